Source: an optimization exercise on an open RTL-to-GDS flow (aim: small area). Production flows keep margins and buffers that such runs may drop. Function was checked by simulation only, so behaviour that the tests miss may differ from the original. Order is by start time. A run may have started before the one above it ended, and the first run may already hold edits. Some runs may be left out. An edit can pass the tests and still lose a function that they never use. The clock cells of runs 5 to 8 come from the design's own scripts or RTL, not from TritonCTS. No driver is modelled on the clock port, so clock power and skew are understated where the tree is cut down; a real chip needs a root buffer or a tree. Power figures rest on the tool's default switching activity, not on a simulated workload.

`flow/design.v`:
```
`timescale 1ns/1ps
module uart_rx #
(
    parameter BAUD_RATE = 9600,
    parameter CLOCK_FREQ = 50000000    
)
(
    input wire clk,
    input wire data_in,      
    input wire rst,
    output reg rx_ready,
    output reg busy,
    output reg frame_error,      
    output reg [7:0] rx
);
localparam CLKS_PER_BIT = CLOCK_FREQ / BAUD_RATE;
reg [31:0] bit_count;
reg [2:0] bit_index;
reg [2:0] state;
reg [7:0] rx_shift;      
wire baud_tick = (bit_count == CLKS_PER_BIT-1);
wire sample_tick = (bit_count == (CLKS_PER_BIT-1)/2);
localparam IDLE  = 3'b00;
localparam START = 3'b01;
localparam DATA  = 3'b10;
localparam STOP  = 3'b11;
always @(posedge clk) begin
    if (rst) begin
        state <= IDLE;
        bit_count <= 0;
        bit_index <= 0;
        rx_ready <= 0;
        rx_shift <= 0;
        frame_error <= 0;
        rx <= 0;
        busy <= 0;
    end else begin
        rx_ready <= 0;
        frame_error <= 0;
        case (state) 
            IDLE: begin
                bit_index <= 3'b0;
                bit_count <= 32'b0;
                busy <= 0;
                if (data_in == 1'b0) begin
                    state <= START; 
                    busy <= 1;
                end
            end
            START: begin
                if (sample_tick) begin
                    if (data_in == 1'b1) 
                        state <= IDLE;   
                    else
                        bit_count <= bit_count + 1;
                end else if (baud_tick) begin
                    state <= DATA;
                    bit_count <= 0;
                end else
                    bit_count <= bit_count + 1;
            end
            DATA: begin
                if (sample_tick)
                    rx_shift[bit_index] <= data_in;
                if (baud_tick) begin
                    if (bit_index == 3'b111)
                        state <= STOP;
                    else
                        bit_index <= bit_index + 1;
                    bit_count <= 0;
                end else
                    bit_count <= bit_count + 1;
            end
            STOP: begin
                if (sample_tick) begin
                    if (data_in == 1'b1) begin
                        rx <= rx_shift;     
                        rx_ready <= 1'b1;
                        frame_error <= 1'b0;
                    end else
                        frame_error <= 1'b1;
                end 
                if (baud_tick) begin
                    state <= IDLE;
                    bit_count <= 0;
                    busy <= 0;
                end else
                    bit_count <= bit_count + 1;
            end
            default: state <= IDLE;
        endcase
    end
end
endmodule
`timescale 1ns/1ps
module uart_tx # 
(
    parameter BAUD_RATE = 9600,
    parameter CLOCK_FREQ = 50000000    
)
(
    input wire clk,              
    input wire rst,
    input wire start,            
    input wire [7:0] data_in,    
    output reg busy,             
    output reg tx                
);
localparam CLKS_PER_BIT = CLOCK_FREQ / BAUD_RATE;
reg [2:0] state;         
reg [7:0] data_reg;
reg [31:0] bit_count;
reg [2:0] bit_index;
wire baud_tick = (bit_count == CLKS_PER_BIT-1);
localparam IDLE  = 3'b00;
localparam START = 3'b01;
localparam DATA  = 3'b10;
localparam STOP  = 3'b11;
always @(posedge clk) begin
    if (rst) begin
        bit_count <= 32'b0;      
        state <= IDLE;
        busy <= 1'b0;
        tx <= 1'b1;              
        bit_index <= 3'b0;
        data_reg <= 0;
    end else begin
        case (state)
            IDLE: begin
                tx <= 1'b1;            
                busy <= 1'b0;           
                bit_index <= 3'b0;
                bit_count <= 32'b0;      
                if (start) begin
                    data_reg <= data_in;
                    state <= START;
                    busy <= 1'b1;
                end
            end
            START: begin
                tx <= 1'b0;
                if (baud_tick) begin
                    state <= DATA;
                    bit_count <= 0;
                end else
                    bit_count <= bit_count + 1;
            end
            DATA: begin
                tx <= data_reg[bit_index];
                if (baud_tick) begin
                    if (bit_index == 3'b111) begin
                        state <= STOP;
                     end else
                        bit_index <= bit_index + 1;
                    bit_count <= 0;
                end else
                    bit_count <= bit_count + 1;
            end
            STOP: begin
                tx <= 1'b1;
                if (baud_tick) begin
                    state <= IDLE;       
                    busy <= 1'b0;
                    bit_count <= 0;
                end else
                    bit_count <= bit_count + 1;
            end
            default: state <= IDLE;
        endcase
    end
end
endmodule
`timescale 1ns/1ps
module uart #
(
    parameter BAUD_RATE = 9600,
    parameter CLOCK_FREQ = 50000000    
)
(
    input wire clk,
    input wire rst,
    input wire start,    
    input wire [7:0] tx_data_in,    
    input wire rx_data_in,  
    output wire busy_tx, 
    output wire busy_rx,
    output wire rx_ready,
    output wire frame_error,
    output wire tx_data_out, 
    output wire [7:0] rx_data_out
);
uart_rx #(
    .BAUD_RATE (BAUD_RATE),
    .CLOCK_FREQ (CLOCK_FREQ)
) receiver (
    .clk         (clk),
    .rst         (rst),
    .data_in     (rx_data_in),
    .rx          (rx_data_out),
    .frame_error (frame_error),
    .rx_ready    (rx_ready),
    .busy        (busy_rx)
);
uart_tx #( 
    .BAUD_RATE (BAUD_RATE), 
    .CLOCK_FREQ (CLOCK_FREQ)
) transmitter (
    .clk     (clk),
    .rst     (rst),
    .start   (start),
    .data_in (tx_data_in),
    .busy    (busy_tx),
    .tx      (tx_data_out)
);
endmodule
```
`flow/run.sh`:
```
#!/bin/bash
# synth_recipe.tcl (not shown) runs the flow's synth.tcl, then flattens the netlist and writes it again
# the make line also repeats each setting of config.mk as NAME=value (left out here)
make -C /OpenROAD-flow-scripts/flow DESIGN_CONFIG=/design/flow/config.mk WORK_HOME=/design/flow/orfs CLKGATE_MAP_FILE= SYNTH_SCRIPT=/design/flow/synth_recipe.tcl finish
```
`flow/config.mk`:
```
export PLATFORM = sky130hd
export DESIGN_NAME = uart
export DESIGN_NICKNAME = uart
export VERILOG_FILES = /design/flow/design.v
export SDC_FILE = /design/flow/constraint.sdc
export NUM_CORES = 4
export LEC_CHECK = 0
export CAP_MARGIN = 20
export CORE_MARGIN = 2
export CORE_UTILIZATION = 40
export SLEW_MARGIN = 20
```
`flow/constraint.sdc`:
```
create_clock -name core_clock -period 20.0 [get_ports {clk}]
set_input_delay 4.0000 -clock core_clock [delete_from_list [all_inputs] [get_ports {clk}]]
set_output_delay 4.0000 -clock core_clock [all_outputs]
set_load 0.01 [all_outputs]
```
==> reports/results.txt, run 1 <==
Total GRT Usage = 0.176
Filler Cell Count = 1257
Library cells used by synthesis = 55
Largest net degree at the start of global routing = 39
CP max stage cell = clkdlybuf4s50_1
Starting DRT DRC Count = 359
Die area = 14000 µm²
Power share of the sequential group = 0.452
Total clock sinks = 103
Crit-path max cell delay = 0.71 ns
Peak supply drop = 0.0410 mV
Die height = 118 µm
Initial antenna violation count = 0
Syn_nets = 654
Top cell type's share of synthesized area = 0.394
Row count = 41
WL per Instance = 14.5 µm
Cell taking the most area after synthesis = dfxtp_1
Routability cong. = 0.826
Critical path fanouts, max = 11
Post-layout net count = 665
Layout Area Growth over Synthesis = 13.0%
Vias/cell = 5.69
Largest registers = receiver.bit_count (32), transmitter.bit_count (32)
Root Driver = clkbuf_16
Final core utilization = 0.466
Clock slew at reported path FFs = 0.07 ns
Sw Pwr = 143 µW
Multi-input logic area = 3000 µm²
FF-to-FF setup slack = 17.36 ns
Drt pass-1 iters = 5
Skew final = 0.00743 ns
Status = no timing/DRC/antenna violations
Die Wd = 118 µm
Logic pwr share = 0.189
Critical path arrival = 6.21 ns
Layout cells sized above 1 = 0.0575
ANT nets after route = 0
N_diodes = 0
Max-slew violation count = 0
IO Count = 25
Mapped cell area = 5230 µm²
Top cells by count, synth = dfxtp_1, nand2_1, nor2_1, a21oi_1, nand3_1
Worst Setup End Kind = flop
Register bit total from synthesis = 103
Cts hold-fix bufs = 0
Max-cap violation count = 0
Clock Power Share = 0.359
Final Setup Violations = 0
Slew @ Worst Pin = 0.901 ns
Worst-Skew Late Latency = 0.34 ns
Mean area per synthesized cell = 8.34 µm²
Cell-internal power = 349 µW
CTS tree = done
CP required = 20.22 ns
H-tree Lvls = 3
Post-CTS resize count = 0
Post-layout min period = 5.99 ns
Post-synth EDFFs = 0
Via count = 4635
Setup crit start kind = primary input
Endpoints failing hold = 0
Drt total wl = 11.8 mm
Post-CTS Setup Bufs = 0
Vias in the first global route = 4464
Crit-path cells = clkdlybuf4s50_1 > nand2_1 > or4_4 > nor4_4 > mux2i_1 > nor2_1
Cells after DPL = 799
Clock Path Buffers = 2
GR Overflow Total = 0
Core Area = 12700 µm²
DRC = 0
Hold Crit Class = reg -> reg
Final Total Pwr = 492 µW
Leakage power = 0.00199 µW
Num CTS Buffers = 9
Sequential fraction of the synthesis area = 0.394
Switching Fraction = 0.290
Starting Density = 0.413
RSZ-0062 raised after global routing = no
Global-route wire length before repair = 20.7 mm
Synth top area cells = dfxtp_1, nand2_1, xor2_1
FFs w/ async S/R, synth = 0
Fin crit share = 0.299
WS Path Type = in -> reg
Pwr dens = 83.2 nW/µm²
Worst rel slew slack = 0.395
Synth Instances = 627
Number of port buffers = 24
Most frequent cell after synthesis = dfxtp_1
Register area = 2060 µm²
Synth warn = 2
HPWL Detailed = 8.22 mm
Fin cells = 815
Post-route setup TNS = 0 ns
Dominant register cell in the synthesized netlist = dfxtp_1
Fmax = 167 MHz
-- per-layer routing --
layer  vias to the layer above  part of all wire  wire, µm  global-route usage
met3                        15             0.032       375              0.0352
li1                       2330                 -         -                   -
met2                        74              0.47      5590               0.292
met1                      2216              0.48      5670               0.230
met5                         -                 0         0                   0
met4                         0             0.014       162              0.0550
-- worst max-delay path, delay by kind of cell --
kind	cells	cell delay [ns]
buffers and inverters	1	0.71
multiplexers	1	0.28
AND/OR/NAND/NOR	4	1.21
-- placed cells by master, fill, tap and decap left out, drive strengths merged, types with 16 or more instances in the layout --
cell,instances
nor4,16
nand3,38
nor2,62
nand2,67
o21ai,20
xor2,27
nand4,32
nor3,17
a21oi,44
clkdlybuf4s50,24
dfxtp,103
-- power groups by stage --
stage / Clock (µW) / Sequential, µW / Combinational [µW]
global placement: 0 / 226 / 90.8
finish: 177 / 222 / 92.9
detailed placement: 0 / 227 / 92.4
floorplan: 0 / 225 / 68.0
CTS: 182 / 222 / 93.0
global route: 191 / 224 / 104
-- kinds of logic (layout without fill, tap and decap cells) --
logic type / after synthesis / in the layout / share of synthesized area
AO/OA/AOI/OAI: 114 / 114 / 0.135
XOR/XNOR: 31 / 31 / 0.0519
adder cells (fa/ha/maj): 15 / 15 / 0.0359
buffers and inverters: 44 / 60 / 0.0330
flip-flops: 103 / 103 / 0.394
multiplexers: 20 / 20 / 0.0440
AND/OR/NAND/NOR: 300 / 300 / 0.306
-- path summary, 6_finish.rpt --
kind                                          endpoint                            startpoint  depth (start not counted)
hold reg to reg   transmitter.data_reg[5]$_SDFFE_PP0P_  transmitter.data_reg[5]$_SDFFE_PP0P_                          2
setup reg to reg    receiver.bit_index[1]$_SDFFE_PP0P_   receiver.bit_count[23]$_SDFFE_PP0P_                          5
setup / recovery           receiver.rx[5]$_SDFFE_PP0P_                            rx_data_in                          6
hold / removal    transmitter.data_reg[5]$_SDFFE_PP0P_  transmitter.data_reg[5]$_SDFFE_PP0P_                          2
-- per-stage QoR --
step | cell area (µm²) | setup slack (ns) | hold WS (ns)
final | 5910 | 14.01 | 0.456
after global placement | 5610 | 13.78 | 0.441
after detailed placement | 5610 | 13.70 | 0.449
after global routing | 5910 | 13.96 | 0.482
after floorplan | 5230 | 14.57 | 0.433
after CTS | 5910 | 14.04 | 0.458
-- layout make-up --
cell class	instances	share of cell area
Inverter	15	0.00953
Clock inverter	5	0.00974
Timing Repair Buffer	29	0.0470
Multi-Input combinational cell	480	0.507
Sequential cell	103	0.349
Tap cell	172	0.0364
Clock buffer	11	0.0411
==> inputs of run 2 (changes only) <==
==> flow/design.v (replaced) <==
`timescale 1ns/1ps
module uart_rx
(
    input wire clk,
    input wire data_in,
    input wire rst,
    output reg rx_ready,
    output wire busy,
    output reg frame_error,
    output reg [7:0] rx
);
reg [11:0] lfsr;
reg [4:0] phase;
reg [7:0] rx_shift;
wire idle = (phase[4:1] == 4'd1);
wire half_end = (lfsr & 12'hEFD) == 12'h2F1;
wire [11:0] lfsr_next = {lfsr[10:0], ~(lfsr[11] ^ lfsr[0])};
assign busy = (phase != 5'd2);
always @(posedge clk) begin
    if (idle || half_end)
        lfsr <= 12'd0;
    else
        lfsr <= lfsr_next;
    if (!idle && half_end && phase[4] && !phase[0])
        rx_shift <= {data_in, rx_shift[7:1]};
    if (rst) begin
        phase <= 5'd2;
        rx_ready <= 1'b0;
        frame_error <= 1'b0;
        rx <= 8'd0;
    end else begin
        rx_ready <= 1'b0;
        frame_error <= 1'b0;
        if (idle) begin
            phase <= data_in ? 5'd2 : 5'd14;
        end else if (half_end) begin
            if (phase == 5'd14 && data_in)
                phase <= 5'd3;
            else
                phase <= phase + 5'd1;
            if (phase == 5'd0) begin
                if (data_in) begin
                    rx <= rx_shift;
                    rx_ready <= 1'b1;
                end else
                    frame_error <= 1'b1;
            end
        end
    end
end
endmodule
`timescale 1ns/1ps
module uart_tx
(
    input wire clk,
    input wire rst,
    input wire start,
    input wire [7:0] data_in,
    output wire busy,
    output reg tx
);
reg [12:0] lfsr;
reg [3:0] state;
reg [7:0] data_reg;
wire idle = (state == 4'd1);
wire bit_end = (lfsr & 13'h17DB) == 13'h00CB;
wire [12:0] lfsr_next = {lfsr[11:0], ~(lfsr[12] ^ lfsr[9])};
assign busy = !idle;
always @(posedge clk) begin
    if (idle || bit_end)
        lfsr <= 13'd0;
    else
        lfsr <= lfsr_next;
    if (idle)
        data_reg <= data_in;
    if (rst) begin
        state <= 4'd1;
        tx <= 1'b1;
    end else begin
        if (idle) begin
            tx <= 1'b1;
            if (start)
                state <= 4'd7;
        end else begin
            if (state == 4'd7)
                tx <= 1'b0;
            else if (state[3])
                tx <= data_reg[state[2:0]];
            else
                tx <= 1'b1;
            if (bit_end)
                state <= state + 4'd1;
        end
    end
end
endmodule
`timescale 1ns/1ps
module uart #
(
    parameter BAUD_RATE = 9600,
    parameter CLOCK_FREQ = 50000000
)
(
    input wire clk,
    input wire rst,
    input wire start,
    input wire [7:0] tx_data_in,
    input wire rx_data_in,
    output wire busy_tx,
    output wire busy_rx,
    output wire rx_ready,
    output wire frame_error,
    output wire tx_data_out,
    output wire [7:0] rx_data_out
);
uart_rx receiver (
    .clk         (clk),
    .rst         (rst),
    .data_in     (rx_data_in),
    .rx          (rx_data_out),
    .frame_error (frame_error),
    .rx_ready    (rx_ready),
    .busy        (busy_rx)
);
uart_tx transmitter (
    .clk     (clk),
    .rst     (rst),
    .start   (start),
    .data_in (tx_data_in),
    .busy    (busy_tx),
    .tx      (tx_data_out)
);
endmodule
==> reports/results.txt, run 2 <==
WS Path Type = reg -> out
Number of port buffers = 24
Pre-CTS setup slack = 14.26 ns
Top cell type's share of synthesized area = 0.398
Sequential fraction of the synthesis area = 0.611
Flip-flop count of the largest register after layout = 13
Library cells used by synthesis = 42
Post-layout min period = 6.08 ns
Max-slew violation count = 0
Mean area per synthesized cell = 11.4 µm²
Crit-path cells = ha_1 > or3b_2 > clkdlybuf4s50_1
Commonest non-fill, non-tap cell in the layout = dfxtp_1
Final Setup Violations = 0
Starting Density = 0.413
Clock Path Buffers = 2
GR Overflow Total = 0
Die Wd = 79.2 µm
Worst Setup End Kind = output port
Post-CTS resize count = 0
Drt total wl = 3.94 mm
Total GRT Usage = 0.139
RSZ-0062 raised after global routing = no
Endpoints failing hold = 0
Routability cong. = 0.808
Synth Instances = 198
Synth top area cells = dfxtp_1, edfxtp_1, and2_1
Total clock sinks = 61
Most frequent cells in the layout = dfxtp_1, clkdlybuf4s50_1, and2_1, edfxtp_1
Pwr dens = 96.0 nW/µm²
Critical path arrival = 2.08 ns
Setup crit start kind = flop
Worst-Skew Late Latency = 0.33 ns
Fin crit share = 0.304
FFs w/ async S/R, synth = 0
Biggest register = transmitter.lfsr
Fmax = 165 MHz
Largest registers = transmitter.lfsr (13), receiver.lfsr (12)
Post-route setup TNS = 0 ns
Clock slew at reported path FFs = 0.06 ns
Starting DRT DRC Count = 98
Register bit total from synthesis = 61
CTS tree = done
Max-cap violation count = 0
Dominant register cell in the synthesized netlist = dfxtp_1
CP max stage cell = or3b_2
Vias in the first global route = 1428
Initial antenna violation count = 0
Final setup margin = 13.92 ns
N_diodes = 0
Global-route wire length before repair = 6.60 mm
Layout Area Growth over Synthesis = 20.9%
Most frequent cell after synthesis = dfxtp_1
WL per Instance = 13.1 µm
Layout cells sized above 1 = 0.0913
Num CTS Buffers = 9
IO Count = 25
Critical path fanouts, max = 7
Post-layout net count = 242
ANT nets after route = 0
Filler Cell Count = 515
Vias/cell = 4.98
Largest net degree at the start of global routing = 22
Drt pass-1 iters = 6
Syn_nets = 215
Skew final = 0.00793 ns
Top cells by count, synth = dfxtp_1, and2_1, edfxtp_1, a21oi_1, o21ai_0
Slew @ Worst Pin = 0.780 ns
H-tree Lvls = 3
DRC = 0
Crit-path max cell delay = 0.53 ns
Cell taking the most area after synthesis = dfxtp_1
Die height = 79.2 µm
Cts hold-fix bufs = 0
Via count = 1505
Root Driver = clkbuf_8
Status = no timing/DRC/antenna violations
Hold Crit Class = reg -> reg
Core Area = 5470 µm²
HPWL Detailed = 2.61 mm
Die area = 6270 µm²
Synth warn = 2
Worst rel slew slack = 0.478
Post-CTS Setup Bufs = 0
Peak supply drop = 0.0421 mV
CP required = 16.00 ns
Leakage power = 0.000978 µW
Post-synth EDFFs = 16
Mapped cell area = 2260 µm²
Row count = 27
Register area = 1380 µm²
Multi-input logic area = 821 µm²
## run 2: area by class of cell
cell class | instances | share of cell area
Sequential cell | 61 | 0.505
Multi-Input combinational cell | 123 | 0.300
Timing Repair Buffer | 26 | 0.0934
Clock buffer | 14 | 0.0595
Tap cell | 72 | 0.0330
Inverter | 4 | 0.00549
Clock inverter | 2 | 0.00320
## run 2: power breakdown
| group | internal, µW | total (µW) | switching, µW |
|---|---|---|---|
| combinational | 13.3 | 27.5 | 14.2 |
| sequential | 136 | 141 | 4.77 |
| clock | 51.3 | 94.0 | 42.7 |
| total | 201 | 262 | 61.7 |
## run 2: path summary, 6_finish.rpt
path                                     startpoint                           endpoint  slack (ns)  cells after the start
setup / recovery  transmitter.state[0]$_SDFFE_PP1P_                            busy_tx       13.92                      3
hold / removal      transmitter.lfsr[11]$_SDFF_PP0_    transmitter.lfsr[12]$_SDFF_PP0_        0.42                      1
setup reg to reg  transmitter.state[0]$_SDFFE_PP1P_  transmitter.state[1]$_SDFFE_PP0P_       17.84                      5
hold reg to reg     transmitter.lfsr[11]$_SDFF_PP0_    transmitter.lfsr[12]$_SDFF_PP0_        0.42                      1
## run 2: critical path: cells and delay by family (launching register included)
kind / cells / cell delay [ns]
and+or+nand+nor: 1 / 0.53
buffers and inverters: 1 / 0.51
DFF: 1 / 0.50
adders and majority gates: 1 / 0.21
## run 2: cells by family (layout without fill, tap and decap cells)
family                   count (synthesis)  after routing  synth area share
AND/OR/NAND/NOR                         76             76             0.204
flip-flops                              61             61             0.611
AO/OA/AOI/OAI                           37             37            0.0974
buffers and inverters                   14             46            0.0288
adder cells (fa/ha/maj)                  5              5            0.0277
XOR/XNOR                                 3              3            0.0116
multiplexers                             2              2            0.0199
## run 2: stage by stage
step                 util  hold WS [ns]  total power (µW)  instance area [µm²]  cells
floorplan               -         0.406               161                 2260    198
global placement    0.468         0.407               171                 2560    286
detailed placement  0.468         0.412               171                 2560    286
CTS                 0.500         0.427               266                 2730    302
global route        0.500         0.442               275                 2730    302
finish              0.500         0.424               262                 2730    302
## run 2: per-layer routing
layer / track usage / share of wire / vias up / wire, µm
met5: 0 / 0 / - / 0
met4: 0.0879 / 0.013 / 0 / 53
met3: 0.0443 / 0.041 / 4 / 161
met2: 0.203 / 0.45 / 30 / 1780
met1: 0.178 / 0.49 / 701 / 1950
li1: - / - / 770 / -
==> inputs of run 3 (changes only) <==
==> flow/design.v (replaced) <==
`timescale 1ns/1ps
module uart_rx
(
    input wire clk,
    input wire data_in,
    input wire rst,
    output reg rx_ready,
    output wire busy,
    output reg frame_error,
    output reg [7:0] rx
);
reg [11:0] lfsr_q;      
localparam [11:0] POL = 12'hAAA;
wire [11:0] lfsr = lfsr_q ^ POL;
reg [3:0] bitno;
reg half;
reg [7:0] rx_shift;
wire idle = !bitno[3] && !bitno[2] && bitno[0];
wire in_start = !bitno[3] && bitno[2];
wire in_stop = !bitno[3] && !bitno[2] && !bitno[0];
wire half_end = (lfsr & 12'hEFD) == 12'h2F1;
wire [11:0] lfsr_next = {lfsr[10:0], ~(lfsr[11] ^ lfsr[0])};
wire mid = half_end && !half;                
wire stop_sample = mid && in_stop;
wire rx_load = stop_sample && data_in;
assign busy = !(idle && !half);
always @(posedge clk) begin
    if (idle || half_end)
        lfsr_q <= POL;
    else
        lfsr_q <= lfsr_next ^ POL;
    if (mid && bitno[3])
        rx_shift <= {data_in, rx_shift[7:1]};
    if (rx_load || rst)
        rx <= rx_shift & {8{~rst}};
    rx_ready <= !rst && rx_load;
    frame_error <= !rst && stop_sample && !data_in;
    half <= !rst && !idle && (half ^ half_end);
    if (rst)
        bitno <= 4'd1;
    else if (idle)
        bitno <= data_in ? 4'd1 : 4'd7;
    else if (half_end && half)
        bitno <= bitno + 4'd1;
    else if (mid && in_start && data_in)
        bitno <= 4'd1;                       
end
endmodule
`timescale 1ns/1ps
module uart_tx
(
    input wire clk,
    input wire rst,
    input wire start,
    input wire [7:0] data_in,
    output wire busy,
    output reg tx
);
reg [12:0] lfsr_q;      
localparam [12:0] POL = 13'h0AAA;
wire [12:0] lfsr = lfsr_q ^ POL;
reg [9:0] frame;
wire idle = (frame == 10'd0);
wire bit_end = (lfsr & 13'h17DB) == 13'h00CB;
wire [12:0] lfsr_next = {lfsr[11:0], ~(lfsr[12] ^ lfsr[9])};
assign busy = !idle;
always @(posedge clk) begin
    if (idle || bit_end)
        lfsr_q <= POL;
    else
        lfsr_q <= lfsr_next ^ POL;
    tx <= rst || idle || frame[0];
    if (rst)
        frame <= 10'd0;
    else if (idle) begin
        if (start)
            frame <= {1'b1, data_in, 1'b0};
    end else if (bit_end)
        frame <= {1'b0, frame[9:1]};
end
endmodule
`timescale 1ns/1ps
module uart #
(
    parameter BAUD_RATE = 9600,
    parameter CLOCK_FREQ = 50000000
)
(
    input wire clk,
    input wire rst,
    input wire start,
    input wire [7:0] tx_data_in,
    input wire rx_data_in,
    output wire busy_tx,
    output wire busy_rx,
    output wire rx_ready,
    output wire frame_error,
    output wire tx_data_out,
    output wire [7:0] rx_data_out
);
uart_rx receiver (
    .clk         (clk),
    .rst         (rst),
    .data_in     (rx_data_in),
    .rx          (rx_data_out),
    .frame_error (frame_error),
    .rx_ready    (rx_ready),
    .busy        (busy_rx)
);
uart_tx transmitter (
    .clk     (clk),
    .rst     (rst),
    .start   (start),
    .data_in (tx_data_in),
    .busy    (busy_tx),
    .tx      (tx_data_out)
);
endmodule
==> flow/flow/run.sh (new file) <==
#!/bin/bash
# Own layout flow: the standard ORFS flow (standard.sh) with three changes
# that only affect area:
#  - synthesis: the standard flow's script, but ABC maps for area instead of speed
#  - port buffers: sky130_fd_sc_hd__buf_1 on every input and output
#  - clock tree: clkbuf_4 buffers, no dummy loads
# Every tool's output goes to the ORFS logs under orfs/logs/, make's to flow.log.
set -euo pipefail
here=$(cd "$(dirname "${BASH_SOURCE[0]}")" && pwd)
work=$(pwd)
{
  echo "set my_abc_script $here/abc_area.script"
  cat "$here/abc_override.tcl"
  cat "$work/synth_recipe.tcl"
} > "$work/own_synth.tcl"
cts="-sink_clustering_enable -repair_clock_nets -sink_clustering_size 20 -sink_clustering_max_diameter 200 -buf_list sky130_fd_sc_hd__clkbuf_4 -dont_use_dummy_load"
bash "$work/standard.sh" \
  SYNTH_SCRIPT="$work/own_synth.tcl" \
  BUFFER_PORTS_ARGS="-buffer_cell sky130_fd_sc_hd__buf_1" \
  CTS_ARGS="$cts" \
  finish > "$work/flow.log" 2>&1
==> flow/flow/abc_area.script (new file) <==
strash
&get -n
&dch -f
&nf -a -R 1000
&put
topo
dnsize
==> flow/flow/abc_override.tcl (new file) <==
# Map with an area-oriented ABC script instead of ORFS's speed script
# (which buffers and upsizes for timing the 20 ns clock never needs).
proc abc {args} {
  global my_abc_script
  set i [lsearch -exact $args -script]
  if {$i >= 0} { set args [lreplace $args $i [expr {$i + 1}] -script $my_abc_script] }
  set j [lsearch -exact $args -D]
  if {$j >= 0} { set args [lreplace $args $j [expr {$j + 1}]] }
  yosys abc {*}$args
}
==> flow/standard.sh (new file) <==
#!/bin/bash
# synth_recipe.tcl (not shown) runs the flow's synth.tcl, then flattens the netlist and writes it again
# the make line also repeats each setting of config.mk as NAME=value (left out here)
make -C /OpenROAD-flow-scripts/flow DESIGN_CONFIG=/design/flow/config.mk WORK_HOME=/design/flow/orfs CLKGATE_MAP_FILE= SYNTH_SCRIPT=/design/flow/synth_recipe.tcl "${@:-finish}"
removed: flow/run.sh
==> reports/results.txt, run 3 <==
Clock slew at reported path FFs = 0.09 ns
Peak supply drop = 0.0390 mV
Main combinational cell family by area after synthesis = simple AND/OR/NAND/NOR gates
Pre-CTS setup slack = 14.60 ns
Die area = 5500 µm²
Final Setup Violations = 0
Multi-input logic area = 617 µm²
Root Driver = clkbuf_4
Top cells by count, synth = dfxtp_1, nor2_1, nand2_1, edfxtp_1
Syn_nets = 190
Slew @ Worst Pin = 0.597 ns
Clock Path Buffers = 2
Cell-internal power = 185 µW
Drt total wl = 3.07 mm
Vias/cell = 4.73
Depth of the most critical reg-to-reg path = 8
Largest net degree at the start of global routing = 28
Layout Area Growth over Synthesis = 13.0%
FFs w/ async S/R, synth = 0
Routability cong. = 0.737
Post-layout net count = 227
Initial antenna violation count = 0
Critical Path Start = transmitter.frame[9]$_SDFFE_PP0P_
Simple-gate portion of the synthesized area = 0.199
Hold WS = 0.370 ns
ANT nets after route = 0
Post-route setup TNS = 0 ns
Setup crit start kind = flop
Commonest non-fill, non-tap cell in the layout = dfxtp_1
HPWL Detailed = 2.10 mm
Most frequent cell after synthesis = dfxtp_1
DRC = 0
Fmax = 171 MHz
WP buf/inv = 2
Final setup margin = 14.16 ns
Skew final = 0.0215 ns
Sequential fraction of the synthesis area = 0.681
Top cell type's share of synthesized area = 0.437
Endpoints failing hold = 0
Hold Crit Class = reg -> reg
Global-route wire length before repair = 5.20 mm
Post-CTS resize count = 0
Number of cells on the critical path = 4
Max-cap violation count = 0
Critical path arrival = 1.84 ns
Worst rel slew slack = 0.598
Register area = 1340 µm²
Flip-flop count of the largest register after layout = 13
Hold Path Stages = 1
Mean area per synthesized cell = 11.3 µm²
Status = no timing/DRC/antenna violations
Cell taking the most area after synthesis = dfxtp_1
CP max stage cell = and3_1
CP required = 16.00 ns
Starting DRT DRC Count = 76
Dominant register cell in the synthesized netlist = dfxtp_1
WL per Instance = 11.1 µm
Worst-Skew Late Latency = 0.38 ns
Filler Cell Count = 442
Core Area = 4720 µm²
Post-layout min period = 5.84 ns
Synth warn = 2
Vias in the first global route = 1218
Synth Area in Adders = 0.0191
Post-synth EDFFs = 16
N_diodes = 0
Total GRT Usage = 0.131
Sw Pwr = 80.5 µW
Layout cells sized above 1 = 0.0524
Largest registers = transmitter.lfsr_q (13), receiver.lfsr_q (12), transmitter.frame (10)
Logic pwr share = 0.227
Cts hold-fix bufs = 0
Starting Density = 0.417
Hold Startpoint = transmitter.lfsr_q[0]$_SDFF_PP0_
H-tree Lvls = 3
Worst Setup End Kind = output port
Crit-path max cell delay = 0.42 ns
Number of port buffers = 24
Clock Power Share = 0.205
Synth Instances = 175
Library cells used by synthesis = 24
Power share of the sequential group = 0.568
Switching Fraction = 0.304
Max-slew violation count = 0
Worst reg2reg path startpoint = transmitter.frame[9]$_SDFFE_PP0P_
Pwr dens = 119 nW/µm²
Biggest register = transmitter.lfsr_q
CTS tree = done
Die Wd = 74.2 µm
Leakage power = 0.000782 µW
Crit-path cells = nor4_1 > and3_1 > clkinv_1 > buf_1
Num CTS Buffers = 9
Via count = 1310
WS Path Type = reg -> out
RSZ-0062 raised after global routing = no
Post-synthesis mux area share = 0.0102
Post-CTS Setup Bufs = 0
Die height = 74.2 µm
Top delay family on crit path = simple AND/OR/NAND/NOR gates
IO Count = 25
Register bit total from synthesis = 59
Drt pass-1 iters = 4
Post-synthesis xor/xnor area fraction = 0.0178
Critical path fanouts, max = 11
Post-synthesis compound-gate area fraction = 0.0667
Fin crit share = 0.292
Mapped cell area = 1970 µm²
Synth top area cells = dfxtp_1, edfxtp_1, nor2_1
Most frequent cells in the layout = dfxtp_1, nor2_1, buf_1, nand2_1, edfxtp_1
Row count = 25
Total clock sinks = 59
GR Overflow Total = 0
==> run 3: cell count changes in the layout (fill, tap and decap cells not counted), sizes merged, moves of 4 or more <==
| cell | delta |
|---|---|
| buf | +24 |
| and2 | -17 |
| nor2 | +23 |
| nand2 | +18 |
| inv | -4 |
| o21ai | -11 |
| clkdlybuf4s50 | -24 |
| or4 | -4 |
| a211oi | +8 |
| nand3 | -6 |
| clkbuf | -5 |
| nor3 | -6 |
==> run 3: power by group through the flow <==
stage | clock network [µW] | logic [µW] | registers [µW]
after floorplan | 0 | 44.1 | 152
after global placement | 0 | 58.8 | 153
after detailed placement | 0 | 58.8 | 153
after CTS | 57.3 | 59.1 | 151
after global routing | 62.5 | 69.1 | 153
final | 54.2 | 60.3 | 151
==> run 3: worst paths after layout <==
check                                            to  slack [ns]
hold reg to reg    transmitter.lfsr_q[1]$_SDFF_PP1_        0.37
setup reg to reg  transmitter.frame[1]$_SDFFE_PP0P_       17.29
hold / removal     transmitter.lfsr_q[1]$_SDFF_PP1_        0.37
setup / recovery                            busy_tx       14.16
==> run 3: through the flow <==
step	instance area, µm²	utilization	cells	total power [µW]
2_1_floorplan	1970	-	175	196
3_3_place_gp	2150	0.455	267	212
3_5_place_dp	2150	0.455	267	212
4_1_cts	2220	0.470	276	267
5_1_grt	2230	0.471	277	284
6_report	2230	0.471	277	265
==> run 3: layout make-up <==
type | count | share of cell area
sequential | 59 | 0.603
multi-input combinational | 113 | 0.277
timing repair buffer | 26 | 0.0472
tap | 67 | 0.0377
clock buffer | 9 | 0.0304
inverter | 3 | 0.00506
==> run 3: routing by layer <==
layer  up-vias  part of all wire  GRT usage
met5         -                 0          0
met4         0             0.029      0.103
met3         9             0.047     0.0501
li1        679                 -          -
met2        26              0.43      0.188
met1       596              0.49      0.158
==> run 3: cell families after synthesis <==
logic type	Yosys count
AND/OR/NAND/NOR	83
flip-flops	59
AO/OA/AOI/OAI	21
XOR/XNOR	4
buffers and inverters	3
adder cells (fa/ha/maj)	3
multiplexers	2
==> inputs of run 4 (changes only) <==
--- a/flow/design.v
+++ b/flow/design.v
@@ -5,7 +5,7 @@
     input wire data_in,
     input wire rst,
-    output reg rx_ready,
+    output wire rx_ready,
     output wire busy,
-    output reg frame_error,
+    output wire frame_error,
     output reg [7:0] rx
 );
@@ -15,5 +15,6 @@
 reg [3:0] bitno;
 reg half;
-reg [7:0] rx_shift;
+reg [7:0] rx_shift_n;    
+reg stop_pulse;          
 wire idle = !bitno[3] && !bitno[2] && bitno[0];
 wire in_start = !bitno[3] && bitno[2];
@@ -24,4 +25,6 @@
 wire stop_sample = mid && in_stop;
 wire rx_load = stop_sample && data_in;
+assign rx_ready = stop_pulse && !rx_shift_n[7];
+assign frame_error = stop_pulse && rx_shift_n[7];
 assign busy = !(idle && !half);
 always @(posedge clk) begin
@@ -30,10 +33,9 @@
     else
         lfsr_q <= lfsr_next ^ POL;
-    if (mid && bitno[3])
-        rx_shift <= {data_in, rx_shift[7:1]};
+    if (mid && (bitno[3] || in_stop))
+        rx_shift_n <= {~data_in, rx_shift_n[7:1]};
     if (rx_load || rst)
-        rx <= rx_shift & {8{~rst}};
-    rx_ready <= !rst && rx_load;
-    frame_error <= !rst && stop_sample && !data_in;
+        rx <= ~rx_shift_n & {8{~rst}};
+    stop_pulse <= !rst && stop_sample;
     half <= !rst && !idle && (half ^ half_end);
     if (rst)
==> reports/results.txt, run 4 <==
Simple-gate portion of the synthesized area = 0.190
Fin cells = 262
Crit-path max cell delay = 0.42 ns
Post-layout net count = 225
Sequential fraction of the synthesis area = 0.683
Hold Path Stages = 1
Endpoints failing hold = 0
Cell taking the most area after synthesis = dfxtp_1
Drt total wl = 2.99 mm
Most frequent cell after synthesis = dfxtp_1
Drt pass-1 iters = 4
ANT nets after route = 0
Die height = 73.6 µm
WL per Instance = 11.4 µm
Starting DRT DRC Count = 55
Mean area per synthesized cell = 11.1 µm²
Core Area = 4690 µm²
Skew final = 0.0225 ns
Worst-Skew Late Latency = 0.39 ns
Status = no timing/DRC/antenna violations
Synth Area in Adders = 0.0194
Critical path fanouts, max = 11
Worst reg2reg path startpoint = transmitter.frame[9]$_SDFFE_PP0P_
Filler Cell Count = 446
H-tree Lvls = 3
Hold Startpoint = receiver.lfsr_q[8]$_SDFF_PP0_
Vias/cell = 4.93
Top cells by count, synth = dfxtp_1, nor2_1, nand2_1, edfxtp_1, a21oi_1
HPWL Detailed = 2.08 mm
Cts hold-fix bufs = 0
Post-CTS Setup Bufs = 0
FF-to-FF setup slack = 17.19 ns
Routability cong. = 0.723
N_diodes = 0
Critical Path Start = transmitter.frame[9]$_SDFFE_PP0P_
RSZ-0062 raised after global routing = no
Post-CTS resize count = 0
Worst Setup End Kind = output port
Post-synthesis compound-gate area fraction = 0.0718
Crit-path cells = nor4_1 > and3_1 > clkinv_1 > buf_1
Total GRT Usage = 0.135
Hold WS = 0.364 ns
Setup crit start kind = flop
Slew @ Worst Pin = 0.976 ns
Layout Area Growth over Synthesis = 11.7%
Worst rel slew slack = 0.347
Clock Path Buffers = 2
Register bit total from synthesis = 58
Syn_nets = 190
Final Setup Violations = 0
Cells after DPL = 253
Most frequent cells in the layout = dfxtp_1, nor2_1, buf_1, nand2_1, edfxtp_1
Flip-flop count of the largest register after layout = 13
Depth of the most critical reg-to-reg path = 7
Synth Instances = 175
Top cell type's share of synthesized area = 0.434
FFs w/ async S/R, synth = 0
Global-route wire length before repair = 5.22 mm
Post-route setup TNS = 0 ns
Fmax = 172 MHz
Synth top area cells = dfxtp_1, edfxtp_1, nor2_1
Post-layout min period = 5.83 ns
CP max stage cell = and3_1
Post-synth EDFFs = 16
Vias in the first global route = 1200
Die area = 5410 µm²
Num CTS Buffers = 9
Total clock sinks = 58
Largest registers = transmitter.lfsr_q (13), receiver.lfsr_q (12), transmitter.frame (10)
Mapped cell area = 1940 µm²
Via count = 1292
Initial antenna violation count = 0
Peak supply drop = 0.0436 mV
Library cells used by synthesis = 26
CTS tree = done
Max-cap violation count = 0
Hold Crit Class = reg -> reg
Dominant register cell in the synthesized netlist = dfxtp_1
Root Driver = clkbuf_4
Starting Density = 0.413
Leakage power = 0.000773 µW
Biggest register = transmitter.lfsr_q
Main combinational cell family by area after synthesis = simple AND/OR/NAND/NOR gates
Register area = 1320 µm²
Die Wd = 73.6 µm
Post-synthesis xor/xnor area fraction = 0.0181
Number of port buffers = 24
Row count = 25
Critical path arrival = 1.83 ns
Pwr dens = 121 nW/µm²
Clock slew at reported path FFs = 0.08 ns
Largest net degree at the start of global routing = 27
CP required = 16.00 ns
Fin crit share = 0.291
Commonest non-fill, non-tap cell in the layout = dfxtp_1
Synth warn = 2
GR Overflow Total = 0
Layout cells sized above 1 = 0.0481
WS Path Type = reg -> out
Post-synthesis mux area share = 0.0103
Max-slew violation count = 0
Multi-input logic area = 599 µm²
IO Count = 25
DRC = 0
run 4: worst paths after layout:
| path | to |
|---|---|
| max reg2reg | transmitter.frame[0]$_SDFFE_PP0P_ |
| min | receiver.lfsr_q[9]$_SDFF_PP1_ |
| min reg2reg | receiver.lfsr_q[9]$_SDFF_PP1_ |
| max | busy_tx |
run 4: worst max-delay path, delay by kind of cell (launching register included):
kind	cells	cell delay, ns
and+or+nand+nor	2	0.70
buffers and inverters	2	0.41
DFF	1	0.33
run 4: cell families after synthesis:
group,Yosys count
muxes,2
buffers and inverters,4
adders and majority gates,3
xor gates and xnor gates,4
and+or+nand+nor,82
DFF,58
AOI/OAI and AO/OA,22
run 4: metrics by stage:
stage / total power (µW) / setup WS, ns / instance area, µm² / util
finish: 261 / 14.17 / 2160 / 0.461
floorplan: 194 / 14.91 / 1940 / -
detailed placement: 210 / 14.38 / 2090 / 0.446
global placement: 210 / 14.39 / 2090 / 0.446
global route: 282 / 13.93 / 2160 / 0.461
CTS: 266 / 14.13 / 2160 / 0.461
run 4: power breakdown:
part           total, µW  leakage [µW]  internal (µW)  switching (µW)
Clock               54.4     0.0000414           20.8            33.5
Sequential           149      0.000496            139            9.60
Combinational       58.2      0.000236           21.3            36.9
Total                261      0.000773            181            80.0
run 4: area by class of cell:
class                   instances  area share
inverters                       4     0.00694
multi-input cells             113       0.277
well taps                      54      0.0313
clock buffers                   9      0.0313
repair buffers                 24      0.0422
flip-flops and latches         58       0.611
run 4: routing by layer:
metal  up-vias  GRT usage  part of all wire
li1        681          -                 -
met5         -          0                 0
met1       578      0.159              0.49
met3         7     0.0796             0.059
met4         0     0.0788             0.023
met2        26      0.189              0.43
==> inputs of run 5 (changes only) <==
==> flow/flow/run.sh (replaced) <==
#!/bin/bash
# Own layout flow: the standard ORFS flow (standard.sh) with changes that
# only affect area:
#  - synthesis: the standard flow's script, but ABC maps for area instead of speed
#    (abc_override.tcl, abc_area.script); the flip-flops are mapped before
#    ABC runs, so they are the standard synthesis's
#  - port buffers: sky130_fd_sc_hd__buf_1 on every input and output
#  - clock tree: a flat tree of 4 buffers (clock_tree.tcl, run after CTS)
# Every tool's output goes to its ORFS log under orfs/logs/, make's to flow.log.
set -euo pipefail
here=$(cd "$(dirname "${BASH_SOURCE[0]}")" && pwd)
work=$(pwd)
{
  echo "set my_abc_script $here/abc_area.script"
  cat "$here/abc_override.tcl"
  cat "$work/synth_recipe.tcl"
} > "$work/own_synth.tcl"
bash "$work/standard.sh" \
  SYNTH_SCRIPT="$work/own_synth.tcl" \
  BUFFER_PORTS_ARGS="-buffer_cell sky130_fd_sc_hd__buf_1" \
  CTS_ARGS="-sink_clustering_enable -repair_clock_nets -buf_list sky130_fd_sc_hd__clkbuf_4 -dont_use_dummy_load" \
  POST_CTS_TCL="$here/clock_tree.tcl" \
  finish > "$work/flow.log" 2>&1
==> flow/flow/clock_tree.tcl (new file) <==
# POST_CTS hook: replace the clock tree that CTS built (a root buffer and 8
# leaf buffers) by a flat one: the clock port drives 4 buffers directly (the
# limit for the clock port), each feeding an equal share of the flip-flops,
# grouped by k-means on their placement.  All flip-flops sit one buffer from
# the clock port, so the tree adds no deliberate skew.
set ct_n    4
set ct_cell sky130_fd_sc_hd__buf_6

set block [ord::get_db_block]
set clk [$block findNet clk]

# flip-flop clock pins, wherever they hang in the current tree
set sinks {}
foreach inst [$block getInsts] {
  set it [$inst findITerm CLK]
  if {$it != "NULL" && [$it getNet] != "NULL"} { lappend sinks $it }
}
# remove every buffer and net of the current tree
set ::ct_old_insts {}
set ::ct_old_nets {}
proc walk {net} {
  global ct_old_insts ct_old_nets
  foreach it [$net getITerms] {
    if {[$it isInputSignal] && [[$it getInst] findITerm CLK] == "NULL"} {
      set inst [$it getInst]
      set m [[$inst getMaster] getName]
      if {[string match *clkbuf* $m] || [string match *clkinv* $m] || [string match *buf* $m]} {
        lappend ct_old_insts $inst
        foreach ot [$inst getITerms] {
          if {[$ot isOutputSignal] && [$ot getNet] != "NULL"} {
            lappend ct_old_nets [$ot getNet]
            walk [$ot getNet]
          }
        }
      }
    }
  }
}
walk $clk
foreach it $sinks { $it disconnect }
foreach inst $::ct_old_insts { odb::dbInst_destroy $inst }
foreach net $::ct_old_nets { if {[llength [$net getITerms]] == 0} { odb::dbNet_destroy $net } }
puts "clock_tree: [llength $sinks] sinks, removed [llength $::ct_old_insts] buffers"

# k-means on sink locations
set pts {}
foreach it $sinks {
  set b [[$it getInst] getBBox]
  lappend pts [list [expr {([$b xMin] + [$b xMax]) / 2.0}] [expr {([$b yMin] + [$b yMax]) / 2.0}]]
}
set pts_sorted [lsort -real -index 0 $pts]
set cents {}
for {set k 0} {$k < $ct_n} {incr k} {
  lappend cents [lindex $pts_sorted [expr {int(($k + 0.5) * [llength $pts] / $ct_n)}]]
}
for {set iter 0} {$iter < 50} {incr iter} {
  set assign {}
  foreach p $pts {
    set best 0; set bd 1e30
    for {set k 0} {$k < $ct_n} {incr k} {
      set c [lindex $cents $k]
      set d [expr {abs([lindex $p 0] - [lindex $c 0]) + abs([lindex $p 1] - [lindex $c 1])}]
      if {$d < $bd} { set bd $d; set best $k }
    }
    lappend assign $best
  }
  set new {}
  for {set k 0} {$k < $ct_n} {incr k} {
    set sx 0; set sy 0; set n 0
    foreach p $pts a $assign { if {$a == $k} { set sx [expr {$sx + [lindex $p 0]}]; set sy [expr {$sy + [lindex $p 1]}]; incr n } }
    if {$n > 0} { lappend new [list [expr {$sx / $n}] [expr {$sy / $n}]] } else { lappend new [lindex $cents $k] }
  }
  set cents $new
}
# balance: at most ceil(n/k) flip-flops per buffer, nearest centre first
set cap [expr {([llength $pts] + $ct_n - 1) / $ct_n}]
set order {}
set i 0
foreach p $pts {
  set ds {}
  foreach c $cents { lappend ds [expr {abs([lindex $p 0] - [lindex $c 0]) + abs([lindex $p 1] - [lindex $c 1])}] }
  set s [lsort -real $ds]
  lappend order [list $i [expr {[lindex $s 1] - [lindex $s 0]}] $ds]
  incr i
}
set load {}
for {set k 0} {$k < $ct_n} {incr k} { lappend load 0 }
set assign [lrepeat [llength $pts] 0]
foreach o [lsort -real -decreasing -index 1 $order] {
  set ds [lindex $o 2]
  set best -1; set bd 1e30
  for {set k 0} {$k < $ct_n} {incr k} {
    if {[lindex $load $k] < $cap && [lindex $ds $k] < $bd} { set bd [lindex $ds $k]; set best $k }
  }
  lset assign [lindex $o 0] $best
  lset load $best [expr {[lindex $load $best] + 1}]
}
for {set k 0} {$k < $ct_n} {incr k} {
  set sx 0; set sy 0; set n 0
  foreach p $pts a $assign { if {$a == $k} { set sx [expr {$sx + [lindex $p 0]}]; set sy [expr {$sy + [lindex $p 1]}]; incr n } }
  if {$n > 0} { lset cents $k [list [expr {$sx / $n}] [expr {$sy / $n}]] }
}
set master [[ord::get_db] findMaster $ct_cell]
for {set k 0} {$k < $ct_n} {incr k} {
  set inst [odb::dbInst_create $block $master clkbuf_flat_$k]
  set net [odb::dbNet_create $block clknet_flat_$k]
  $net setSigType CLOCK
  [$inst findITerm A] connect $clk
  [$inst findITerm X] connect $net
  set n 0
  foreach it $sinks a $assign { if {$a == $k} { $it connect $net; incr n } }
  set c [lindex $cents $k]
  $inst setLocation [expr {int([lindex $c 0])}] [expr {int([lindex $c 1])}]
  $inst setPlacementStatus PLACED
  puts "clock_tree: buffer $k drives $n flip-flops"
}
detailed_placement
estimate_parasitics -placement
report_clock_skew
==> reports/results.txt, run 5 <==
Synth warn = 2
Global-route wire length before repair = 5.07 mm
Max-slew violation count = 0
Vias/cell = 4.97
N_diodes = 0
Syn_nets = 190
Layout Area Growth over Synthesis = 10.5%
Fin crit share = 0.279
Hold Crit Class = reg -> reg
Mapped cell area = 1940 µm²
Filler Cell Count = 445
Post-route setup TNS = 0 ns
Cells after DPL = 253
Library cells used by synthesis = 26
Register bit total from synthesis = 58
Max-cap violation count = 0
Routability cong. = 0.723
Crit-path max cell delay = 0.42 ns
WS Path Type = reg -> out
Hold Startpoint = transmitter.lfsr_q[2]$_SDFF_PP0_
Synth Instances = 175
Die height = 73.6 µm
Setup crit start kind = flop
Crit-path cells = nor4_1 > and3_1 > clkinv_1 > buf_1
Endpoints failing hold = 0
Skew final = 0.00982 ns
Commonest non-fill, non-tap cell in the layout = dfxtp_1
Sequential fraction of the synthesis area = 0.683
Mean area per synthesized cell = 11.1 µm²
Depth of the most critical reg-to-reg path = 7
Final Setup Violations = 0
Total GRT Usage = 0.124
Dominant register cell in the synthesized netlist = dfxtp_1
Worst reg2reg path startpoint = transmitter.frame[9]$_SDFFE_PP0P_
Peak supply drop = 0.0450 mV
Critical path arrival = 1.57 ns
Worst-Skew Late Latency = 0.13 ns
Starting Density = 0.413
Leakage power = 0.000756 µW
DRC = 0
Largest net degree at the start of global routing = 27
Post-synth EDFFs = 16
Die Wd = 73.6 µm
WL per Instance = 11.3 µm
Die area = 5410 µm²
Via count = 1277
Number of port buffers = 24
Row count = 25
Core Area = 4690 µm²
Post-layout min period = 5.57 ns
Initial antenna violation count = 0
Pwr dens = 117 nW/µm²
Starting DRT DRC Count = 56
CP max stage cell = and3_1
Critical Path Start = transmitter.frame[9]$_SDFFE_PP0P_
GR Overflow Total = 0
Biggest register = transmitter.lfsr_q
Worst Setup End Kind = output port
Worst rel slew slack = 0.333
HPWL Detailed = 2.08 mm
Vias in the first global route = 1164
Most frequent cell after synthesis = dfxtp_1
Post-layout net count = 220
Fin cells = 257
RSZ-0062 raised after global routing = no
FF-to-FF setup slack = 17.17 ns
Layout cells sized above 1 = 0.0246
Worst Setup EP = busy_tx
Status = no timing/DRC/antenna violations
Cell taking the most area after synthesis = dfxtp_1
FF-to-FF End = transmitter.frame[0]$_SDFFE_PP0P_
Total clock sinks = 58
FFs w/ async S/R, synth = 0
Top cells by count, synth = dfxtp_1, nor2_1, nand2_1, edfxtp_1, a21oi_1
Slew @ Worst Pin = 0.997 ns
Drt pass-1 iters = 4
Largest registers = transmitter.lfsr_q (13), receiver.lfsr_q (12), transmitter.frame (10)
Critical path fanouts, max = 11
Top cell type's share of synthesized area = 0.434
CP required = 16.00 ns
Fmax = 180 MHz
IO Count = 25
Clock slew at reported path FFs = 0.09 ns
Flip-flop count of the largest register after layout = 13
Synth top area cells = dfxtp_1, edfxtp_1, nor2_1
Most frequent cells in the layout = dfxtp_1, nor2_1, buf_1, nand2_1, edfxtp_1
ANT nets after route = 0
Drt total wl = 2.90 mm
[run 5: changes by cell type in the layout (fill, tap and decap cells not counted)]
cell	change
buf_6	+4
clkbuf_4	-9
[run 5: worst min path at each step]
stage                                                  end  slack (ns)  cells past startpoint
after floorplan              receiver.lfsr_q[9]$_SDFF_PP1_        0.34                      1
after global placement       receiver.lfsr_q[9]$_SDFF_PP1_        0.35                      1
after detailed placement  transmitter.lfsr_q[3]$_SDFF_PP1_        0.35                      1
after global routing      transmitter.lfsr_q[3]$_SDFF_PP1_        0.38                      1
final                     transmitter.lfsr_q[3]$_SDFF_PP1_        0.37                      1
[run 5: per-stage QoR]
stage	cell area (µm²)	hold WS [ns]	power (µW)	setup WS, ns	utilization
after global placement	2090	0.347	210	14.39	0.446
after global routing	2140	0.380	268	14.23	0.456
after floorplan	1940	0.343	194	14.91	-
after detailed placement	2090	0.354	210	14.38	0.446
final	2140	0.372	250	14.43	0.456
[run 5: kinds of logic after synthesis]
logic type | share of synthesized area
and+or+nand+nor | 0.190
DFF | 0.683
AOI/OAI and AO/OA | 0.0718
xor gates and xnor gates | 0.0181
buffers and inverters | 0.00775
adders and majority gates | 0.0194
muxes | 0.0103
[run 5: worst max-delay path: cells and delay by family (launching register included)]
kind                   cells  cell delay (ns)
buffers and inverters      2             0.41
and+or+nand+nor            2             0.70
DFF                        1             0.34
[run 5: layer usage]
layer  GRT usage  wire length (µm)  vias to the layer above
met5           0                 0                        -
li1            -                 -                      666
met2       0.191              1270                       27
met3      0.0343               129                        6
met1       0.158              1430                      578
met4      0.0667                68                        0
[run 5: power breakdown]
| group | total, µW | internal, µW | switching [µW] |
|---|---|---|---|
| sequential | 149 | 139 | 9.46 |
| clock | 42.7 | 16.0 | 26.6 |
| combinational | 58.5 | 21.3 | 37.1 |
| total | 250 | 176 | 73.2 |
[run 5: layout make-up]
class	count	area, µm²	share of cell area
repair buffers	24	91.3	0.0427
multi-input cells	113	599	0.280
inverters	4	15.0	0.00702
flip-flops and latches	58	1320	0.618
plain buffers	4	45.0	0.0211
well taps	54	67.6	0.0316
==> inputs of run 6 (changes only) <==
--- a/flow/design.v
+++ b/flow/design.v
@@ -10,21 +10,20 @@
     output reg [7:0] rx
 );
+localparam IDLE = 2'd0, START = 2'd1, DATA = 2'd2, STOP = 2'd3;
 reg [11:0] lfsr_q;      
 localparam [11:0] POL = 12'hAAA;
 wire [11:0] lfsr = lfsr_q ^ POL;
-reg [3:0] bitno;
+reg [1:0] state;
 reg half;
-reg [7:0] rx_shift_n;    
+reg [8:0] shreg;
 reg stop_pulse;          
-wire idle = !bitno[3] && !bitno[2] && bitno[0];
-wire in_start = !bitno[3] && bitno[2];
-wire in_stop = !bitno[3] && !bitno[2] && !bitno[0];
+wire idle = (state == IDLE);
 wire half_end = (lfsr & 12'hEFD) == 12'h2F1;
 wire [11:0] lfsr_next = {lfsr[10:0], ~(lfsr[11] ^ lfsr[0])};
 wire mid = half_end && !half;                
-wire stop_sample = mid && in_stop;
-wire rx_load = stop_sample && data_in;
-assign rx_ready = stop_pulse && !rx_shift_n[7];
-assign frame_error = stop_pulse && rx_shift_n[7];
+wire bit_end = half_end && half;
+wire stop_sample = mid && state == STOP;
+assign rx_ready = stop_pulse && shreg[8];
+assign frame_error = stop_pulse && !shreg[8];
 assign busy = !(idle && !half);
 always @(posedge clk) begin
@@ -33,18 +32,22 @@
     else
         lfsr_q <= lfsr_next ^ POL;
-    if (mid && (bitno[3] || in_stop))
-        rx_shift_n <= {~data_in, rx_shift_n[7:1]};
-    if (rx_load || rst)
-        rx <= ~rx_shift_n & {8{~rst}};
+    if (idle)
+        shreg <= 9'h100;
+    else if (mid && state[1])
+        shreg <= {data_in, shreg[8:1]};
+    if (rst)
+        rx <= 8'd0;
+    else if (stop_sample && data_in)
+        rx <= shreg[8:1];
     stop_pulse <= !rst && stop_sample;
     half <= !rst && !idle && (half ^ half_end);
     if (rst)
-        bitno <= 4'd1;
+        state <= IDLE;
     else if (idle)
-        bitno <= data_in ? 4'd1 : 4'd7;
-    else if (half_end && half)
-        bitno <= bitno + 4'd1;
-    else if (mid && in_start && data_in)
-        bitno <= 4'd1;                       
+        state <= data_in ? IDLE : START;
+    else if (mid && state == START && data_in)
+        state <= IDLE;                       
+    else if (bit_end && (state != DATA || shreg[0]))
+        state <= state + 2'd1;
 end
 endmodule
@@ -75,9 +78,7 @@
     if (rst)
         frame <= 10'd0;
-    else if (idle) begin
-        if (start)
-            frame <= {1'b1, data_in, 1'b0};
-    end else if (bit_end)
-        frame <= {1'b0, frame[9:1]};
+    else
+        frame <= ({10{idle && start}} & {1'b1, data_in, 1'b0})
+               | (bit_end ? {1'b0, frame[9:1]} : frame);
 end
 endmodule
--- a/flow/flow/run.sh
+++ b/flow/flow/run.sh
@@ -3,6 +3,7 @@
 # only affect area:
 #  - synthesis: the standard flow's script, but ABC maps for area instead of speed
-#    (abc_override.tcl, abc_area.script); the flip-flops are mapped before
-#    ABC runs, so they are the standard synthesis's
+#    (abc_override.tcl, abc_area.script), and no half adders are extracted
+#    before ABC (ADDER_MAP_FILE empty); the flip-flops are mapped by the
+#    same dfflibmap step, so they are the standard synthesis's
 #  - port buffers: sky130_fd_sc_hd__buf_1 on every input and output
 #  - clock tree: a flat tree of 4 buffers (clock_tree.tcl, run after CTS)
@@ -18,4 +19,5 @@
 bash "$work/standard.sh" \
   SYNTH_SCRIPT="$work/own_synth.tcl" \
+  ADDER_MAP_FILE= \
   BUFFER_PORTS_ARGS="-buffer_cell sky130_fd_sc_hd__buf_1" \
   CTS_ARGS="-sink_clustering_enable -repair_clock_nets -buf_list sky130_fd_sc_hd__clkbuf_4 -dont_use_dummy_load" \
==> flow/flow/abc_area.script (replaced) <==
strash
&get -n
&deepsyn -T 30
&dch -f
&nf -a -R 1000
&put
topo
dnsize
==> reports/results.txt, run 6 <==
Total clock sinks = 57
Sw Pwr = 59.5 µW
Leakage power = 0.000752 µW
Main combinational cell family by area after synthesis = simple AND/OR/NAND/NOR gates
Pwr dens = 110 nW/µm²
Register bit total from synthesis = 57
Max-cap violation count = 0
FFs w/ async S/R, synth = 0
Post-synthesis xor/xnor area fraction = 0.0148
Post-synthesis mux area share = 0
Synth top area cells = dfxtp_1, a22o_1, nand2_1
Hold Path Stages = 1
Hold Startpoint = receiver.lfsr_q[8]$_SDFF_PP0_
Critical path arrival = 5.52 ns
Register area = 1140 µm²
Switching Fraction = 0.274
Total GRT Usage = 0.133
ANT nets after route = 0
WS Path Type = in -> reg
Post-synth EDFFs = 0
Clock slew at reported path FFs = 0.09 ns
Mapped cell area = 1770 µm²
Setup crit start kind = primary input
WL per Instance = 12.1 µm
Post-layout min period = 5.45 ns
Critical path fanouts, max = 9
Multi-input logic area = 619 µm²
Drt total wl = 3.02 mm
Synth Instances = 170
IO Count = 25
Most frequent cells in the layout = dfxtp_1, nand2_1, buf_1, nor2_1, a22o_1
Logic pwr share = 0.178
Number of port buffers = 24
Filler Cell Count = 419
Top cells by count, synth = dfxtp_1, nand2_1, nor2_1, a22o_1, a22oi_1
RSZ-0062 raised after global routing = no
Post-route setup TNS = 0 ns
Core Area = 4320 µm²
Commonest non-fill, non-tap cell in the layout = dfxtp_1
Largest net degree at the start of global routing = 16
Final Setup Violations = 0
Routability cong. = 0.789
Clock Power Share = 0.192
Simple-gate portion of the synthesized area = 0.198
Die area = 4980 µm²
Syn_nets = 182
Final setup margin = 14.55 ns
Flip-flop count of the largest register after layout = 13
Vias in the first global route = 1207
Vias/cell = 5.04
Post-synthesis compound-gate area fraction = 0.137
N_diodes = 0
CP required = 20.07 ns
Skew final = 0.00850 ns
Fin crit share = 0.273
Worst rel slew slack = 0.435
DRC = 0
Biggest register = transmitter.lfsr_q
Die Wd = 70.6 µm
Library cells used by synthesis = 23
Cell taking the most area after synthesis = dfxtp_1
Fmax = 183 MHz
Worst Setup End Kind = flop
Cell-internal power = 158 µW
Top cell type's share of synthesized area = 0.644
Mean area per synthesized cell = 10.4 µm²
Layout Area Growth over Synthesis = 11.3%
Max-slew violation count = 0
Status = no timing/DRC/antenna violations
Starting Density = 0.410
Via count = 1260
Worst reg2reg path startpoint = receiver.lfsr_q[9]$_SDFF_PP1_
Sequential fraction of the synthesis area = 0.644
Layout cells sized above 1 = 0.0202
Die height = 70.6 µm
Global-route wire length before repair = 5.26 mm
GR Overflow Total = 0
Initial antenna violation count = 0
Endpoints failing hold = 0
Post-layout net count = 212
Dominant register cell in the synthesized netlist = dfxtp_1
Depth of the most critical reg-to-reg path = 8
Row count = 24
Synth warn = 2
Starting DRT DRC Count = 31
Slew @ Worst Pin = 0.845 ns
Pre-CTS setup slack = 14.41 ns
Largest registers = transmitter.lfsr_q (13), receiver.lfsr_q (12), transmitter.frame (10)
HPWL Detailed = 2.25 mm
Peak supply drop = 0.0620 mV
Critical Path Start = rst
Most frequent cell after synthesis = dfxtp_1
Power share of the sequential group = 0.629
Drt pass-1 iters = 4
Synth Area in Adders = 0
Worst-Skew Late Latency = 0.12 ns
Hold Crit Class = reg -> reg
run 6: cells by family (layout without fill, tap and decap cells):
family	count (synthesis)	after routing
xor+xnor	3	3
flops	57	57
simple gates	77	77
buf+inv	3	31
compound gates	30	30
run 6: worst max-delay path: stages:
cell      delay [ns]
buf_1           0.29
clkinv_1        0.13
and3_1          0.19
and2_0          0.28
nor2_1          0.42
a22o_1          0.20
run 6: power by group through the flow:
stage | Clock (µW) | Combinational, µW | Sequential (µW)
floorplan | 0 | 28.3 | 137
global placement | 0 | 38.8 | 138
detailed placement | 0 | 39.3 | 139
global route | 48.0 | 44.4 | 139
finish | 41.8 | 38.8 | 137
run 6: through the flow:
| step | total power (µW) | utilization | hold slack [ns] | cell area, µm² | std cells |
|---|---|---|---|---|---|
| 2_1_floorplan | 166 | - | 0.343 | 1770 | 170 |
| 3_3_place_gp | 177 | 0.446 | 0.346 | 1930 | 246 |
| 3_5_place_dp | 178 | 0.446 | 0.353 | 1930 | 246 |
| 5_1_grt | 231 | 0.456 | 0.377 | 1970 | 250 |
| 6_report | 217 | 0.456 | 0.363 | 1970 | 250 |
run 6: worst paths after layout:
check / end / slack (ns)
max: receiver.rx[3]$_SDFFE_PP0P_ / 14.55
min: receiver.lfsr_q[9]$_SDFF_PP1_ / 0.36
max reg2reg: receiver.rx[3]$_SDFFE_PP0P_ / 17.11
min reg2reg: receiver.lfsr_q[9]$_SDFF_PP1_ / 0.36
run 6: final cells by class:
cell class	instances	area share
Timing Repair Buffer	24	0.0457
Multi-Input combinational cell	110	0.314
Buffer	4	0.0228
Tap cell	52	0.0330
Inverter	3	0.00571
Sequential cell	57	0.579
run 6: layer usage:
layer	global-route usage	vias up	wire, µm
met1	0.162	571	1420
met4	0.0524	0	56
met2	0.214	33	1370
met5	0	-	0
met3	0.0513	5	174
li1	-	651	-
==> inputs of run 7 (changes only) <==
--- a/flow/design.v
+++ b/flow/design.v
@@ -19,5 +19,6 @@
 reg stop_pulse;          
 wire idle = (state == IDLE);
-wire half_end = (lfsr & 12'hEFD) == 12'h2F1;
+localparam [11:0] LFSR_INIT = 12'hA9C;
+wire half_end = (lfsr & 12'hB37) == 12'h337;
 wire [11:0] lfsr_next = {lfsr[10:0], ~(lfsr[11] ^ lfsr[0])};
 wire mid = half_end && !half;                
@@ -29,5 +30,5 @@
 always @(posedge clk) begin
     if (idle || half_end)
-        lfsr_q <= POL;
+        lfsr_q <= LFSR_INIT ^ POL;
     else
         lfsr_q <= lfsr_next ^ POL;
@@ -67,10 +68,11 @@
 reg [9:0] frame;
 wire idle = (frame == 10'd0);
-wire bit_end = (lfsr & 13'h17DB) == 13'h00CB;
-wire [12:0] lfsr_next = {lfsr[11:0], ~(lfsr[12] ^ lfsr[9])};
+localparam [12:0] LFSR_INIT = 13'h0358;
+wire bit_end = (lfsr & 13'h173B) == 13'h133B;
+wire [12:0] lfsr_next = {lfsr[11:0], ~(lfsr[12] ^ lfsr[0])};
 assign busy = !idle;
 always @(posedge clk) begin
     if (idle || bit_end)
-        lfsr_q <= POL;
+        lfsr_q <= LFSR_INIT ^ POL;
     else
         lfsr_q <= lfsr_next ^ POL;
==> flow/flow/abc_area.script (replaced) <==
strash
&get -n
&deepsyn -T 30
&dch -f
&nf -a -R 1000
&put
mfs3 -ae
topo
dnsize
==> reports/results.txt, run 7 <==
Slew @ Worst Pin = 0.668 ns
Max-cap violation count = 0
Worst Setup End Kind = output port
Worst-Skew Late Latency = 0.12 ns
Sw Pwr = 67.4 µW
Row count = 24
Vias in the first global route = 1241
GR Overflow Total = 0
Final Setup Violations = 0
Post-layout net count = 215
FF-to-FF setup slack = 17.20 ns
Mean area per synthesized cell = 10.2 µm²
Crit-path max cell delay = 0.33 ns
Die area = 4960 µm²
Syn_nets = 185
Fmax = 187 MHz
HPWL Detailed = 2.26 mm
Total GRT Usage = 0.138
Crit-path cells = nor4_1 > and3_1 > clkinv_1 > buf_1
Pwr dens = 121 nW/µm²
Top cell type's share of synthesized area = 0.646
Logic pwr share = 0.195
Starting DRT DRC Count = 64
Final core utilization = 0.458
Power share of the sequential group = 0.625
Library cells used by synthesis = 22
Total clock sinks = 57
Multi-input logic area = 613 µm²
Biggest register = transmitter.lfsr_q
Routability cong. = 0.768
CP max stage cell = dfxtp_1
Post-layout min period = 5.36 ns
Number of port buffers = 24
Cell taking the most area after synthesis = dfxtp_1
Synth warn = 2
Layout cells sized above 1 = 0.0199
Endpoints failing hold = 0
Hold Path Stages = 1
Drt pass-1 iters = 4
Leakage power = 0.000793 µW
Top cells by count, synth = dfxtp_1, nand2_1, nor2_1, a22o_1, a22oi_1
DRC = 0
Filler Cell Count = 433
Global-route wire length before repair = 5.44 mm
Peak supply drop = 0.0536 mV
Skew final = 0.00925 ns
Switching Fraction = 0.284
Cell-internal power = 170 µW
Critical path arrival = 1.36 ns
Max-slew violation count = 0
Depth of the most critical reg-to-reg path = 10
Flip-flop count of the largest register after layout = 13
Drt total wl = 3.06 mm
Clock slew at reported path FFs = 0.09 ns
N_diodes = 0
Most frequent cell after synthesis = dfxtp_1
Post-synth EDFFs = 0
ANT nets after route = 0
Vias/cell = 5.00
Register bit total from synthesis = 57
Post-route setup TNS = 0 ns
Sequential fraction of the synthesis area = 0.646
Commonest non-fill, non-tap cell in the layout = dfxtp_1
Die Wd = 70.4 µm
RSZ-0062 raised after global routing = no
WS Path Type = reg -> out
Dominant register cell in the synthesized netlist = dfxtp_1
Fin crit share = 0.268
Clock Power Share = 0.179
Synth Instances = 173
WL per Instance = 12.1 µm
Initial antenna violation count = 0
Largest net degree at the start of global routing = 16
Hold WS = 0.370 ns
Largest registers = transmitter.lfsr_q (13), receiver.lfsr_q (12), transmitter.frame (10)
Status = no timing/DRC/antenna violations
Mapped cell area = 1770 µm²
Die height = 70.4 µm
Critical path fanouts, max = 5
Synth top area cells = dfxtp_1, a22o_1, nand2_1
Hold Crit Class = reg -> reg
CP required = 16.00 ns
Layout Area Growth over Synthesis = 11.3%
IO Count = 25
Register area = 1140 µm²
Core Area = 4290 µm²
Starting Density = 0.411
Setup crit start kind = flop
FFs w/ async S/R, synth = 0
Worst rel slew slack = 0.553
Most frequent cells in the layout = dfxtp_1, nand2_1, nor2_1, buf_1, a22o_1
Via count = 1264
run 7: layer usage:
metal / vias up / global-route usage / part of all wire / wire length, µm
met4: 0 / 0.0641 / 0.017 / 52
met1: 585 / 0.163 / 0.47 / 1430
met2: 24 / 0.232 / 0.47 / 1430
li1: 649 / - / - / -
met3: 6 / 0.0361 / 0.048 / 148
met5: - / 0 / 0 / 0
run 7: path summary, 6_finish.rpt:
check                                                      start                          endpoint
worst min-delay path            transmitter.lfsr_q[7]$_SDFF_PP1_  transmitter.lfsr_q[8]$_SDFF_PP1_
worst min register to register  transmitter.lfsr_q[7]$_SDFF_PP1_  transmitter.lfsr_q[8]$_SDFF_PP1_
worst max register to register     receiver.lfsr_q[9]$_SDFF_PP0_       receiver.rx[6]$_SDFFE_PP0P_
worst max-delay path             transmitter.frame[6]$_SDFF_PP0_                           busy_tx
run 7: kinds of logic after synthesis:
family	count (synthesis)	share of synthesized area
DFF	57	0.646
and+or+nand+nor	81	0.203
xor gates and xnor gates	3	0.0149
AOI/OAI and AO/OA	29	0.129
buffers and inverters	3	0.00638
run 7: metrics by stage:
| step | total power [µW] | instance area [µm²] | setup WS [ns] | cells |
|---|---|---|---|---|
| floorplan | 183 | 1770 | 15.06 | 173 |
| global placement | 195 | 1920 | 14.72 | 249 |
| detailed placement | 198 | 1920 | 14.58 | 249 |
| global route | 254 | 1970 | 14.50 | 253 |
| finish | 237 | 1970 | 14.64 | 253 |
run 7: layout make-up:
type,count,area share
flip-flops and latches,57,0.581
multi-input cells,113,0.312
repair buffers,24,0.0458
well taps,52,0.0331
plain buffers,4,0.0229
inverters,3,0.00573
run 7: critical path: cells and delay by family (launching register included):
family | cells | cell delay (ns)
flops | 1 | 0.33
simple gates | 2 | 0.58
buf+inv | 2 | 0.32
run 7: power by group through the flow:
stage          registers [µW]  logic (µW)  clock network, µW
2_1_floorplan             148        35.5                  0
3_3_place_gp              150        45.1                  0
3_5_place_dp              151        47.3                  0
5_1_grt                   151        54.7               48.2
6_report                  149        46.4               42.5
==> inputs of run 8 (changes only) <==
--- a/flow/flow/run.sh
+++ b/flow/flow/run.sh
@@ -7,5 +7,5 @@
 #    same dfflibmap step, so they are the standard synthesis's
 #  - port buffers: sky130_fd_sc_hd__buf_1 on every input and output
-#  - clock tree: a flat tree of 4 buffers (clock_tree.tcl, run after CTS)
+#  - clock tree: a flat tree of 2 buffers (clock_tree.tcl, run after CTS)
 # Every tool's output goes to its ORFS log under orfs/logs/, make's to flow.log.
 set -euo pipefail
--- a/flow/flow/clock_tree.tcl
+++ b/flow/flow/clock_tree.tcl
@@ -1,9 +1,9 @@
 # POST_CTS hook: replace the clock tree that CTS built (a root buffer and 8
-# leaf buffers) by a flat one: the clock port drives 4 buffers directly (the
-# limit for the clock port), each feeding an equal share of the flip-flops,
+# leaf buffers) by a flat one: the clock port drives 2 buffers directly (the
+# limit for the clock port is 4), each feeding half of the flip-flops,
 # grouped by k-means on their placement.  All flip-flops sit one buffer from
 # the clock port, so the tree adds no deliberate skew.
-set ct_n    4
-set ct_cell sky130_fd_sc_hd__buf_6
+set ct_n    2
+set ct_cell sky130_fd_sc_hd__buf_12
 
 set block [ord::get_db_block]
==> reports/results.txt, run 8 <==
Post-layout min period = 5.36 ns
Largest net degree at the start of global routing = 30
Starting Density = 0.411
Synth top area cells = dfxtp_1, a22o_1, nand2_1
Die area = 4960 µm²
N_diodes = 0
Global-route wire length before repair = 5.34 mm
GR Overflow Total = 0
Endpoints failing hold = 0
Core Area = 4290 µm²
Crit-path max cell delay = 0.34 ns
Hold Crit Class = reg -> reg
Mapped cell area = 1770 µm²
Initial antenna violation count = 0
Largest registers = transmitter.lfsr_q (13), receiver.lfsr_q (12), transmitter.frame (10)
Commonest non-fill, non-tap cell in the layout = dfxtp_1
Most frequent cells in the layout = dfxtp_1, nand2_1, nor2_1, buf_1, a22o_1
Setup crit start kind = flop
FFs w/ async S/R, synth = 0
Die Wd = 70.4 µm
HPWL Detailed = 2.26 mm
Post-route setup TNS = 0 ns
Drt pass-1 iters = 4
Die height = 70.4 µm
DRC = 0
Mean area per synthesized cell = 10.2 µm²
Critical path fanouts, max = 5
Register bit total from synthesis = 57
Post-layout net count = 213
Status = no timing/DRC/antenna violations
WL per Instance = 12.1 µm
Worst rel slew slack = 0.534
Post-synth EDFFs = 0
Depth of the most critical reg-to-reg path = 10
Skew final = 0.00183 ns
Syn_nets = 185
Max-cap violation count = 0
Top delay family on crit path = simple AND/OR/NAND/NOR gates
Dominant register cell in the synthesized netlist = dfxtp_1
Worst reg2reg path startpoint = receiver.lfsr_q[9]$_SDFF_PP0_
Synth Instances = 173
WS Path Type = reg -> out
Max-slew violation count = 0
CP max stage cell = dfxtp_1
Total GRT Usage = 0.131
Leakage power = 0.000787 µW
Hold Startpoint = transmitter.lfsr_q[7]$_SDFF_PP1_
FF-to-FF End = receiver.rx[1]$_SDFFE_PP0P_
Starting DRT DRC Count = 76
Library cells used by synthesis = 22
Crit-path cells = nor4_1 > and3_1 > clkinv_1 > buf_1
FF-to-FF setup slack = 17.19 ns
Top cell type's share of synthesized area = 0.646
Cell taking the most area after synthesis = dfxtp_1
Layout Area Growth over Synthesis = 11.1%
Biggest register = transmitter.lfsr_q
Synth warn = 2
Via count = 1258
Drt total wl = 3.03 mm
ANT nets after route = 0
Total clock sinks = 57
Fin crit share = 0.268
CP required = 16.00 ns
Top cells by count, synth = dfxtp_1, nand2_1, nor2_1, a22o_1, a22oi_1
Slew @ Worst Pin = 0.697 ns
Final Total Pwr = 238 µW
WP buf/inv = 2
Final Setup Violations = 0
Flip-flop count of the largest register after layout = 13
Worst-Skew Late Latency = 0.14 ns
Vias/cell = 5.01
Hold Path End = transmitter.lfsr_q[8]$_SDFF_PP1_
Pwr dens = 121 nW/µm²
Number of port buffers = 24
Row count = 24
Critical Path Start = transmitter.frame[2]$_SDFF_PP0_
Peak supply drop = 0.0514 mV
Vias in the first global route = 1229
Fmax = 187 MHz
Most frequent cell after synthesis = dfxtp_1
Layout cells sized above 1 = 0.0101
Routability cong. = 0.768
IO Count = 25
Sequential fraction of the synthesis area = 0.646
Hold Path Stages = 1
Worst Setup End Kind = output port
RSZ-0062 raised after global routing = no
Clock slew at reported path FFs = 0.10 ns
Critical path arrival = 1.36 ns
run 8: cell counts after synthesis:
No cell type changed its count.
run 8: where the power goes:
group          switching (µW)  internal (µW)  leakage, µW  total, µW
clock network            26.7           16.3    0.0000188       43.0
logic                    28.9           17.4     0.000301       46.4
registers                12.0            136     0.000468        148
run 8: per-layer routing:
| metal | up-vias | part of all wire | global-route usage | wire, µm |
|---|---|---|---|---|
| met5 | - | 0 | 0 | 0 |
| met4 | 0 | 0.0093 | 0.0385 | 28 |
| met3 | 2 | 0.041 | 0.0231 | 125 |
| met2 | 21 | 0.47 | 0.235 | 1430 |
| met1 | 589 | 0.48 | 0.161 | 1440 |
| li1 | 646 | - | - | - |
run 8: logic make-up after synthesis:
family | Yosys count | synth area share
DFF | 57 | 0.646
xor gates and xnor gates | 3 | 0.0149
and+or+nand+nor | 81 | 0.203
AOI/OAI and AO/OA | 29 | 0.129
buffers and inverters | 3 | 0.00638
run 8: metrics by stage:
stage	instance area, µm²	utilization	setup slack (ns)	std cells	hold slack, ns
3_3_place_gp	1920	0.447	14.72	249	0.346
3_5_place_dp	1920	0.447	14.58	249	0.351
5_1_grt	1960	0.457	14.53	251	0.397
6_report	1960	0.457	14.64	251	0.374
2_1_floorplan	1770	-	15.06	173	0.343
run 8: layout make-up:
type	instances	area (µm²)
Buffer	2	40.0
Fill cell	425	2330
Inverter	3	11.3
Multi-Input combinational cell	113	613
Sequential cell	57	1140
Tap cell	52	65.1
Timing Repair Buffer	24	90.1
run 8: worst max path at each step:
stage | endpoint | cells past startpoint
2_1_floorplan | busy_tx | 3
5_1_grt | busy_tx | 4
3_5_place_dp | receiver.rx[1]$_SDFFE_PP0P_ | 5
6_report | busy_tx | 4
3_3_place_gp | receiver.rx[1]$_SDFFE_PP0P_ | 5
run 8: worst reg2reg max path: cells and delay by family, from the launching register on:
kind | cells | cell delay (ns)
simple gates | 9 | 2.15
flops | 1 | 0.33
compound gates | 1 | 0.23

[separate check: timing with driven ports]
In the flow no input, the clock included, has a driving cell. The finished layouts below were timed again as built, in two steps. Step 1 sets driving cells, clkbuf_16 on the clock port and buf_2 on the other inputs (assumed; they add their load-dependent delay and slew). Step 2 also shifts input and output timing later by t, the mid clock arrival at the registers, as if the neighbouring blocks saw the same clock. Slacks: ideal ports / drivers / drivers and shift; pairs: ideal ports / drivers.
run | t, ns | setup WS [ns] | cell pins on the clock port's net
run 1 | 0.380 | 14.014 / 14.030 / 13.650 | 1
run 2 | 0.353 | 13.923 / 13.893 / 14.246 | 1
run 3 | 0.394 | 14.160 / 14.138 / 14.533 | 1
run 4 | 0.400 | 14.172 / 14.148 / 14.548 | 1
run 5 | 0.179 | 14.430 / 14.372 / 14.551 | 4
run 6 | 0.174 | 14.549 / 14.581 / 14.407 | 4
run 7 | 0.175 | 14.642 / 14.585 / 14.536 | 4
run 8 | 0.182 | 14.640 / 14.592 / 14.530 | 2
After both steps every run listed still meets setup and hold. For run 1, which loses most, drivers alone change the setup slack by +0.016 ns; drivers and shift together by -0.364 ns.
